From an optimization exercise on the open Yosys and OpenROAD flow, aimed at small area, a short achievable clock period and few clock cycles per item; shortcuts taken in it are not production practice.
Function was checked by simulation only, so behaviour that the tests miss may differ from the original.
Order is by start time. A run may have started before the one above it ended, and the first run may already hold edits.
Some runs may be left out. An edit can pass the tests and still lose a function that they never use.
Power and IR drop assume default switching activity.

===== design/flow/config.mk =====
export PLATFORM = sky130hd
export DESIGN_NAME = nlayer1
export DESIGN_NICKNAME = nlayer1
export VERILOG_FILES = /design/flow/design.v
export SDC_FILE = /design/flow/constraint.sdc
export NUM_CORES = 4
export LEC_CHECK = 0
export CAP_MARGIN = 20
export CORE_MARGIN = 2
export CORE_UTILIZATION = 45
export SLEW_MARGIN = 20

===== design/flow/constraint.sdc =====
create_clock -name core_clock -period 12.0 [get_ports {aclk}]
set_input_delay 2.4000 -clock core_clock [delete_from_list [all_inputs] [get_ports {aclk}]]
set_output_delay 2.4000 -clock core_clock [all_outputs]
set_load 0.01 [all_outputs]

===== design/flow/design.v =====
`timescale 1ns / 1ps
module weight_cache(
  input         clk,
  input         we,
  input  [14:0] wsel,
  input  [15:0] d,
  input  [14:0] rsel,
  output [15:0] spo
);
wire [15:0] term [0:15];
assign term[15] = 16'h0;
genvar k;
generate
  for (k = 0; k < 15; k = k + 1) begin : word
    reg [15:0] q;
    always @(posedge clk)
      if (we & wsel[k]) q <= d;
    assign term[k] = q & {16{rsel[k]}};
  end
endgenerate
assign spo = ((term[0] | term[1]) | (term[2] | term[3])) | ((term[4] | term[5]) | (term[6] | term[7]))
           | ((term[8] | term[9]) | (term[10] | term[11])) | ((term[12] | term[13]) | term[14]);
endmodule
module my_multi_addere(
  input             clk,
  input             fb,
  input      [7:0]  one,
  input      [7:0]  two,
  input      [7:0]  neg,
  input      [15:0] w,
  output reg [27:0] s,
  output reg [27:1] c
);
wire [27:0] sg = s & {28{fb}};
wire [27:0] cg = {c & {27{fb}}, 1'b0};
wire pp0_0;
wire pp0_1;
wire pp0_2;
wire pp0_3;
wire pp0_4;
wire pp0_5;
wire pp0_6;
wire pp0_7;
wire pp0_8;
wire pp0_9;
wire pp0_10;
wire pp0_11;
wire pp0_12;
wire pp0_13;
wire pp0_14;
wire pp0_15;
wire pp0_16;
wire pp1_0;
wire pp1_1;
wire pp1_2;
wire pp1_3;
wire pp1_4;
wire pp1_5;
wire pp1_6;
wire pp1_7;
wire pp1_8;
wire pp1_9;
wire pp1_10;
wire pp1_11;
wire pp1_12;
wire pp1_13;
wire pp1_14;
wire pp1_15;
wire pp1_16;
wire pp2_0;
wire pp2_1;
wire pp2_2;
wire pp2_3;
wire pp2_4;
wire pp2_5;
wire pp2_6;
wire pp2_7;
wire pp2_8;
wire pp2_9;
wire pp2_10;
wire pp2_11;
wire pp2_12;
wire pp2_13;
wire pp2_14;
wire pp2_15;
wire pp2_16;
wire pp3_0;
wire pp3_1;
wire pp3_2;
wire pp3_3;
wire pp3_4;
wire pp3_5;
wire pp3_6;
wire pp3_7;
wire pp3_8;
wire pp3_9;
wire pp3_10;
wire pp3_11;
wire pp3_12;
wire pp3_13;
wire pp3_14;
wire pp3_15;
wire pp3_16;
wire pp4_0;
wire pp4_1;
wire pp4_2;
wire pp4_3;
wire pp4_4;
wire pp4_5;
wire pp4_6;
wire pp4_7;
wire pp4_8;
wire pp4_9;
wire pp4_10;
wire pp4_11;
wire pp4_12;
wire pp4_13;
wire pp4_14;
wire pp4_15;
wire pp4_16;
wire pp5_0;
wire pp5_1;
wire pp5_2;
wire pp5_3;
wire pp5_4;
wire pp5_5;
wire pp5_6;
wire pp5_7;
wire pp5_8;
wire pp5_9;
wire pp5_10;
wire pp5_11;
wire pp5_12;
wire pp5_13;
wire pp5_14;
wire pp5_15;
wire pp5_16;
wire pp6_0;
wire pp6_1;
wire pp6_2;
wire pp6_3;
wire pp6_4;
wire pp6_5;
wire pp6_6;
wire pp6_7;
wire pp6_8;
wire pp6_9;
wire pp6_10;
wire pp6_11;
wire pp6_12;
wire pp6_13;
wire pp6_14;
wire pp6_15;
wire pp7_0;
wire pp7_1;
wire pp7_2;
wire pp7_3;
wire pp7_4;
wire pp7_5;
wire pp7_6;
wire pp7_7;
wire pp7_8;
wire pp7_9;
wire pp7_10;
wire pp7_11;
wire pp7_12;
wire pp7_13;
wire s0, c0;
wire s1, c1;
wire s2, c2;
wire s3, c3;
wire s4, c4;
wire s5, c5;
wire s6, c6;
wire s7, c7;
wire s8, c8;
wire s9, c9;
wire s10, c10;
wire s11, c11;
wire s12, c12;
wire s13, c13;
wire s14, c14;
wire s15, c15;
wire s16, c16;
wire s17, c17;
wire s18, c18;
wire s19, c19;
wire s20, c20;
wire s21, c21;
wire s22, c22;
wire s23, c23;
wire s24, c24;
wire s25, c25;
wire s26, c26;
wire s27, c27;
wire s28, c28;
wire s29, c29;
wire s30, c30;
wire s31, c31;
wire s32, c32;
wire s33, c33;
wire s34, c34;
wire s35, c35;
wire s36, c36;
wire s37, c37;
wire s38, c38;
wire s39, c39;
wire s40, c40;
wire s41, c41;
wire s42, c42;
wire s43, c43;
wire s44, c44;
wire s45, c45;
wire s46, c46;
wire s47, c47;
wire s48, c48;
wire s49, c49;
wire s50, c50;
wire s51, c51;
wire s52, c52;
wire s53, c53;
wire s54, c54;
wire s55, c55;
wire s56, c56;
wire s57, c57;
wire s58, c58;
wire s59, c59;
wire s60, c60;
wire s61, c61;
wire s62, c62;
wire s63, c63;
wire s64, c64;
wire s65, c65;
wire s66, c66;
wire s67, c67;
wire s68, c68;
wire s69, c69;
wire s70, c70;
wire s71, c71;
wire s72, c72;
wire s73, c73;
wire s74, c74;
wire s75, c75;
wire s76, c76;
wire s77, c77;
wire s78, c78;
wire s79, c79;
wire s80, c80;
wire s81, c81;
wire s82, c82;
wire s83, c83;
wire s84, c84;
wire s85, c85;
wire s86, c86;
wire s87, c87;
wire s88, c88;
wire s89, c89;
wire s90, c90;
wire s91, c91;
wire s92, c92;
wire s93, c93;
wire s94, c94;
wire s95, c95;
wire s96, c96;
wire s97, c97;
wire s98, c98;
wire s99, c99;
wire s100, c100;
wire s101, c101;
wire s102, c102;
wire s103, c103;
wire s104, c104;
wire s105, c105;
wire s106, c106;
wire s107, c107;
wire s108, c108;
wire s109, c109;
wire s110, c110;
wire s111, c111;
wire s112, c112;
wire s113, c113;
wire s114, c114;
wire s115, c115;
wire s116, c116;
wire s117, c117;
wire s118, c118;
wire s119, c119;
wire s120, c120;
wire s121, c121;
wire s122, c122;
wire s123, c123;
wire s124, c124;
wire s125, c125;
wire s126, c126;
wire s127, c127;
wire s128, c128;
wire s129, c129;
wire s130, c130;
wire s131, c131;
wire s132, c132;
wire s133, c133;
wire s134, c134;
wire s135, c135;
wire s136, c136;
wire s137, c137;
wire s138, c138;
wire s139, c139;
wire s140, c140;
wire s141, c141;
wire s142, c142;
wire s143, c143;
wire s144, c144;
wire s145, c145;
wire s146, c146;
wire s147, c147;
wire s148, c148;
wire s149, c149;
wire s150, c150;
wire s151, c151;
wire s152, c152;
wire s153, c153;
wire s154, c154;
wire s155, c155;
wire s156, c156;
wire s157, c157;
wire s158, c158;
wire s159, c159;
wire s160, c160;
wire s161, c161;
wire s162, c162;
wire s163, c163;
assign pp0_0 = (one[0] & w[0]) ^ neg[0];
assign pp0_1 = ((one[0] & w[1]) | (two[0] & w[0])) ^ neg[0];
assign pp0_2 = ((one[0] & w[2]) | (two[0] & w[1])) ^ neg[0];
assign pp0_3 = ((one[0] & w[3]) | (two[0] & w[2])) ^ neg[0];
assign pp0_4 = ((one[0] & w[4]) | (two[0] & w[3])) ^ neg[0];
assign pp0_5 = ((one[0] & w[5]) | (two[0] & w[4])) ^ neg[0];
assign pp0_6 = ((one[0] & w[6]) | (two[0] & w[5])) ^ neg[0];
assign pp0_7 = ((one[0] & w[7]) | (two[0] & w[6])) ^ neg[0];
assign pp0_8 = ((one[0] & w[8]) | (two[0] & w[7])) ^ neg[0];
assign pp0_9 = ((one[0] & w[9]) | (two[0] & w[8])) ^ neg[0];
assign pp0_10 = ((one[0] & w[10]) | (two[0] & w[9])) ^ neg[0];
assign pp0_11 = ((one[0] & w[11]) | (two[0] & w[10])) ^ neg[0];
assign pp0_12 = ((one[0] & w[12]) | (two[0] & w[11])) ^ neg[0];
assign pp0_13 = ((one[0] & w[13]) | (two[0] & w[12])) ^ neg[0];
assign pp0_14 = ((one[0] & w[14]) | (two[0] & w[13])) ^ neg[0];
assign pp0_15 = ((one[0] & w[15]) | (two[0] & w[14])) ^ neg[0];
assign pp0_16 = ((one[0] & w[15]) | (two[0] & w[15])) ^ neg[0];
assign pp1_0 = (one[1] & w[0]) ^ neg[1];
assign pp1_1 = ((one[1] & w[1]) | (two[1] & w[0])) ^ neg[1];
assign pp1_2 = ((one[1] & w[2]) | (two[1] & w[1])) ^ neg[1];
assign pp1_3 = ((one[1] & w[3]) | (two[1] & w[2])) ^ neg[1];
assign pp1_4 = ((one[1] & w[4]) | (two[1] & w[3])) ^ neg[1];
assign pp1_5 = ((one[1] & w[5]) | (two[1] & w[4])) ^ neg[1];
assign pp1_6 = ((one[1] & w[6]) | (two[1] & w[5])) ^ neg[1];
assign pp1_7 = ((one[1] & w[7]) | (two[1] & w[6])) ^ neg[1];
assign pp1_8 = ((one[1] & w[8]) | (two[1] & w[7])) ^ neg[1];
assign pp1_9 = ((one[1] & w[9]) | (two[1] & w[8])) ^ neg[1];
assign pp1_10 = ((one[1] & w[10]) | (two[1] & w[9])) ^ neg[1];
assign pp1_11 = ((one[1] & w[11]) | (two[1] & w[10])) ^ neg[1];
assign pp1_12 = ((one[1] & w[12]) | (two[1] & w[11])) ^ neg[1];
assign pp1_13 = ((one[1] & w[13]) | (two[1] & w[12])) ^ neg[1];
assign pp1_14 = ((one[1] & w[14]) | (two[1] & w[13])) ^ neg[1];
assign pp1_15 = ((one[1] & w[15]) | (two[1] & w[14])) ^ neg[1];
assign pp1_16 = ((one[1] & w[15]) | (two[1] & w[15])) ^ neg[1];
assign pp2_0 = (one[2] & w[0]) ^ neg[2];
assign pp2_1 = ((one[2] & w[1]) | (two[2] & w[0])) ^ neg[2];
assign pp2_2 = ((one[2] & w[2]) | (two[2] & w[1])) ^ neg[2];
assign pp2_3 = ((one[2] & w[3]) | (two[2] & w[2])) ^ neg[2];
assign pp2_4 = ((one[2] & w[4]) | (two[2] & w[3])) ^ neg[2];
assign pp2_5 = ((one[2] & w[5]) | (two[2] & w[4])) ^ neg[2];
assign pp2_6 = ((one[2] & w[6]) | (two[2] & w[5])) ^ neg[2];
assign pp2_7 = ((one[2] & w[7]) | (two[2] & w[6])) ^ neg[2];
assign pp2_8 = ((one[2] & w[8]) | (two[2] & w[7])) ^ neg[2];
assign pp2_9 = ((one[2] & w[9]) | (two[2] & w[8])) ^ neg[2];
assign pp2_10 = ((one[2] & w[10]) | (two[2] & w[9])) ^ neg[2];
assign pp2_11 = ((one[2] & w[11]) | (two[2] & w[10])) ^ neg[2];
assign pp2_12 = ((one[2] & w[12]) | (two[2] & w[11])) ^ neg[2];
assign pp2_13 = ((one[2] & w[13]) | (two[2] & w[12])) ^ neg[2];
assign pp2_14 = ((one[2] & w[14]) | (two[2] & w[13])) ^ neg[2];
assign pp2_15 = ((one[2] & w[15]) | (two[2] & w[14])) ^ neg[2];
assign pp2_16 = ((one[2] & w[15]) | (two[2] & w[15])) ^ neg[2];
assign pp3_0 = (one[3] & w[0]) ^ neg[3];
assign pp3_1 = ((one[3] & w[1]) | (two[3] & w[0])) ^ neg[3];
assign pp3_2 = ((one[3] & w[2]) | (two[3] & w[1])) ^ neg[3];
assign pp3_3 = ((one[3] & w[3]) | (two[3] & w[2])) ^ neg[3];
assign pp3_4 = ((one[3] & w[4]) | (two[3] & w[3])) ^ neg[3];
assign pp3_5 = ((one[3] & w[5]) | (two[3] & w[4])) ^ neg[3];
assign pp3_6 = ((one[3] & w[6]) | (two[3] & w[5])) ^ neg[3];
assign pp3_7 = ((one[3] & w[7]) | (two[3] & w[6])) ^ neg[3];
assign pp3_8 = ((one[3] & w[8]) | (two[3] & w[7])) ^ neg[3];
assign pp3_9 = ((one[3] & w[9]) | (two[3] & w[8])) ^ neg[3];
assign pp3_10 = ((one[3] & w[10]) | (two[3] & w[9])) ^ neg[3];
assign pp3_11 = ((one[3] & w[11]) | (two[3] & w[10])) ^ neg[3];
assign pp3_12 = ((one[3] & w[12]) | (two[3] & w[11])) ^ neg[3];
assign pp3_13 = ((one[3] & w[13]) | (two[3] & w[12])) ^ neg[3];
assign pp3_14 = ((one[3] & w[14]) | (two[3] & w[13])) ^ neg[3];
assign pp3_15 = ((one[3] & w[15]) | (two[3] & w[14])) ^ neg[3];
assign pp3_16 = ((one[3] & w[15]) | (two[3] & w[15])) ^ neg[3];
assign pp4_0 = (one[4] & w[0]) ^ neg[4];
assign pp4_1 = ((one[4] & w[1]) | (two[4] & w[0])) ^ neg[4];
assign pp4_2 = ((one[4] & w[2]) | (two[4] & w[1])) ^ neg[4];
assign pp4_3 = ((one[4] & w[3]) | (two[4] & w[2])) ^ neg[4];
assign pp4_4 = ((one[4] & w[4]) | (two[4] & w[3])) ^ neg[4];
assign pp4_5 = ((one[4] & w[5]) | (two[4] & w[4])) ^ neg[4];
assign pp4_6 = ((one[4] & w[6]) | (two[4] & w[5])) ^ neg[4];
assign pp4_7 = ((one[4] & w[7]) | (two[4] & w[6])) ^ neg[4];
assign pp4_8 = ((one[4] & w[8]) | (two[4] & w[7])) ^ neg[4];
assign pp4_9 = ((one[4] & w[9]) | (two[4] & w[8])) ^ neg[4];
assign pp4_10 = ((one[4] & w[10]) | (two[4] & w[9])) ^ neg[4];
assign pp4_11 = ((one[4] & w[11]) | (two[4] & w[10])) ^ neg[4];
assign pp4_12 = ((one[4] & w[12]) | (two[4] & w[11])) ^ neg[4];
assign pp4_13 = ((one[4] & w[13]) | (two[4] & w[12])) ^ neg[4];
assign pp4_14 = ((one[4] & w[14]) | (two[4] & w[13])) ^ neg[4];
assign pp4_15 = ((one[4] & w[15]) | (two[4] & w[14])) ^ neg[4];
assign pp4_16 = ((one[4] & w[15]) | (two[4] & w[15])) ^ neg[4];
assign pp5_0 = (one[5] & w[0]) ^ neg[5];
assign pp5_1 = ((one[5] & w[1]) | (two[5] & w[0])) ^ neg[5];
assign pp5_2 = ((one[5] & w[2]) | (two[5] & w[1])) ^ neg[5];
assign pp5_3 = ((one[5] & w[3]) | (two[5] & w[2])) ^ neg[5];
assign pp5_4 = ((one[5] & w[4]) | (two[5] & w[3])) ^ neg[5];
assign pp5_5 = ((one[5] & w[5]) | (two[5] & w[4])) ^ neg[5];
assign pp5_6 = ((one[5] & w[6]) | (two[5] & w[5])) ^ neg[5];
assign pp5_7 = ((one[5] & w[7]) | (two[5] & w[6])) ^ neg[5];
assign pp5_8 = ((one[5] & w[8]) | (two[5] & w[7])) ^ neg[5];
assign pp5_9 = ((one[5] & w[9]) | (two[5] & w[8])) ^ neg[5];
assign pp5_10 = ((one[5] & w[10]) | (two[5] & w[9])) ^ neg[5];
assign pp5_11 = ((one[5] & w[11]) | (two[5] & w[10])) ^ neg[5];
assign pp5_12 = ((one[5] & w[12]) | (two[5] & w[11])) ^ neg[5];
assign pp5_13 = ((one[5] & w[13]) | (two[5] & w[12])) ^ neg[5];
assign pp5_14 = ((one[5] & w[14]) | (two[5] & w[13])) ^ neg[5];
assign pp5_15 = ((one[5] & w[15]) | (two[5] & w[14])) ^ neg[5];
assign pp5_16 = ((one[5] & w[15]) | (two[5] & w[15])) ^ neg[5];
assign pp6_0 = (one[6] & w[0]) ^ neg[6];
assign pp6_1 = ((one[6] & w[1]) | (two[6] & w[0])) ^ neg[6];
assign pp6_2 = ((one[6] & w[2]) | (two[6] & w[1])) ^ neg[6];
assign pp6_3 = ((one[6] & w[3]) | (two[6] & w[2])) ^ neg[6];
assign pp6_4 = ((one[6] & w[4]) | (two[6] & w[3])) ^ neg[6];
assign pp6_5 = ((one[6] & w[5]) | (two[6] & w[4])) ^ neg[6];
assign pp6_6 = ((one[6] & w[6]) | (two[6] & w[5])) ^ neg[6];
assign pp6_7 = ((one[6] & w[7]) | (two[6] & w[6])) ^ neg[6];
assign pp6_8 = ((one[6] & w[8]) | (two[6] & w[7])) ^ neg[6];
assign pp6_9 = ((one[6] & w[9]) | (two[6] & w[8])) ^ neg[6];
assign pp6_10 = ((one[6] & w[10]) | (two[6] & w[9])) ^ neg[6];
assign pp6_11 = ((one[6] & w[11]) | (two[6] & w[10])) ^ neg[6];
assign pp6_12 = ((one[6] & w[12]) | (two[6] & w[11])) ^ neg[6];
assign pp6_13 = ((one[6] & w[13]) | (two[6] & w[12])) ^ neg[6];
assign pp6_14 = ((one[6] & w[14]) | (two[6] & w[13])) ^ neg[6];
assign pp6_15 = ((one[6] & w[15]) | (two[6] & w[14])) ^ neg[6];
assign pp7_0 = (one[7] & w[0]) ^ neg[7];
assign pp7_1 = ((one[7] & w[1]) | (two[7] & w[0])) ^ neg[7];
assign pp7_2 = ((one[7] & w[2]) | (two[7] & w[1])) ^ neg[7];
assign pp7_3 = ((one[7] & w[3]) | (two[7] & w[2])) ^ neg[7];
assign pp7_4 = ((one[7] & w[4]) | (two[7] & w[3])) ^ neg[7];
assign pp7_5 = ((one[7] & w[5]) | (two[7] & w[4])) ^ neg[7];
assign pp7_6 = ((one[7] & w[6]) | (two[7] & w[5])) ^ neg[7];
assign pp7_7 = ((one[7] & w[7]) | (two[7] & w[6])) ^ neg[7];
assign pp7_8 = ((one[7] & w[8]) | (two[7] & w[7])) ^ neg[7];
assign pp7_9 = ((one[7] & w[9]) | (two[7] & w[8])) ^ neg[7];
assign pp7_10 = ((one[7] & w[10]) | (two[7] & w[9])) ^ neg[7];
assign pp7_11 = ((one[7] & w[11]) | (two[7] & w[10])) ^ neg[7];
assign pp7_12 = ((one[7] & w[12]) | (two[7] & w[11])) ^ neg[7];
assign pp7_13 = ((one[7] & w[13]) | (two[7] & w[12])) ^ neg[7];
assign s0 = pp0_12 ^ pp1_10;
assign c0 = pp0_12 & pp1_10;
assign s1 = pp0_13 ^ pp1_11;
assign c1 = pp0_13 & pp1_11;
assign s2 = pp0_14 ^ pp1_12 ^ pp2_10;
assign c2 = (pp0_14 & pp1_12) | (pp0_14 & pp2_10) | (pp1_12 & pp2_10);
assign s3 = pp3_8 ^ pp4_6;
assign c3 = pp3_8 & pp4_6;
assign s4 = pp0_15 ^ pp1_13 ^ pp2_11;
assign c4 = (pp0_15 & pp1_13) | (pp0_15 & pp2_11) | (pp1_13 & pp2_11);
assign s5 = pp3_9 ^ pp4_7;
assign c5 = pp3_9 & pp4_7;
assign s6 = ~pp0_16 ^ pp1_14 ^ pp2_12;
assign c6 = (~pp0_16 & pp1_14) | (~pp0_16 & pp2_12) | (pp1_14 & pp2_12);
assign s7 = pp3_10 ^ pp4_8 ^ pp5_6;
assign c7 = (pp3_10 & pp4_8) | (pp3_10 & pp5_6) | (pp4_8 & pp5_6);
assign s8 = pp1_15 ^ pp2_13 ^ pp3_11;
assign c8 = (pp1_15 & pp2_13) | (pp1_15 & pp3_11) | (pp2_13 & pp3_11);
assign s9 = pp4_9 ^ pp5_7;
assign c9 = pp4_9 & pp5_7;
assign s10 = ~pp1_16 ^ pp2_14 ^ pp3_12;
assign c10 = (~pp1_16 & pp2_14) | (~pp1_16 & pp3_12) | (pp2_14 & pp3_12);
assign s11 = pp2_15 ^ pp3_13;
assign c11 = pp2_15 & pp3_13;
assign s12 = pp0_6 ^ pp1_4;
assign c12 = pp0_6 & pp1_4;
assign s13 = pp0_7 ^ pp1_5;
assign c13 = pp0_7 & pp1_5;
assign s14 = pp0_8 ^ pp1_6 ^ pp2_4;
assign c14 = (pp0_8 & pp1_6) | (pp0_8 & pp2_4) | (pp1_6 & pp2_4);
assign s15 = pp3_2 ^ pp4_0;
assign c15 = pp3_2 & pp4_0;
assign s16 = pp0_9 ^ pp1_7 ^ pp2_5;
assign c16 = (pp0_9 & pp1_7) | (pp0_9 & pp2_5) | (pp1_7 & pp2_5);
assign s17 = pp3_3 ^ pp4_1;
assign c17 = pp3_3 & pp4_1;
assign s18 = pp0_10 ^ pp1_8 ^ pp2_6;
assign c18 = (pp0_10 & pp1_8) | (pp0_10 & pp2_6) | (pp1_8 & pp2_6);
assign s19 = pp3_4 ^ pp4_2 ^ pp5_0;
assign c19 = (pp3_4 & pp4_2) | (pp3_4 & pp5_0) | (pp4_2 & pp5_0);
assign s20 = neg[5] ^ sg[10];
assign c20 = neg[5] & sg[10];
assign s21 = pp0_11 ^ pp1_9 ^ pp2_7;
assign c21 = (pp0_11 & pp1_9) | (pp0_11 & pp2_7) | (pp1_9 & pp2_7);
assign s22 = pp3_5 ^ pp4_3 ^ pp5_1;
assign c22 = (pp3_5 & pp4_3) | (pp3_5 & pp5_1) | (pp4_3 & pp5_1);
assign s23 = sg[11] ^ cg[11];
assign c23 = sg[11] & cg[11];
assign s24 = s0 ^ pp2_8 ^ pp3_6;
assign c24 = (s0 & pp2_8) | (s0 & pp3_6) | (pp2_8 & pp3_6);
assign s25 = pp4_4 ^ pp5_2 ^ pp6_0;
assign c25 = (pp4_4 & pp5_2) | (pp4_4 & pp6_0) | (pp5_2 & pp6_0);
assign s26 = neg[6] ^ sg[12] ^ cg[12];
assign c26 = (neg[6] & sg[12]) | (neg[6] & cg[12]) | (sg[12] & cg[12]);
assign s27 = c0 ^ s1 ^ pp2_9;
assign c27 = (c0 & s1) | (c0 & pp2_9) | (s1 & pp2_9);
assign s28 = pp3_7 ^ pp4_5 ^ pp5_3;
assign c28 = (pp3_7 & pp4_5) | (pp3_7 & pp5_3) | (pp4_5 & pp5_3);
assign s29 = pp6_1 ^ sg[13] ^ cg[13];
assign c29 = (pp6_1 & sg[13]) | (pp6_1 & cg[13]) | (sg[13] & cg[13]);
assign s30 = c1 ^ s2 ^ s3;
assign c30 = (c1 & s2) | (c1 & s3) | (s2 & s3);
assign s31 = pp5_4 ^ pp6_2 ^ pp7_0;
assign c31 = (pp5_4 & pp6_2) | (pp5_4 & pp7_0) | (pp6_2 & pp7_0);
assign s32 = neg[7] ^ sg[14] ^ cg[14];
assign c32 = (neg[7] & sg[14]) | (neg[7] & cg[14]) | (sg[14] & cg[14]);
assign s33 = c2 ^ c3 ^ s4;
assign c33 = (c2 & c3) | (c2 & s4) | (c3 & s4);
assign s34 = s5 ^ pp5_5 ^ pp6_3;
assign c34 = (s5 & pp5_5) | (s5 & pp6_3) | (pp5_5 & pp6_3);
assign s35 = pp7_1 ^ sg[15] ^ cg[15];
assign c35 = (pp7_1 & sg[15]) | (pp7_1 & cg[15]) | (sg[15] & cg[15]);
assign s36 = c4 ^ c5 ^ s6;
assign c36 = (c4 & c5) | (c4 & s6) | (c5 & s6);
assign s37 = s7 ^ pp6_4 ^ pp7_2;
assign c37 = (s7 & pp6_4) | (s7 & pp7_2) | (pp6_4 & pp7_2);
assign s38 = sg[16] ^ cg[16] ^ 1'b1;
assign c38 = (sg[16] & cg[16]) | (sg[16] & 1'b1) | (cg[16] & 1'b1);
assign s39 = c6 ^ c7 ^ s8;
assign c39 = (c6 & c7) | (c6 & s8) | (c7 & s8);
assign s40 = s9 ^ pp6_5 ^ pp7_3;
assign c40 = (s9 & pp6_5) | (s9 & pp7_3) | (pp6_5 & pp7_3);
assign s41 = sg[17] ^ cg[17] ^ 1'b1;
assign c41 = (sg[17] & cg[17]) | (sg[17] & 1'b1) | (cg[17] & 1'b1);
assign s42 = c8 ^ c9 ^ s10;
assign c42 = (c8 & c9) | (c8 & s10) | (c9 & s10);
assign s43 = pp4_10 ^ pp5_8 ^ pp6_6;
assign c43 = (pp4_10 & pp5_8) | (pp4_10 & pp6_6) | (pp5_8 & pp6_6);
assign s44 = pp7_4 ^ sg[18] ^ cg[18];
assign c44 = (pp7_4 & sg[18]) | (pp7_4 & cg[18]) | (sg[18] & cg[18]);
assign s45 = c10 ^ s11 ^ pp4_11;
assign c45 = (c10 & s11) | (c10 & pp4_11) | (s11 & pp4_11);
assign s46 = pp5_9 ^ pp6_7 ^ pp7_5;
assign c46 = (pp5_9 & pp6_7) | (pp5_9 & pp7_5) | (pp6_7 & pp7_5);
assign s47 = sg[19] ^ cg[19] ^ 1'b1;
assign c47 = (sg[19] & cg[19]) | (sg[19] & 1'b1) | (cg[19] & 1'b1);
assign s48 = c11 ^ ~pp2_16 ^ pp3_14;
assign c48 = (c11 & ~pp2_16) | (c11 & pp3_14) | (~pp2_16 & pp3_14);
assign s49 = pp4_12 ^ pp5_10 ^ pp6_8;
assign c49 = (pp4_12 & pp5_10) | (pp4_12 & pp6_8) | (pp5_10 & pp6_8);
assign s50 = pp7_6 ^ sg[20] ^ cg[20];
assign c50 = (pp7_6 & sg[20]) | (pp7_6 & cg[20]) | (sg[20] & cg[20]);
assign s51 = pp3_15 ^ pp4_13 ^ pp5_11;
assign c51 = (pp3_15 & pp4_13) | (pp3_15 & pp5_11) | (pp4_13 & pp5_11);
assign s52 = pp6_9 ^ pp7_7 ^ sg[21];
assign c52 = (pp6_9 & pp7_7) | (pp6_9 & sg[21]) | (pp7_7 & sg[21]);
assign s53 = cg[21] ^ 1'b1;
assign c53 = cg[21] & 1'b1;
assign s54 = ~pp3_16 ^ pp4_14 ^ pp5_12;
assign c54 = (~pp3_16 & pp4_14) | (~pp3_16 & pp5_12) | (pp4_14 & pp5_12);
assign s55 = pp6_10 ^ pp7_8 ^ sg[22];
assign c55 = (pp6_10 & pp7_8) | (pp6_10 & sg[22]) | (pp7_8 & sg[22]);
assign s56 = pp4_15 ^ pp5_13 ^ pp6_11;
assign c56 = (pp4_15 & pp5_13) | (pp4_15 & pp6_11) | (pp5_13 & pp6_11);
assign s57 = pp7_9 ^ sg[23];
assign c57 = pp7_9 & sg[23];
assign s58 = ~pp4_16 ^ pp5_14 ^ pp6_12;
assign c58 = (~pp4_16 & pp5_14) | (~pp4_16 & pp6_12) | (pp5_14 & pp6_12);
assign s59 = pp5_15 ^ pp6_13;
assign c59 = pp5_15 & pp6_13;
assign s60 = pp0_2 ^ pp1_0;
assign c60 = pp0_2 & pp1_0;
assign s61 = pp0_3 ^ pp1_1;
assign c61 = pp0_3 & pp1_1;
assign s62 = pp0_4 ^ pp1_2 ^ pp2_0;
assign c62 = (pp0_4 & pp1_2) | (pp0_4 & pp2_0) | (pp1_2 & pp2_0);
assign s63 = neg[2] ^ sg[4];
assign c63 = neg[2] & sg[4];
assign s64 = pp0_5 ^ pp1_3 ^ pp2_1;
assign c64 = (pp0_5 & pp1_3) | (pp0_5 & pp2_1) | (pp1_3 & pp2_1);
assign s65 = sg[5] ^ cg[5];
assign c65 = sg[5] & cg[5];
assign s66 = s12 ^ pp2_2 ^ pp3_0;
assign c66 = (s12 & pp2_2) | (s12 & pp3_0) | (pp2_2 & pp3_0);
assign s67 = neg[3] ^ sg[6] ^ cg[6];
assign c67 = (neg[3] & sg[6]) | (neg[3] & cg[6]) | (sg[6] & cg[6]);
assign s68 = c12 ^ s13 ^ pp2_3;
assign c68 = (c12 & s13) | (c12 & pp2_3) | (s13 & pp2_3);
assign s69 = pp3_1 ^ sg[7] ^ cg[7];
assign c69 = (pp3_1 & sg[7]) | (pp3_1 & cg[7]) | (sg[7] & cg[7]);
assign s70 = c13 ^ s14 ^ s15;
assign c70 = (c13 & s14) | (c13 & s15) | (s14 & s15);
assign s71 = neg[4] ^ sg[8] ^ cg[8];
assign c71 = (neg[4] & sg[8]) | (neg[4] & cg[8]) | (sg[8] & cg[8]);
assign s72 = c14 ^ c15 ^ s16;
assign c72 = (c14 & c15) | (c14 & s16) | (c15 & s16);
assign s73 = s17 ^ sg[9] ^ cg[9];
assign c73 = (s17 & sg[9]) | (s17 & cg[9]) | (sg[9] & cg[9]);
assign s74 = c16 ^ c17 ^ s18;
assign c74 = (c16 & c17) | (c16 & s18) | (c17 & s18);
assign s75 = s19 ^ s20 ^ cg[10];
assign c75 = (s19 & s20) | (s19 & cg[10]) | (s20 & cg[10]);
assign s76 = c18 ^ c19 ^ c20;
assign c76 = (c18 & c19) | (c18 & c20) | (c19 & c20);
assign s77 = s21 ^ s22 ^ s23;
assign c77 = (s21 & s22) | (s21 & s23) | (s22 & s23);
assign s78 = c21 ^ c22 ^ c23;
assign c78 = (c21 & c22) | (c21 & c23) | (c22 & c23);
assign s79 = s24 ^ s25 ^ s26;
assign c79 = (s24 & s25) | (s24 & s26) | (s25 & s26);
assign s80 = c24 ^ c25 ^ c26;
assign c80 = (c24 & c25) | (c24 & c26) | (c25 & c26);
assign s81 = s27 ^ s28 ^ s29;
assign c81 = (s27 & s28) | (s27 & s29) | (s28 & s29);
assign s82 = c27 ^ c28 ^ c29;
assign c82 = (c27 & c28) | (c27 & c29) | (c28 & c29);
assign s83 = s30 ^ s31 ^ s32;
assign c83 = (s30 & s31) | (s30 & s32) | (s31 & s32);
assign s84 = c30 ^ c31 ^ c32;
assign c84 = (c30 & c31) | (c30 & c32) | (c31 & c32);
assign s85 = s33 ^ s34 ^ s35;
assign c85 = (s33 & s34) | (s33 & s35) | (s34 & s35);
assign s86 = c33 ^ c34 ^ c35;
assign c86 = (c33 & c34) | (c33 & c35) | (c34 & c35);
assign s87 = s36 ^ s37 ^ s38;
assign c87 = (s36 & s37) | (s36 & s38) | (s37 & s38);
assign s88 = c36 ^ c37 ^ c38;
assign c88 = (c36 & c37) | (c36 & c38) | (c37 & c38);
assign s89 = s39 ^ s40 ^ s41;
assign c89 = (s39 & s40) | (s39 & s41) | (s40 & s41);
assign s90 = c39 ^ c40 ^ c41;
assign c90 = (c39 & c40) | (c39 & c41) | (c40 & c41);
assign s91 = s42 ^ s43 ^ s44;
assign c91 = (s42 & s43) | (s42 & s44) | (s43 & s44);
assign s92 = c42 ^ c43 ^ c44;
assign c92 = (c42 & c43) | (c42 & c44) | (c43 & c44);
assign s93 = s45 ^ s46 ^ s47;
assign c93 = (s45 & s46) | (s45 & s47) | (s46 & s47);
assign s94 = c45 ^ c46 ^ c47;
assign c94 = (c45 & c46) | (c45 & c47) | (c46 & c47);
assign s95 = s48 ^ s49 ^ s50;
assign c95 = (s48 & s49) | (s48 & s50) | (s49 & s50);
assign s96 = c48 ^ c49 ^ c50;
assign c96 = (c48 & c49) | (c48 & c50) | (c49 & c50);
assign s97 = s51 ^ s52 ^ s53;
assign c97 = (s51 & s52) | (s51 & s53) | (s52 & s53);
assign s98 = c51 ^ c52 ^ c53;
assign c98 = (c51 & c52) | (c51 & c53) | (c52 & c53);
assign s99 = s54 ^ s55 ^ cg[22];
assign c99 = (s54 & s55) | (s54 & cg[22]) | (s55 & cg[22]);
assign s100 = c54 ^ c55 ^ s56;
assign c100 = (c54 & c55) | (c54 & s56) | (c55 & s56);
assign s101 = s57 ^ cg[23] ^ 1'b1;
assign c101 = (s57 & cg[23]) | (s57 & 1'b1) | (cg[23] & 1'b1);
assign s102 = c56 ^ c57 ^ s58;
assign c102 = (c56 & c57) | (c56 & s58) | (c57 & s58);
assign s103 = pp7_10 ^ sg[24] ^ cg[24];
assign c103 = (pp7_10 & sg[24]) | (pp7_10 & cg[24]) | (sg[24] & cg[24]);
assign s104 = c58 ^ s59 ^ pp7_11;
assign c104 = (c58 & s59) | (c58 & pp7_11) | (s59 & pp7_11);
assign s105 = sg[25] ^ cg[25] ^ 1'b1;
assign c105 = (sg[25] & cg[25]) | (sg[25] & 1'b1) | (cg[25] & 1'b1);
assign s106 = c59 ^ ~pp5_16 ^ pp6_14;
assign c106 = (c59 & ~pp5_16) | (c59 & pp6_14) | (~pp5_16 & pp6_14);
assign s107 = pp7_12 ^ sg[26] ^ cg[26];
assign c107 = (pp7_12 & sg[26]) | (pp7_12 & cg[26]) | (sg[26] & cg[26]);
assign s108 = pp6_15 ^ pp7_13 ^ sg[27];
assign c108 = (pp6_15 & pp7_13) | (pp6_15 & sg[27]) | (pp7_13 & sg[27]);
assign s109 = cg[27] ^ 1'b1;
assign c109 = cg[27] & 1'b1;
assign s110 = s60 ^ neg[1];
assign c110 = s60 & neg[1];
assign s111 = c60 ^ s61 ^ sg[3];
assign c111 = (c60 & s61) | (c60 & sg[3]) | (s61 & sg[3]);
assign s112 = c61 ^ s62 ^ s63;
assign c112 = (c61 & s62) | (c61 & s63) | (s62 & s63);
assign s113 = c62 ^ c63 ^ s64;
assign c113 = (c62 & c63) | (c62 & s64) | (c63 & s64);
assign s114 = c64 ^ c65 ^ s66;
assign c114 = (c64 & c65) | (c64 & s66) | (c65 & s66);
assign s115 = c66 ^ c67 ^ s68;
assign c115 = (c66 & c67) | (c66 & s68) | (c67 & s68);
assign s116 = c68 ^ c69 ^ s70;
assign c116 = (c68 & c69) | (c68 & s70) | (c69 & s70);
assign s117 = c70 ^ c71 ^ s72;
assign c117 = (c70 & c71) | (c70 & s72) | (c71 & s72);
assign s118 = c72 ^ c73 ^ s74;
assign c118 = (c72 & c73) | (c72 & s74) | (c73 & s74);
assign s119 = c74 ^ c75 ^ s76;
assign c119 = (c74 & c75) | (c74 & s76) | (c75 & s76);
assign s120 = c76 ^ c77 ^ s78;
assign c120 = (c76 & c77) | (c76 & s78) | (c77 & s78);
assign s121 = c78 ^ c79 ^ s80;
assign c121 = (c78 & c79) | (c78 & s80) | (c79 & s80);
assign s122 = c80 ^ c81 ^ s82;
assign c122 = (c80 & c81) | (c80 & s82) | (c81 & s82);
assign s123 = c82 ^ c83 ^ s84;
assign c123 = (c82 & c83) | (c82 & s84) | (c83 & s84);
assign s124 = c84 ^ c85 ^ s86;
assign c124 = (c84 & c85) | (c84 & s86) | (c85 & s86);
assign s125 = c86 ^ c87 ^ s88;
assign c125 = (c86 & c87) | (c86 & s88) | (c87 & s88);
assign s126 = c88 ^ c89 ^ s90;
assign c126 = (c88 & c89) | (c88 & s90) | (c89 & s90);
assign s127 = c90 ^ c91 ^ s92;
assign c127 = (c90 & c91) | (c90 & s92) | (c91 & s92);
assign s128 = c92 ^ c93 ^ s94;
assign c128 = (c92 & c93) | (c92 & s94) | (c93 & s94);
assign s129 = c94 ^ c95 ^ s96;
assign c129 = (c94 & c95) | (c94 & s96) | (c95 & s96);
assign s130 = c96 ^ c97 ^ s98;
assign c130 = (c96 & c97) | (c96 & s98) | (c97 & s98);
assign s131 = c98 ^ c99 ^ s100;
assign c131 = (c98 & c99) | (c98 & s100) | (c99 & s100);
assign s132 = c100 ^ c101 ^ s102;
assign c132 = (c100 & c101) | (c100 & s102) | (c101 & s102);
assign s133 = c102 ^ c103 ^ s104;
assign c133 = (c102 & c103) | (c102 & s104) | (c103 & s104);
assign s134 = c104 ^ c105 ^ s106;
assign c134 = (c104 & c105) | (c104 & s106) | (c105 & s106);
assign s135 = c106 ^ c107 ^ s108;
assign c135 = (c106 & c107) | (c106 & s108) | (c107 & s108);
assign s136 = pp0_0 ^ neg[0] ^ sg[0];
assign c136 = (pp0_0 & neg[0]) | (pp0_0 & sg[0]) | (neg[0] & sg[0]);
assign s137 = pp0_1 ^ sg[1] ^ cg[1];
assign c137 = (pp0_1 & sg[1]) | (pp0_1 & cg[1]) | (sg[1] & cg[1]);
assign s138 = s110 ^ sg[2] ^ cg[2];
assign c138 = (s110 & sg[2]) | (s110 & cg[2]) | (sg[2] & cg[2]);
assign s139 = c110 ^ s111 ^ cg[3];
assign c139 = (c110 & s111) | (c110 & cg[3]) | (s111 & cg[3]);
assign s140 = c111 ^ s112 ^ cg[4];
assign c140 = (c111 & s112) | (c111 & cg[4]) | (s112 & cg[4]);
assign s141 = c112 ^ s113 ^ s65;
assign c141 = (c112 & s113) | (c112 & s65) | (s113 & s65);
assign s142 = c113 ^ s114 ^ s67;
assign c142 = (c113 & s114) | (c113 & s67) | (s114 & s67);
assign s143 = c114 ^ s115 ^ s69;
assign c143 = (c114 & s115) | (c114 & s69) | (s115 & s69);
assign s144 = c115 ^ s116 ^ s71;
assign c144 = (c115 & s116) | (c115 & s71) | (s116 & s71);
assign s145 = c116 ^ s117 ^ s73;
assign c145 = (c116 & s117) | (c116 & s73) | (s117 & s73);
assign s146 = c117 ^ s118 ^ s75;
assign c146 = (c117 & s118) | (c117 & s75) | (s118 & s75);
assign s147 = c118 ^ s119 ^ s77;
assign c147 = (c118 & s119) | (c118 & s77) | (s119 & s77);
assign s148 = c119 ^ s120 ^ s79;
assign c148 = (c119 & s120) | (c119 & s79) | (s120 & s79);
assign s149 = c120 ^ s121 ^ s81;
assign c149 = (c120 & s121) | (c120 & s81) | (s121 & s81);
assign s150 = c121 ^ s122 ^ s83;
assign c150 = (c121 & s122) | (c121 & s83) | (s122 & s83);
assign s151 = c122 ^ s123 ^ s85;
assign c151 = (c122 & s123) | (c122 & s85) | (s123 & s85);
assign s152 = c123 ^ s124 ^ s87;
assign c152 = (c123 & s124) | (c123 & s87) | (s124 & s87);
assign s153 = c124 ^ s125 ^ s89;
assign c153 = (c124 & s125) | (c124 & s89) | (s125 & s89);
assign s154 = c125 ^ s126 ^ s91;
assign c154 = (c125 & s126) | (c125 & s91) | (s126 & s91);
assign s155 = c126 ^ s127 ^ s93;
assign c155 = (c126 & s127) | (c126 & s93) | (s127 & s93);
assign s156 = c127 ^ s128 ^ s95;
assign c156 = (c127 & s128) | (c127 & s95) | (s128 & s95);
assign s157 = c128 ^ s129 ^ s97;
assign c157 = (c128 & s129) | (c128 & s97) | (s129 & s97);
assign s158 = c129 ^ s130 ^ s99;
assign c158 = (c129 & s130) | (c129 & s99) | (s130 & s99);
assign s159 = c130 ^ s131 ^ s101;
assign c159 = (c130 & s131) | (c130 & s101) | (s131 & s101);
assign s160 = c131 ^ s132 ^ s103;
assign c160 = (c131 & s132) | (c131 & s103) | (s132 & s103);
assign s161 = c132 ^ s133 ^ s105;
assign c161 = (c132 & s133) | (c132 & s105) | (s133 & s105);
assign s162 = c133 ^ s134 ^ s107;
assign c162 = (c133 & s134) | (c133 & s107) | (s134 & s107);
assign s163 = c134 ^ s135 ^ s109;
assign c163 = (c134 & s135) | (c134 & s109) | (s135 & s109);
wire [27:0] ns = {c162, c161, c160, c159, c158, c157, c156, c155, c154, c153, c152, c151, c150, c149, c148, c147, c146, c145, c144, c143, c142, c141, c140, c139, c138, c137, c136, s136};
wire [27:0] nc = {s163, s162, s161, s160, s159, s158, s157, s156, s155, s154, s153, s152, s151, s150, s149, s148, s147, s146, s145, s144, s143, s142, s141, s140, s139, s138, s137, 1'b0};
always @(posedge clk) begin
  s <= ns;
  c <= nc[27:1];
end
endmodule
`timescale 1ns / 1ps
module nlayer1(
    input           aclk,
    input           aresetn,
    input   [15:0]  w_tdata,
    input   [7:0]   w_tid, 
    input          s_tvalid,
    output         s_tready,
    input  [15:0]  s_tdata,
    input          s_tlast,
    output        m_tvalid,
    input         m_tready,
    output  [15:0]  m_tdata0,
    output  [15:0]  m_tdata1,
    output  [15:0]  m_tdata2,
    input   [3:0] input_dim
    );
assign s_tready = 1'b1;
reg        wv_r;           
reg [19:0] wn_oh;          
reg [15:0] wd_r;           
reg [14:0] wa_oh;          
always @(posedge aclk)
begin
  wd_r  <= w_tdata;
  wn_oh <= (w_tid[7:5] == 3'b100) ? (20'h1 << w_tid[4:0]) : 20'h0;
end
always @(posedge aclk or negedge aresetn)
begin
  if (aresetn == 1'b0) begin
    wv_r  <= 1'b0;
    wa_oh <= 15'h1;
  end else begin
    wv_r  <= (w_tid[7:5] == 3'b100);
    wa_oh <= wv_r ? {wa_oh[13:0], 1'b0} : 15'h1;
  end
end
reg  [3:0]  dm1_r;         
reg  [3:0]  in_cnt;        
reg  [14:0] rsel;          
reg  [7:0]  one_r, two_r, neg_r;    
reg         fb;            
reg         last1;         
reg  [6:0]  osel;          
reg         mvalid;
wire last  = (in_cnt == dm1_r);
wire first = (in_cnt == 4'h0);
wire [16:0] xe = {s_tdata, 1'b0};
wire [7:0] enc_one, enc_two, enc_neg;
genvar i;
generate
  for (i = 0; i < 8; i = i + 1) begin : benc
    assign enc_one[i] = xe[2*i+1] ^ xe[2*i];
    assign enc_two[i] = (xe[2*i+2] & ~xe[2*i+1] & ~xe[2*i]) | (~xe[2*i+2] & xe[2*i+1] & xe[2*i]);
    assign enc_neg[i] = xe[2*i+2];
  end
endgenerate
always @(posedge aclk)
begin
  dm1_r <= input_dim - 4'h1;
  rsel  <= 15'h1 << in_cnt;
  one_r <= enc_one & {8{s_tvalid}};
  two_r <= enc_two & {8{s_tvalid}};
  neg_r <= enc_neg & {8{s_tvalid}};
  fb    <= ~(s_tvalid & first);
end
always @(posedge aclk or negedge aresetn)
begin
  if (aresetn == 1'b0) begin
    in_cnt <= 4'h0;
    last1  <= 1'b0;
    osel   <= 7'h0;
    mvalid <= 1'b0;
  end else begin
    in_cnt <= (s_tvalid & ~last) ? in_cnt + 4'h1 : 4'h0;
    last1  <= s_tvalid & last;
    osel   <= {osel[5:0], last1};
    mvalid <= |osel;
  end
end
wire [27:0] acc_s [0:20];
wire [27:1] acc_c [0:20];
assign acc_s[20] = 28'h0;
assign acc_c[20] = 27'h0;
generate
  for (i = 0; i < 20; i = i + 1) begin : layer1
    wire [15:0] w;
    weight_cache weight_cache00 (
      .clk(aclk),
      .we(wn_oh[i]),
      .wsel(wa_oh),
      .d(wd_r),
      .rsel(rsel),
      .spo(w)
    );
    my_multi_addere blocks00 (
      .clk(aclk),
      .fb(fb),
      .one(one_r),
      .two(two_r),
      .neg(neg_r),
      .w(w),
      .s(acc_s[i]),
      .c(acc_c[i])
    );
  end
endgenerate
reg [15:0] out0, out1, out2;
wire [27:0] sel_s [0:2];
wire [27:1] sel_c [0:2];
wire [27:0] sum [0:2];
generate
  for (i = 0; i < 3; i = i + 1) begin : lane
    assign sel_s[i] = (acc_s[7*i+0] & {28{osel[0]}}) | (acc_s[7*i+1] & {28{osel[1]}})
                    | (acc_s[7*i+2] & {28{osel[2]}}) | (acc_s[7*i+3] & {28{osel[3]}})
                    | (acc_s[7*i+4] & {28{osel[4]}}) | (acc_s[7*i+5] & {28{osel[5]}})
                    | (acc_s[7*i+6] & {28{osel[6]}});
    assign sel_c[i] = (acc_c[7*i+0] & {27{osel[0]}}) | (acc_c[7*i+1] & {27{osel[1]}})
                    | (acc_c[7*i+2] & {27{osel[2]}}) | (acc_c[7*i+3] & {27{osel[3]}})
                    | (acc_c[7*i+4] & {27{osel[4]}}) | (acc_c[7*i+5] & {27{osel[5]}})
                    | (acc_c[7*i+6] & {27{osel[6]}});
    assign sum[i] = sel_s[i] + {sel_c[i], 1'b0};
  end
endgenerate
always @(posedge aclk)
begin
  out0 <= sum[0][27] ? 16'h0 : sum[0][27:12];
  out1 <= sum[1][27] ? 16'h0 : sum[1][27:12];
  out2 <= osel[6] ? 16'h0100 : (sum[2][27] ? 16'h0 : sum[2][27:12]);
end
assign m_tvalid = mvalid;
assign m_tdata0 = out0;
assign m_tdata1 = out1;
assign m_tdata2 = out2;
endmodule

===== design/flow/run.sh =====
#!/bin/bash
# synth_recipe.tcl (not shown) runs the flow's synth.tcl, then flattens the netlist and writes it again
# the make line also repeats each setting of config.mk as NAME=value (left out here)
make -C /OpenROAD-flow-scripts/flow DESIGN_CONFIG=/design/flow/config.mk WORK_HOME=/design/flow/orfs CLKGATE_MAP_FILE= SYNTH_SCRIPT=/design/flow/synth_recipe.tcl finish

==> out/qor.json, run 1 <==
{
  "timing.final.max_slew_violations": {"value": 0},
  "grt_antenna_before_repair": {"value": 57},
  "port_buffers": {"value": 92},
  "grt_setup_unrepaired": {"value": "no"},
  "post_cts_hold_buffer_count": {"value": 0},
  "maximum_clock_skew_at_final_layout": {"value": 0.08526, "unit": "ns"},
  "grt_max_degree": {"value": 221},
  "leakage_power": {"value": 128.0, "unit": "nW"},
  "post_synth.cell_area_avg": {"value": 13.28, "unit": "µm²"},
  "chipWidth": {"value": 857.4, "unit": "µm"},
  "yosysSeqAreaShare": {"value": 51.69, "unit": "%"},
  "clockBufferDepth": {"value": 4},
  "slew_headroom": {"value": 4.482, "unit": "%"},
  "synth.lib_cells_used.distinct": {"value": 65},
  "start_util": {"value": 45.14, "unit": "%"},
  "cts.reportedPaths.clkPinSlew": {"value": 0.06, "unit": "ns"},
  "detailroute.via_count": {"value": 216000},
  "clock_tree.htree_level_count": {"value": 6},
  "synth_cells": {"value": 24670},
  "report.final.setup_viol": {"value": 0},
  "worst_setup_path_end_kind": {"value": "flip-flop"},
  "fraction_of_layout_instances_using_a_drive_strength_above_1": {"value": 7.684, "unit": "%"},
  "layout_min_cycle_time": {"value": 6.549, "unit": "ns"},
  "clock-root-buffer": {"value": "sky130_fd_sc_hd__clkbuf_16"},
  "synth-async-reset-ratio": {"value": 0.4790, "unit": "%"},
  "clock_tree_from_tritoncts": {"value": "done"},
  "wl": {"value": 1086000, "unit": "µm"},
  "layout.failed_checks": {"value": "antenna violations"},
  "post-cts-setup-buffers": {"value": 0},
  "p_per_area": {"value": 227.3, "unit": "nW/µm²"},
  "netlist.top_cell.by_area": {"value": "sky130_fd_sc_hd__edfxtp_1"},
  "final.hold.worst_slack": {"value": 0.3556, "unit": "ns"},
  "fin_nets": {"value": 27490},
  "layout_worst_path_cycle_share": {"value": 54.57, "unit": "%"},
  "netlist_area": {"value": 327700, "unit": "µm²"},
  "synth_top_area_share": {"value": 43.98, "unit": "%"},
  "ys_top_cells_by_area": {"value": "sky130_fd_sc_hd__edfxtp_1, sky130_fd_sc_hd__fa_1, sky130_fd_sc_hd__a22oi_1"},
  "synth-edff-count": {"value": 4800},
  "yosysWarnings": {"value": 3},
  "worstSetupPathType": {"value": "reg2reg"},
  "status": {"value": "finished with violations"},
  "fp.coreArea": {"value": 726100, "unit": "µm²"},
  "grt_pass1_vias": {"value": 220100},
  "grt_pass1_wl": {"value": 1574000, "unit": "µm"},
  "worstHoldPathCells": {"value": 0},
  "worst-endpoint-required": {"value": 12.98, "unit": "ns"},
  "core_rows": {"value": 313},
  "crit_path_start_kind": {"value": "flip-flop"},
  "ir_worst_vdd": {"value": 0.0001675, "unit": "V"},
  "number_of_buffers_inserted_during_clock_tree_synthesis": {"value": 649},
  "gr-usage-all-layers": {"value": 28.98, "unit": "%"},
  "dp_hpwl": {"value": 648100, "unit": "µm"},
  "synth_top_flop_cell": {"value": "sky130_fd_sc_hd__edfxtp_1"},
  "ys_ff_latch": {"value": 6054},
  "place.gp.congestion": {"value": 0.8683},
  "max_cap_viol_count": {"value": 0},
  "r2r.worst_path.cells": {"value": 15},
  "drt.antenna.violating_nets": {"value": 1},
  "dr.pass1.iters": {"value": 9},
  "worstMarginPinSlew": {"value": 1.433, "unit": "ns"},
  "vias_per_cell": {"value": 6.279},
  "achievable-frequency": {"value": 152.7, "unit": "MHz"},
  "clock-sinks": {"value": 6054},
  "critical_path_peak_fanout": {"value": 44},
  "dieArea": {"value": 735100, "unit": "µm²"},
  "cts_resized": {"value": 0},
  "worst_hold_path_type": {"value": "reg2reg"},
  "routedWlPerCell": {"value": 31.57, "unit": "µm"},
  "final_hold_viol_count": {"value": 0},
  "num_io_pins": {"value": 99},
  "worst_ep_arrival_time": {"value": 7.53, "unit": "ns"},
  "drt_iter0_markers": {"value": 29110},
  "area.growth.synth_to_final": {"value": 10.34, "unit": "%"},
  "setup-tns-final": {"value": 0, "unit": "ns"},
  "drc_errors": {"value": 0},
  "dieHeight": {"value": 857.4, "unit": "µm"},
  "worstSkewPairLatency": {"value": 1.17, "unit": "ns"},
  "aggregate_global_routing_overflow": {"value": 0}
}
[synth_stat cells (6+ instances only)]
| cell type | number |
|---|---|
| sky130_fd_sc_hd__and2_1 | 797 |
| sky130_fd_sc_hd__nand3_1 | 176 |
| sky130_fd_sc_hd__a22o_1 | 321 |
| sky130_fd_sc_hd__nand2_1 | 962 |
| sky130_fd_sc_hd__edfxtp_1 | 4800 |
| sky130_fd_sc_hd__a22oi_1 | 4018 |
| sky130_fd_sc_hd__inv_1 | 2522 |
| sky130_fd_sc_hd__or2_2 | 7 |
| sky130_fd_sc_hd__xor2_1 | 1117 |
| sky130_fd_sc_hd__xnor2_1 | 1675 |
| sky130_fd_sc_hd__a222oi_1 | 428 |
| sky130_fd_sc_hd__buf_2 | 275 |
| sky130_fd_sc_hd__o21ai_0 | 48 |
| sky130_fd_sc_hd__a221oi_1 | 323 |
| sky130_fd_sc_hd__a211oi_1 | 11 |
| sky130_fd_sc_hd__a21o_1 | 20 |
| sky130_fd_sc_hd__o21a_1 | 10 |
| sky130_fd_sc_hd__nor4_1 | 8 |
| sky130_fd_sc_hd__nor3_1 | 23 |
| sky130_fd_sc_hd__buf_1 | 207 |
| sky130_fd_sc_hd__dfxtp_1 | 1225 |
| sky130_fd_sc_hd__nor2b_1 | 12 |
| sky130_fd_sc_hd__a31oi_1 | 7 |
| sky130_fd_sc_hd__ha_1 | 561 |
| sky130_fd_sc_hd__a21oi_1 | 58 |
| sky130_fd_sc_hd__fa_1 | 2680 |
| sky130_fd_sc_hd__and3_1 | 331 |
| sky130_fd_sc_hd__clkbuf_1 | 1524 |
| sky130_fd_sc_hd__o21bai_1 | 6 |
| sky130_fd_sc_hd__nand4_1 | 331 |
| sky130_fd_sc_hd__nor2_1 | 87 |
| sky130_fd_sc_hd__nand3b_1 | 6 |
| sky130_fd_sc_hd__nor2_2 | 11 |
| sky130_fd_sc_hd__dfrtp_1 | 28 |
[cell families (layout without fill, tap and decap cells)]
group           Yosys count  count (layout)  share of synthesized area (%)
fa+ha+maj              3241            3241                          18.51
simple gates           2768            2768                          4.416
xor+xnor               2792            2792                          7.462
flops                  6054            6054                          51.69
other cells               2              78                       0.002292
mux                       4               4                        0.01222
compound gates         5275            5275                          12.59
buf+inv                4536            4590                          5.314
[worst max-delay path, stage by stage (launching register included)]
cell and delay [ns]:
sky130_fd_sc_hd__dfxtp_4 0.81, sky130_fd_sc_hd__buf_4 0.83, sky130_fd_sc_hd__buf_4 0.84, sky130_fd_sc_hd__a22o_1 0.24, sky130_fd_sc_hd__a221oi_1 0.05, sky130_fd_sc_hd__nand4_1 0.19, sky130_fd_sc_hd__buf_4 0.38, sky130_fd_sc_hd__a22oi_1 0.17
sky130_fd_sc_hd__xnor2_1 0.19, sky130_fd_sc_hd__fa_1 0.55, sky130_fd_sc_hd__fa_1 0.56, sky130_fd_sc_hd__inv_1 0.05, sky130_fd_sc_hd__fa_1 0.39, sky130_fd_sc_hd__fa_1 0.52, sky130_fd_sc_hd__inv_1 0.05, sky130_fd_sc_hd__fa_1 0.44
[power by group]
part / switching, mW / total [mW] / internal [mW]
clock network: 8.84 / 20.0 / 11.2
registers: 2.02 / 27.6 / 25.6
logic: 20.8 / 34.5 / 13.7
total: 31.7 / 82.2 / 50.5
[through the flow]
stage | instance area, µm² | instances | utilization, % | worst slack (ns) | total power [mW]
2_1_floorplan | 327700 | 24670 | - | 7.068 | 51.60
3_3_place_gp | 339900 | 33130 | 46.81 | 5.650 | 61.58
3_5_place_dp | 340100 | 33140 | 46.85 | 5.630 | 62.38
4_1_cts | 361200 | 34320 | 49.75 | 5.563 | 82.66
5_1_grt | 361500 | 34350 | 49.78 | 5.339 | 89.32
6_report | 361600 | 34410 | 49.80 | 5.451 | 82.18
[final cells by class]
type	instances	area, µm²
Clock buffer	839	17420
Tap cell	9607	12020
Clock inverter	342	3628
Sequential cell	6054	169600
Multi-Input combinational cell	14080	141000
Fill cell	62060	364500
Inverter	2522	9467
Timing Repair Buffer	887	8195
Antenna cell	74	185.2
[layout by cell type, fill, tap and decap left out, types with 20 or more instances in the layout]
| cell | Yosys | routed |
|---|---|---|
| sky130_fd_sc_hd__buf_12 | 0 | 87 |
| sky130_fd_sc_hd__diode_2 | 0 | 74 |
| sky130_fd_sc_hd__nand4_1 | 331 | 331 |
| sky130_fd_sc_hd__clkinv_2 | 0 | 96 |
| sky130_fd_sc_hd__nand3_1 | 176 | 176 |
| sky130_fd_sc_hd__a21o_1 | 20 | 20 |
| sky130_fd_sc_hd__xor2_1 | 1117 | 1117 |
| sky130_fd_sc_hd__a21oi_1 | 58 | 58 |
| sky130_fd_sc_hd__clkbuf_16 | 0 | 655 |
| sky130_fd_sc_hd__clkdlybuf4s50_1 | 0 | 90 |
| sky130_fd_sc_hd__a222oi_1 | 428 | 428 |
| sky130_fd_sc_hd__xnor2_1 | 1675 | 1674 |
| sky130_fd_sc_hd__and2_1 | 797 | 727 |
| sky130_fd_sc_hd__buf_4 | 4 | 683 |
| sky130_fd_sc_hd__fa_1 | 2680 | 2680 |
| sky130_fd_sc_hd__edfxtp_1 | 4800 | 4800 |
| sky130_fd_sc_hd__nor3_1 | 23 | 21 |
| sky130_fd_sc_hd__a22o_1 | 321 | 321 |
| sky130_fd_sc_hd__dfxtp_1 | 1225 | 1169 |
| sky130_fd_sc_hd__and3_1 | 331 | 331 |
| sky130_fd_sc_hd__clkinv_1 | 0 | 113 |
| sky130_fd_sc_hd__o21ai_0 | 48 | 48 |
| sky130_fd_sc_hd__dfxtp_4 | 0 | 56 |
| sky130_fd_sc_hd__clkinvlp_4 | 0 | 20 |
| sky130_fd_sc_hd__clkinv_16 | 0 | 30 |
| sky130_fd_sc_hd__clkbuf_1 | 1524 | 150 |
| sky130_fd_sc_hd__nor2_1 | 87 | 87 |
| sky130_fd_sc_hd__a22oi_1 | 4018 | 4018 |
| sky130_fd_sc_hd__clkbuf_8 | 0 | 34 |
| sky130_fd_sc_hd__nand2_1 | 962 | 962 |
| sky130_fd_sc_hd__inv_1 | 2522 | 2521 |
| sky130_fd_sc_hd__and2_2 | 0 | 70 |
| sky130_fd_sc_hd__bufinv_16 | 0 | 38 |
| sky130_fd_sc_hd__ha_1 | 561 | 561 |
| sky130_fd_sc_hd__a221oi_1 | 323 | 323 |
[layer usage]
layer | track usage (%) | vias up | part of all wire (%)
li1 | - | 87770 | -
met1 | 41.58 | 112500 | 40
met2 | 43.86 | 13990 | 44
met3 | 6.531 | 1769 | 12
met4 | 9.568 | 18 | 3.7
met5 | 0.09679 | - | 0.012
[registers in the layout, summed over array words and instances, names as in the netlist, 16 cells and up]
register,cells
layer1.blocks00.c,540
wd_r,16
layer1.weight_cache00.word.q,4800
wn_oh,20
layer1.blocks00.s,560
[path summary, 6_finish.rpt]
| check | start | end | slack, ns |
|---|---|---|---|
| worst max-delay path | rsel[13] | layer1[3].blocks00.c[19] | 5.45 |
| worst min-delay path | last1 | osel[0] | 0.36 |
| worst max register to register | rsel[13] | layer1[3].blocks00.c[19] | 5.45 |
| worst min register to register | last1 | osel[0] | 0.36 |
| max in group asynchronous | aresetn | wa_oh[13] | 9.83 |
| min in group asynchronous | aresetn | osel[2] | 1.43 |
Testbench counts, summed over its fixed seeds: cycles 10,400, items 800.
==> run 2: changes to the inputs <==
--- a/design/flow/design.v
+++ b/design/flow/design.v
@@ -2,8 +2,8 @@
 module weight_cache(
-  input         clk,
-  input         we,
-  input  [14:0] wsel,
-  input  [15:0] d,
-  input  [14:0] rsel,
-  output [15:0] spo
+  input             clk,
+  input             we,
+  input      [14:0] wsel,
+  input      [15:0] d,
+  input      [14:0] rsel,
+  output reg [15:0] spo
 );
@@ -20,4 +20,5 @@
 endgenerate
-assign spo = ((term[0] | term[1]) | (term[2] | term[3])) | ((term[4] | term[5]) | (term[6] | term[7]))
-           | ((term[8] | term[9]) | (term[10] | term[11])) | ((term[12] | term[13]) | term[14]);
+always @(posedge clk)
+  spo <= ((term[0] | term[1]) | (term[2] | term[3])) | ((term[4] | term[5]) | (term[6] | term[7]))
+       | ((term[8] | term[9]) | (term[10] | term[11])) | ((term[12] | term[13]) | term[14]);
 endmodule
@@ -837,5 +838,10 @@
 reg  [3:0]  in_cnt;        
-reg  [14:0] rsel;          
-reg  [7:0]  one_r, two_r, neg_r;    
-reg         fb;            
+reg  [14:0] rs    [0:4];   
+reg  [7:0]  one_r [0:5];   
+reg  [7:0]  two_r [0:5];
+reg  [7:0]  neg_r [0:5];
+reg  [7:0]  onen_r [0:5];  
+reg  [7:0]  twon_r [0:5];  
+reg  [7:0]  negn_r [0:5];  
+reg         fb    [0:5];   
 reg         last1;         
@@ -845,2 +851,3 @@
 wire first = (in_cnt == 4'h0);
+wire [14:0] rsel_now = 15'h1 << in_cnt;
 wire [16:0] xe = {s_tdata, 1'b0};
@@ -857,9 +864,30 @@
 begin
-  dm1_r <= input_dim - 4'h1;
-  rsel  <= 15'h1 << in_cnt;
-  one_r <= enc_one & {8{s_tvalid}};
-  two_r <= enc_two & {8{s_tvalid}};
-  neg_r <= enc_neg & {8{s_tvalid}};
-  fb    <= ~(s_tvalid & first);
+  dm1_r    <= input_dim - 4'h1;
+  rs[0]    <= rsel_now;
+  one_r[0] <= enc_one & {8{s_tvalid}};
+  two_r[0] <= enc_two & {8{s_tvalid}};
+  neg_r[0] <= enc_neg & {8{s_tvalid}};
+  onen_r[0] <= ~(enc_one & {8{s_tvalid}});
+  twon_r[0] <= ~(enc_two & {8{s_tvalid}});
+  negn_r[0] <= ~(enc_neg & {8{s_tvalid}});
+  fb[0]    <= ~(s_tvalid & first);
 end
+generate
+  for (i = 1; i < 6; i = i + 1) begin : hop
+    always @(posedge aclk)
+    begin
+      one_r[i] <= one_r[i-1];
+      two_r[i] <= two_r[i-1];
+      neg_r[i] <= neg_r[i-1];
+      onen_r[i] <= onen_r[i-1];
+      twon_r[i] <= twon_r[i-1];
+      negn_r[i] <= negn_r[i-1];
+      fb[i]    <= fb[i-1];
+    end
+  end
+  for (i = 1; i < 5; i = i + 1) begin : rhop
+    always @(posedge aclk)
+      rs[i] <= rs[i-1];
+  end
+endgenerate
 always @(posedge aclk or negedge aresetn)
@@ -884,2 +912,5 @@
   for (i = 0; i < 20; i = i + 1) begin : layer1
+    localparam integer H = i % 7;                  
+    localparam integer P = (H == 0) ? 0 : H - 1;   
+    localparam integer N = (H == 1) || (H >= 2 && i / 7 == 1);  
     wire [15:0] w;
@@ -890,3 +921,3 @@
       .d(wd_r),
-      .rsel(rsel),
+      .rsel((H < 2) ? rsel_now : rs[H - 2]),
       .spo(w)
@@ -895,6 +926,6 @@
       .clk(aclk),
-      .fb(fb),
-      .one(one_r),
-      .two(two_r),
-      .neg(neg_r),
+      .fb(fb[P]),
+      .one(N ? ~onen_r[P] : one_r[P]),
+      .two(N ? ~twon_r[P] : two_r[P]),
+      .neg(N ? ~negn_r[P] : neg_r[P]),
       .w(w),
@@ -905,17 +936,24 @@
 endgenerate
-reg [15:0] out0, out1, out2;
-wire [27:0] sel_s [0:2];
-wire [27:1] sel_c [0:2];
-wire [27:0] sum [0:2];
+reg  [15:0] out0, out1, out2;
+reg  [27:0] lsel_s [0:2];      
+reg  [27:1] lsel_c [0:2];
+wire [27:0] sum0 [0:2];        
+wire [27:0] suml [0:2];        
+wire [15:0] y0 [0:2];
+wire [15:0] yl [0:2];
 generate
   for (i = 0; i < 3; i = i + 1) begin : lane
-    assign sel_s[i] = (acc_s[7*i+0] & {28{osel[0]}}) | (acc_s[7*i+1] & {28{osel[1]}})
-                    | (acc_s[7*i+2] & {28{osel[2]}}) | (acc_s[7*i+3] & {28{osel[3]}})
-                    | (acc_s[7*i+4] & {28{osel[4]}}) | (acc_s[7*i+5] & {28{osel[5]}})
-                    | (acc_s[7*i+6] & {28{osel[6]}});
-    assign sel_c[i] = (acc_c[7*i+0] & {27{osel[0]}}) | (acc_c[7*i+1] & {27{osel[1]}})
-                    | (acc_c[7*i+2] & {27{osel[2]}}) | (acc_c[7*i+3] & {27{osel[3]}})
-                    | (acc_c[7*i+4] & {27{osel[4]}}) | (acc_c[7*i+5] & {27{osel[5]}})
-                    | (acc_c[7*i+6] & {27{osel[6]}});
-    assign sum[i] = sel_s[i] + {sel_c[i], 1'b0};
+    always @(posedge aclk)
+    begin
+      lsel_s[i] <= (acc_s[7*i+1] & {28{osel[0]}}) | (acc_s[7*i+2] & {28{osel[1]}})
+                 | (acc_s[7*i+3] & {28{osel[2]}}) | (acc_s[7*i+4] & {28{osel[3]}})
+                 | (acc_s[7*i+5] & {28{osel[4]}}) | (acc_s[7*i+6] & {28{osel[5]}});
+      lsel_c[i] <= (acc_c[7*i+1] & {27{osel[0]}}) | (acc_c[7*i+2] & {27{osel[1]}})
+                 | (acc_c[7*i+3] & {27{osel[2]}}) | (acc_c[7*i+4] & {27{osel[3]}})
+                 | (acc_c[7*i+5] & {27{osel[4]}}) | (acc_c[7*i+6] & {27{osel[5]}});
+    end
+    assign sum0[i] = acc_s[7*i] + {acc_c[7*i], 1'b0};
+    assign suml[i] = lsel_s[i] + {lsel_c[i], 1'b0};
+    assign y0[i] = sum0[i][27] ? 16'h0 : sum0[i][27:12];
+    assign yl[i] = suml[i][27] ? 16'h0 : suml[i][27:12];
   end
@@ -924,5 +962,5 @@
 begin
-  out0 <= sum[0][27] ? 16'h0 : sum[0][27:12];
-  out1 <= sum[1][27] ? 16'h0 : sum[1][27:12];
-  out2 <= osel[6] ? 16'h0100 : (sum[2][27] ? 16'h0 : sum[2][27:12]);
+  out0 <= osel[0] ? y0[0] : yl[0];
+  out1 <= osel[0] ? y0[1] : yl[1];
+  out2 <= osel[6] ? 16'h0100 : (osel[0] ? y0[2] : yl[2]);
 end
==> design/flow/flow/run.sh (new file) <==
#!/bin/bash
# The standard layout, except that:
# - buffer_ports (global placement) puts a sky130_fd_sc_hd__buf_4 on every
#   input and output port instead of the cell it picks by itself (a
#   clkdlybuf4s50_1, a slow delay buffer);
# - the antenna repair after detailed routing may take up to 12 rounds
#   instead of 5.
set -euo pipefail
export BUFFER_PORTS_ARGS="-buffer_cell sky130_fd_sc_hd__buf_4"
export MAX_REPAIR_ANTENNAS_ITER_DRT=12
bash standard.sh > standard.log 2>&1
==> design/flow/standard.sh (new file) <==
#!/bin/bash
# synth_recipe.tcl (not shown) runs the flow's synth.tcl, then flattens the netlist and writes it again
# the make line also repeats each setting of config.mk as NAME=value (left out here)
make -C /OpenROAD-flow-scripts/flow DESIGN_CONFIG=/design/flow/config.mk WORK_HOME=/design/flow/orfs CLKGATE_MAP_FILE= SYNTH_SCRIPT=/design/flow/synth_recipe.tcl "${@:-finish}"
removed: design/flow/run.sh
==> out/qor.json, run 2 <==
{
  "status": {"value": "no timing/DRC/antenna violations"},
  "maximum_clock_skew_at_final_layout": {"value": 0.1136, "unit": "ns"},
  "worstMarginPinSlew": {"value": 1.316, "unit": "ns"},
  "worst_slack": {"value": 7.154, "unit": "ns"},
  "clockBufferDepth": {"value": 4},
  "dp_hpwl": {"value": 780600, "unit": "µm"},
  "finish.instance_area": {"value": 383400, "unit": "µm²"},
  "cp_cell_sequence": {"value": "buf_4"},
  "timing.final.max_slew_violations": {"value": 0},
  "achievable-frequency": {"value": 206.4, "unit": "MHz"},
  "grt_antenna_before_repair": {"value": 134},
  "dieArea": {"value": 779300, "unit": "µm²"},
  "drc_errors": {"value": 0},
  "max_cap_viol_count": {"value": 0},
  "regMostFlops": {"value": "layer1.weight_cache00.word.q"},
  "vias_per_cell": {"value": 6.066},
  "yosysSeqAreaShare": {"value": 53.41, "unit": "%"},
  "number_of_buffers_inserted_during_clock_tree_synthesis": {"value": 703},
  "drt.antenna.violating_nets": {"value": 0},
  "grt_pass1_vias": {"value": 226400},
  "mostFrequentLayoutCell": {"value": "sky130_fd_sc_hd__edfxtp_1"},
  "detailroute.via_count": {"value": 225100},
  "leakage_power": {"value": 140.1, "unit": "nW"},
  "netlist.top_cell.by_area": {"value": "sky130_fd_sc_hd__edfxtp_1"},
  "yosys.cell_count.top_type": {"value": "sky130_fd_sc_hd__edfxtp_1"},
  "port_buffers": {"value": 92},
  "yosysWarnings": {"value": 23},
  "setup.reg_to_reg.worst_slack": {"value": 7.26, "unit": "ns"},
  "clock_tree.htree_level_count": {"value": 6},
  "cts.reportedPaths.clkPinSlew": {"value": 0.07, "unit": "ns"},
  "place.gp.congestion": {"value": 0.9738},
  "mostFrequentLayoutCells": {"value": "sky130_fd_sc_hd__edfxtp_1, sky130_fd_sc_hd__inv_1, sky130_fd_sc_hd__a22oi_1"},
  "synth_compound_gate_area_share": {"value": 12.00, "unit": "%"},
  "gr-usage-all-layers": {"value": 30.06, "unit": "%"},
  "n_fill_cell": {"value": 65830},
  "setup-tns-final": {"value": 0, "unit": "ns"},
  "layout_min_cycle_time": {"value": 4.846, "unit": "ns"},
  "fin_nets": {"value": 29200},
  "crit-reg2reg-launch": {"value": "twon_r[0][1]"},
  "synth_top_family_by_area": {"value": "adder cells"},
  "r2r.worst_path.cells": {"value": 11},
  "startpoint": {"value": "out1[4]"},
  "wl": {"value": 1191000, "unit": "µm"},
  "cts_resized": {"value": 0},
  "synthSimpleGateAreaFrac": {"value": 4.063, "unit": "%"},
  "cp-endpoint": {"value": "m_tdata1[4]"},
  "path_delay_family": {"value": "flip-flops"},
  "pre_cts_ws": {"value": 7.410, "unit": "ns"},
  "final_cells": {"value": 37100},
  "grt_pass1_wl": {"value": 1690000, "unit": "µm"},
  "synth-async-reset-ratio": {"value": 0.4224, "unit": "%"},
  "largest_register_ffs": {"value": 4800},
  "final.hold.worst_slack": {"value": 0.3469, "unit": "ns"},
  "drt_iter0_markers": {"value": 29480},
  "cpMaxStageDelayCell": {"value": "sky130_fd_sc_hd__dfxtp_1"},
  "reg2reg_to": {"value": "layer1[8].blocks00.c[19]"},
  "ir_worst_vdd": {"value": 0.0001893, "unit": "V"},
  "synth_cells": {"value": 26550},
  "synth_top_area_share": {"value": 41.47, "unit": "%"},
  "layout_worst_path_cycle_share": {"value": 40.38, "unit": "%"},
  "synth_xor_area_share": {"value": 7.172, "unit": "%"},
  "placement.cell_area": {"value": 358200, "unit": "µm²"},
  "clock-sinks": {"value": 6865},
  "total_power": {"value": 91.13, "unit": "mW"},
  "critical_path_peak_fanout": {"value": 7},
  "critical_path_cell_count": {"value": 1},
  "worst-endpoint-required": {"value": 9.60, "unit": "ns"},
  "synth.top_cells.by_count": {"value": "sky130_fd_sc_hd__edfxtp_1, sky130_fd_sc_hd__inv_1, sky130_fd_sc_hd__a22oi_1, sky130_fd_sc_hd__fa_1, sky130_fd_sc_hd__xnor2_1"},
  "crit_path_start_kind": {"value": "flip-flop"},
  "worst_hold_path_type": {"value": "reg2reg"},
  "routedWlPerCell": {"value": 32.11, "unit": "µm"},
  "report.final.setup_viol": {"value": 0},
  "dieHeight": {"value": 882.8, "unit": "µm"},
  "synth_top_flop_cell": {"value": "sky130_fd_sc_hd__edfxtp_1"},
  "worstSkewPairLatency": {"value": 1.22, "unit": "ns"},
  "largestRegisters": {"value": "layer1.weight_cache00.word.q: 4800 flops, layer1.blocks00.s: 560 flops, layer1.blocks00.c: 540 flops"},
  "clock_tree_from_tritoncts": {"value": "done"},
  "post-cts-setup-buffers": {"value": 0},
  "num_io_pins": {"value": 99},
  "share_of_synthesized_cell_area_in_full_adder_half_adder_and_majority_cells": {"value": 17.73, "unit": "%"},
  "ys_top_cells_by_area": {"value": "sky130_fd_sc_hd__edfxtp_1, sky130_fd_sc_hd__fa_1, sky130_fd_sc_hd__dfxtp_1"},
  "worst_setup_path_end_kind": {"value": "primary output"},
  "area.growth.synth_to_final": {"value": 10.33, "unit": "%"},
  "netlist_area": {"value": 347500, "unit": "µm²"},
  "post_cts_hold_buffer_count": {"value": 0},
  "start_util": {"value": 45.19, "unit": "%"},
  "ys_ff_latch": {"value": 6865},
  "worstSetupPathType": {"value": "reg2out"},
  "postLayoutCoreUtil": {"value": 49.86, "unit": "%"},
  "grt_max_degree": {"value": 177},
  "synth-edff-count": {"value": 4800},
  "core_rows": {"value": 322},
  "aggregate_global_routing_overflow": {"value": 0},
  "place_inst": {"value": 35310},
  "worst_ep_arrival_time": {"value": 2.45, "unit": "ns"},
  "path_buf_inv": {"value": 1},
  "grt_setup_unrepaired": {"value": "no"},
  "slew_headroom": {"value": 12.27, "unit": "%"},
  "max_stage_delay": {"value": 1.01, "unit": "ns"},
  "p_per_area": {"value": 237.7, "unit": "nW/µm²"},
  "fraction_of_layout_instances_using_a_drive_strength_above_1": {"value": 7.879, "unit": "%"},
  "final_hold_viol_count": {"value": 0},
  "post_synth.cell_area_avg": {"value": 13.09, "unit": "µm²"},
  "multiplexer_area_fraction_after_synthesis": {"value": 0.009001, "unit": "%"},
  "dr.pass1.iters": {"value": 14},
  "clock-root-buffer": {"value": "sky130_fd_sc_hd__clkbuf_16"},
  "synth.lib_cells_used.distinct": {"value": 80},
  "fp.coreArea": {"value": 769100, "unit": "µm²"},
  "chipWidth": {"value": 882.8, "unit": "µm"}
}
-- run 2: final cells by class --
type	instances	area, µm²	area share [%]
Timing Repair Buffer	714	5725	1.493
Inverter	3042	11420	2.978
Antenna cell	456	1141	0.2976
Clock inverter	353	4362	1.137
Sequential cell	6865	186000	48.51
Clock buffer	958	19380	5.055
Multi-Input combinational cell	14510	142600	37.20
Tap cell	10210	12770	3.330
-- run 2: cell families (layout without fill, tap and decap cells) --
family	Yosys count	in the layout
AO/OA/AOI/OAI	5564	5564
XOR/XNOR	2846	2846
adder cells (fa/ha/maj)	3317	3317
buffers and inverters	5184	5067
flip-flops	6865	6865
multiplexers	3	3
other	2	460
AND/OR/NAND/NOR	2771	2771
-- run 2: layer usage --
layer | up-vias | global-route usage [%] | share of wire, % | wire length, µm
met3 | 2482 | 6.896 | 10 | 124800
met5 | - | 0 | 0.034 | 406
met4 | 58 | 18.95 | 7.2 | 85670
met2 | 13260 | 45.60 | 45 | 533400
met1 | 116200 | 39.18 | 38 | 446800
li1 | 93050 | - | - | -
-- run 2: worst min-delay path by stage --
stage,endpoint,cells past startpoint,start
after floorplan,fb[1],0,fb[0]
after global placement,neg_r[4][0],0,neg_r[3][0]
after detailed placement,neg_r[4][0],0,neg_r[3][0]
after CTS,neg_r[4][0],0,neg_r[3][0]
after global routing,neg_r[4][0],0,neg_r[3][0]
final,neg_r[4][0],0,neg_r[3][0]
-- run 2: power breakdown --
| group | internal, mW | switching (mW) | total (mW) |
|---|---|---|---|
| combinational | 14.1 | 21.5 | 35.6 |
| sequential | 28.8 | 4.18 | 33.0 |
| clock | 12.7 | 9.88 | 22.6 |
| total | 55.6 | 35.6 | 91.1 |
Testbench counts for the RTL of run 2, summed over its fixed seeds: cycles 10,400, items 800.

-- re-timing with driven ports --
How much do the figures lean on ideal ports? The routed layouts below were timed once more, with nothing changed but the port constraints. Step 1 sets driving cells, clkbuf_16 on the clock port and buf_2 on the other inputs (assumed; they add their load-dependent delay and slew). Step 2 adds t to the input delays and takes it off the output delays; t is the mean of the earliest and latest rising clock arrival at the registers after step 1. Input paths then give back, and output paths get back, about the clock's delay inside the block. Slacks: ideal / step 1 / step 2; pairs: ideal / step 1.
run | t, ns | slack for setup (ns) | worst setup path after step 2
run 1 | 1.276 | 5.451 / 5.451 / 5.451 | register to register
run 2 | 1.295 | 7.154 / 7.005 / 7.260 | register to register
